This design comes from an exercise in tuning for small area on the open sky130 flow, not from production work. Function was checked by simulation only, so behaviour that the tests miss may differ from the original. Runs are listed by start time; runs that overlapped did not see each other's results, and the first one shown may already differ from the original design. The series may have gaps, and a smaller design here may also do less where the tests do not look. Power and IR drop assume default switching activity.

--- flow/run.sh ---
#!/bin/bash
# synth_recipe.tcl (not shown) runs the flow's synth.tcl, then flattens the netlist and writes it again
# the make line also repeats each setting of config.mk as NAME=value (left out here)
make -C /OpenROAD-flow-scripts/flow DESIGN_CONFIG=/design/flow/config.mk WORK_HOME=/design/flow/orfs CLKGATE_MAP_FILE= SYNTH_SCRIPT=/design/flow/synth_recipe.tcl finish
--- flow/config.mk ---
export PLATFORM = sky130hd
export DESIGN_NAME = MIPS_top_module
export DESIGN_NICKNAME = MIPS_top_module
export VERILOG_FILES = /design/flow/design.v
export SDC_FILE = /design/flow/constraint.sdc
export NUM_CORES = 4
export LEC_CHECK = 0
export CAP_MARGIN = 20
export CORE_MARGIN = 2
export CORE_UTILIZATION = 40
export SLEW_MARGIN = 20
--- flow/constraint.sdc ---
create_clock -name core_clock -period 12.0 [get_ports {clk}]
set_input_delay 2.4000 -clock core_clock [delete_from_list [all_inputs] [get_ports {clk}]]
set_output_delay 2.4000 -clock core_clock [all_outputs]
set_load 0.01 [all_outputs]
--- flow/design.v ---
`timescale 1ns / 1ps
module MIPS_top_module(data_out,data_in, clk, interrupt, reset,
                       pm_addr, pm_data, dm_en, dm_we, dm_addr, dm_wdata, dm_rdata);
output [7:0] data_out;
wire [7:0] A, B, current_address, mux_ans_dm, ans_wb;
wire [19:0] ins;
input [7:0] data_in;
input clk, interrupt, reset;
output [7:0] pm_addr;
input [19:0] pm_data;
output dm_en, dm_we;
output [7:0] dm_addr, dm_wdata;
input [7:0] dm_rdata;
wire [3:0] flag_ex;
wire [7:0] ans_ex,B_Bypass,jmp_loc,Imm;
wire [4:0] RW_ex,op_dec,RW_dec,RW_dm;
wire mem_en_ex,mem_rw_ex,mem_mux_sel_ex,mem_en_dec,mem_rw_dec,mem_mux_sel_dec,pc_mux_sel,stall,stall_pm,imm_sel;
wire [1:0] mux_sel_A, mux_sel_B;
wire [19:0] ins_pm;
Execution_Block e(flag_ex,ans_ex,data_out,B_Bypass,mem_en_ex,mem_rw_ex,mem_mux_sel_ex,RW_ex,A,B,data_in,op_dec,clk,mem_en_dec,mem_rw_dec,mem_mux_sel_dec,RW_dec,reset); 
PC_IM pc(ins,ins_pm,current_address,jmp_loc,pc_mux_sel,stall,stall_pm,reset,clk,pm_addr,pm_data);
Reg_Bank r(A,B,ins,RW_dm,ans_ex,mux_ans_dm,ans_wb,Imm,mux_sel_A,mux_sel_B,imm_sel,clk,reset);
Data_Mem dm(mux_ans_dm,RW_dm,ans_ex,B_Bypass,RW_ex,mem_en_ex,mem_rw_ex,mem_mux_sel_ex,clk,reset,dm_en,dm_we,dm_addr,dm_wdata,dm_rdata);
Stall_Control_Block scb(stall, stall_pm, ins_pm, clk, reset);
Jump_Control_Block jcb(pc_mux_sel,jmp_loc,ins,clk,interrupt,current_address,flag_ex,reset);
Data_Dependency dd(mux_sel_A,mux_sel_B,imm_sel,Imm,mem_en_dec,mem_rw_dec,mem_mux_sel_dec,RW_dec,op_dec,ins,clk,reset);
Writeback_Block wb(ans_wb,mux_ans_dm,clk,reset);
endmodule
`timescale 1ns / 1ps
module PC_IM(ins,ins_pm,current_address,jmp_loc,pc_mux_sel,stall,stall_pm,reset,clk,pm_addr,pm_data);
	output [19:0] ins,ins_pm;
	output [7:0] current_address;
	input [7:0] jmp_loc;
	input pc_mux_sel,stall,stall_pm,reset,clk;
	output [7:0] pm_addr;
	input [19:0] pm_data;
	reg [7:0] address_hold,next_address;
	reg [19:0] ins_out;
	wire [7:0] current_address_temp,i_address,curr_addr, addr_temp, next_addr_temp;
	wire [19:0] ins_pm_temp,ins_temp;
    assign current_address_temp = (stall == 1'b1) ? address_hold : next_address;
    assign current_address = (pc_mux_sel == 1'b1) ? jmp_loc : current_address_temp;  
    assign curr_addr = (reset == 1'b0) ? 8'b0 : current_address;	 
	 assign ins_pm = (reset == 1'b0) ? 20'b0 : ins; 
	assign ins = (stall_pm == 1'b1) ? ins_out : ins_pm_temp;
	assign  ins_temp = (reset == 1'b0) ? 20'b0 : ins;
   assign i_address = current_address + 8'b00000001;    
	assign addr_temp = (reset == 1'b0) ? 8'b0 : current_address;
	assign next_addr_temp = (reset == 1'b0) ? 8'b0 : i_address;
   always@(posedge clk)
	  begin
	       address_hold <= addr_temp;
			 next_address <= next_addr_temp;
			 ins_out <= ins_temp;
	  end
assign pm_addr = curr_addr;
assign ins_pm_temp = pm_data;
endmodule
`timescale 1ns / 1ps
module Reg_Bank(A,B,ins,RW_dm,ans_ex,mux_ans_dm,ans_wb,imm,mux_sel_A,mux_sel_B,imm_sel,clk,reset);
output [7:0] A,B;
input [19:0] ins;
input [4:0] RW_dm;
input [7:0] ans_ex, mux_ans_dm, ans_wb, imm;
input [1:0] mux_sel_A, mux_sel_B;
input imm_sel, clk, reset;
wire [7:0] reg_A, reg_B;
wire [7:0] temp_B; 
reg  [7:0] temp_ra, temp_rb;
reg  [7:0] memory [31:0];
integer i;
assign reg_A = (reset==1'b0) ? 0 : temp_ra;
assign reg_B = (reset==1'b0) ? 0 : temp_rb;
always@(posedge clk)
begin 
	temp_ra <= memory[ins[9:5]];
	temp_rb <= memory[ins[4:0]];
	if (reset == 1'b0)
	begin
		for (i = 0; i < 32; i = i + 1)
			memory[i] <= (i == 5) ? 8'h00 : i;
	end
	else
		memory[RW_dm] <= mux_ans_dm;
end
assign A = 	(mux_sel_A == 2'b00) ? reg_A :
				(mux_sel_A == 2'b01) ? ans_ex :
				(mux_sel_A == 2'b10) ? mux_ans_dm :
				(mux_sel_A == 2'b11) ? ans_wb :
				8'bx;
assign temp_B = (mux_sel_B == 2'b00) ? reg_B :
					(mux_sel_B == 2'b01) ? ans_ex :
					(mux_sel_B == 2'b10) ? mux_ans_dm :
					(mux_sel_B == 2'b11) ? ans_wb :
					8'bx;
assign B = (imm_sel == 0) ? temp_B : imm;
endmodule
`timescale 1ns / 1ps
module Data_Mem(mux_ans_dm,RW_dm,ans_ex,B_Bypass,RW_ex,mem_en_ex,mem_rw_ex,mem_mux_sel_ex,clk,reset,dm_en,dm_we,dm_addr,dm_wdata,dm_rdata);
output [7:0] mux_ans_dm;
output reg [4:0] RW_dm;
input [7:0] ans_ex, B_Bypass;
input [4:0] RW_ex;
input mem_en_ex, mem_rw_ex, mem_mux_sel_ex, clk, reset;
output dm_en, dm_we;
output [7:0] dm_addr, dm_wdata;
input [7:0] dm_rdata;
wire [7:0] ans_dm, ans_ex_temp;
reg [7:0] ans_reg;
reg mem_mux_sel_dm;
wire [4:0] RW_ex_temp;
wire mem_mul_sel_ex_temp;
assign RW_ex_temp = (reset == 1'b1) ? RW_ex : 0;
assign mem_mul_sel_ex_temp = (reset == 1'b1) ? mem_mux_sel_ex : 0;
assign ans_ex_temp = (reset == 1'b1) ? ans_ex : 0;
always @(posedge clk)
begin
		RW_dm <= RW_ex_temp;
		mem_mux_sel_dm <= mem_mul_sel_ex_temp;
		ans_reg <= ans_ex_temp;
end
assign dm_en = mem_en_ex;
assign dm_we = mem_rw_ex;
assign dm_addr = ans_ex;
assign dm_wdata = B_Bypass;
assign ans_dm = dm_rdata;
assign mux_ans_dm = (mem_mux_sel_dm == 0) ? ans_reg : ans_dm;
endmodule
`timescale 1ns / 1ps
module Execution_Block(flag_ex,ans_ex,data_out,B_Bypass,mem_en_ex,mem_rw_ex,mem_mux_sel_ex,RW_ex,A,B,data_in,op_dec,clk,mem_en_dec,mem_rw_dec,mem_mux_sel_dec,RW_dec,reset); 
output [3:0] flag_ex;
output reg [7:0] ans_ex,data_out,B_Bypass;
output reg [4:0] RW_ex;
output reg mem_en_ex,mem_rw_ex,mem_mux_sel_ex;
input [7:0] A,B,data_in;
input [4:0] op_dec,RW_dec;
input clk,reset,mem_en_dec,mem_rw_dec,mem_mux_sel_dec;
wire [7:0] data_out_buff,ans_temp,t_add,t_sub,temp_rsa,comp_B,ans_ex_temp,data_out_temp,B_bypass_temp;
wire [3:0] flag_temp,flag;
reg [3:0] flag_ex_reg;
wire [6:0] ct,cs;
wire [4:0] RW_ex_temp;
wire a_carry,s_carry,overflow_a,overflow_s,zero,parity,mem_en_ex_temp,mem_rw_ex_temp,mem_mux_sel_ex_temp;
assign comp_B = (~B) + 8'b00000001;
assign {ct[0],t_add[0]} = A[0] + B[0];
assign {ct[1],t_add[1]} = A[1] + B[1] + ct[0];
assign {ct[2],t_add[2]} = A[2] + B[2] + ct[1];
assign {ct[3],t_add[3]} = A[3] + B[3] + ct[2];
assign {ct[4],t_add[4]} = A[4] + B[4] + ct[3];
assign {ct[5],t_add[5]} = A[5] + B[5] + ct[4];
assign {ct[6],t_add[6]} = A[6] + B[6] + ct[5];
assign {a_carry,t_add[7]} = A[7] + B[7] + ct[6];
assign overflow_a = a_carry ^ ct[6];
assign {cs[0],t_sub[0]} = A[0] + comp_B[0];
assign {cs[1],t_sub[1]} = A[1] + comp_B[1] + cs[0];
assign {cs[2],t_sub[2]} = A[2] + comp_B[2] + cs[1];
assign {cs[3],t_sub[3]} = A[3] + comp_B[3] + cs[2];
assign {cs[4],t_sub[4]} = A[4] + comp_B[4] + cs[3];
assign {cs[5],t_sub[5]} = A[5] + comp_B[5] + cs[4];
assign {cs[6],t_sub[6]} = A[6] + comp_B[6] + cs[5];
assign {s_carry,t_sub[7]} = A[7] + comp_B[7] + cs[6];
assign overflow_s = s_carry ^ cs[6];
assign temp_rsa = (B[2:0] == 3'b000) ? A :
                  (B[2:0] == 3'b001) ? {A[7],A[7:1]} :
						(B[2:0] == 3'b010) ? {A[7],A[7],A[7:2]} :
						(B[2:0] == 3'b011) ? {A[7],A[7],A[7],A[7:3]} :
						(B[2:0] == 3'b100) ? {A[7],A[7],A[7],A[7],A[7:4]} :
						(B[2:0] == 3'b101) ? {A[7],A[7],A[7],A[7],A[7],A[7:5]} :
               	(B[2:0] == 3'b110) ? {A[7],A[7],A[7],A[7],A[7],A[7],A[7:6]} :
                  {A[7],A[7],A[7],A[7],A[7],A[7],A[7],A[7]};
assign data_out_buff = (op_dec == 5'b10111) ? A : data_out;
assign ans_temp = (op_dec == 5'b00000) ? t_add :
                  (op_dec == 5'b00001) ? t_sub :
						(op_dec == 5'b00010) ? B :
						(op_dec == 5'b00100) ? A&B :
						(op_dec == 5'b00101) ? A|B :
						(op_dec == 5'b00110) ? A^B :
						(op_dec == 5'b00111) ? (~B) :
						(op_dec == 5'b01000) ? t_add :
						(op_dec == 5'b01001) ? t_sub :
						(op_dec == 5'b01010) ? B :
						(op_dec == 5'b01100) ? A&B :
						(op_dec == 5'b01101) ? A|B :
						(op_dec == 5'b01110) ? A^B :
						(op_dec == 5'b01111) ? (~B) :
						(op_dec == 5'b10000) ? ans_ex:
						(op_dec == 5'b10001) ? ans_ex:
						(op_dec == 5'b10100) ? A :
						(op_dec == 5'b10101) ? A :
						(op_dec == 5'b10110) ? data_in :
						(op_dec == 5'b10111) ? ans_ex :
						(op_dec == 5'b11000) ? ans_ex:
						(op_dec == 5'b11001) ? A<<B :
						(op_dec == 5'b11010) ? A>>B : 
						(op_dec == 5'b11011) ? temp_rsa :
						(op_dec == 5'b11100) ? ans_ex:
						(op_dec == 5'b11101) ? ans_ex :
						(op_dec == 5'b11110) ? ans_ex:
						(op_dec == 5'b11111) ? ans_ex: 8'b0;
assign zero = ~(ans_temp[0] | ans_temp[1] | ans_temp[2] | ans_temp[3] | ans_temp[4] | ans_temp[5] | ans_temp[6] | ans_temp[7]);
assign parity =  (ans_temp[0] ^ ans_temp[1] ^ ans_temp[2] ^ ans_temp[3] ^ans_temp[4] ^ans_temp[5] ^ ans_temp[6] ^ ans_temp[7]);
assign flag_temp =(op_dec == 5'b00000) ? {parity,overflow_a,zero,a_carry} :
                  (op_dec == 5'b00001) ? {parity,overflow_s,zero,s_carry} :
						(op_dec == 5'b00010) ? {parity,1'b0,zero,1'b0} :
						(op_dec == 5'b00100) ? {parity,1'b0,zero,1'b0} :
						(op_dec == 5'b00101) ? {parity,1'b0,zero,1'b0} :
						(op_dec == 5'b00110) ? {parity,1'b0,zero,1'b0} :
						(op_dec == 5'b00111) ? {parity,1'b0,zero,1'b0} :
						(op_dec == 5'b01000) ? {parity,overflow_a,zero,a_carry} :
						(op_dec == 5'b01001) ? {parity,overflow_s,zero,s_carry} :
						(op_dec == 5'b01010) ? {parity,1'b0,zero,1'b0} :
						(op_dec == 5'b01100) ? {parity,1'b0,zero,1'b0} :
						(op_dec == 5'b01101) ? {parity,1'b0,zero,1'b0} :
						(op_dec == 5'b01110) ? {parity,1'b0,zero,1'b0} :
						(op_dec == 5'b01111) ? {parity,1'b0,zero,1'b0} :
						(op_dec == 5'b10000) ? 4'b0000 :
						(op_dec == 5'b10001) ? 4'b0000 :
						(op_dec == 5'b10100) ? flag_ex_reg :
						(op_dec == 5'b10101) ? flag_ex_reg :
						(op_dec == 5'b10110) ? {parity,1'b0,zero,1'b0} :
						(op_dec == 5'b10111) ? flag_ex_reg :
						(op_dec == 5'b11000) ? flag_ex_reg :
						(op_dec == 5'b11001) ? {parity,1'b0,zero,1'b0} :
						(op_dec == 5'b11010) ? {parity,1'b0,zero,1'b0} :
						(op_dec == 5'b11011) ? {parity,1'b0,zero,1'b0} :
						(op_dec == 5'b11100) ? flag_ex_reg :
						(op_dec == 5'b11101) ? flag_ex_reg :
						(op_dec == 5'b11110) ? flag_ex_reg :
						(op_dec == 5'b11111) ? flag_ex_reg : 8'b0;
assign flag_ex  = flag_temp;
assign ans_ex_temp = (reset ==1'b0) ? 0 : ans_temp;
assign B_bypass_temp = (reset ==1'b0) ? 0 : B;
assign data_out_temp = (reset ==1'b0) ? 0 : data_out_buff;
assign RW_ex_temp = (reset ==1'b0) ? 0 : RW_dec;
assign mem_en_ex_temp = (reset ==1'b0) ? 0 : mem_en_dec;
assign mem_rw_ex_temp = (reset ==1'b0) ? 0 : mem_rw_dec;
assign mem_mux_sel_ex_temp = (reset ==1'b0) ? 0 : mem_mux_sel_dec;
assign flag = (reset == 1'b0) ? 0 : flag_ex;
always@(posedge clk)
begin
	 begin
	    ans_ex <= ans_ex_temp;
		 B_Bypass <= B_bypass_temp;
		 data_out <= data_out_temp;
       mem_en_ex <= mem_en_ex_temp;
		 mem_rw_ex <= mem_rw_ex_temp;
		 mem_mux_sel_ex <= mem_mux_sel_ex_temp;
		 RW_ex <= RW_ex_temp;
		 flag_ex_reg <= flag;
	 end
end
endmodule
`timescale 1ns / 1ps
module Data_Dependency(mux_sel_a,mux_sel_b,imm_sel,Imm,mem_en_dec,mem_rw_dec,mem_mux_sel_dec,RW_dec,op_dec,ins,clk,reset);
output  [7:0] Imm;
output reg [4:0] RW_dec, op_dec;
output [1:0] mux_sel_a, mux_sel_b;
output reg imm_sel, mem_en_dec, mem_rw_dec;
output mem_mux_sel_dec;
input [19:0] ins;
input clk, reset;
wire [4:0] op_dec_temp, t1_a, t1_b, t2, t3, t4, t;
wire  c_t2_t1_a, c_t3_t1_a, c_t4_t1_a, c_t2_t1_b, c_t3_t1_b, c_t4_t1_b, and2_a, and3_a, and2_b, and3_b;
wire c_and, unc_and, ld_and, imm_and, ld_st_and, a1,a2, ld_and_temp, a1_temp, a2_temp, imm_sel_temp, nor_temp;
wire [4:0] imm_temp;
wire [14:0] ext,ins_temp;
reg ld_and_r;
reg [4:0] t1_a_out, t1_b_out, t2_out, t3_out, t4_out,imm_reg;
assign op_dec_temp = (reset == 1'b0) ? 0 : ins[19:15];
assign imm_and = ((~ins[19]) & ins[18]);
assign ld_st_and = (ins[19] & (~ins[18]) & ins[17] & (~ins[16]));
assign a1_temp = (reset == 1'b0) ? 0 : a1;
assign a1 = (~mem_rw_dec) & ins[15];
assign a2_temp = (reset == 1'b0) ? 0 : a2;
assign a2 = (~mem_en_dec) & ld_st_and;
assign mem_mux_sel_dec = (~mem_rw_dec) & mem_en_dec;
assign imm_sel_temp = (reset == 1'b0) ? 0 : imm_and;
assign imm_temp = (reset == 1'b0) ? 0: ins[4:0];
assign c_and = (ins[19] & ins[18] & (~ins[17]) & (~ins[16]) & (~ins[15]));
assign unc_and = (ins[19] & ins[18] & ins[17]);
assign ld_and_temp = (reset == 1'b0) ? 0 : ld_and;
assign ld_and = (ins[19] & (~ins[18]) & ins[17] & (~ins[16]) & (~ins[15]) & (~ld_and_r));
assign nor_temp = ~(c_and | unc_and | ld_and_r);
assign ext = {15{nor_temp}};
assign ins_temp = ext & ins[14:0];
assign t1_a = (reset == 1'b0) ? 0 : ins_temp[9:5];
assign t1_b = (reset == 1'b0) ? 0 : ins_temp[4:0];
assign t = (reset == 1'b0) ? 0 : ins_temp[14:10];
assign t2 = (reset == 1'b0) ? 0 : RW_dec;
assign t3 = (reset == 1'b0) ? 0 : t2_out;
assign t4 = (reset == 1'b0) ? 0 : t3_out;
always @(posedge clk)
begin
	op_dec <= op_dec_temp;
	mem_rw_dec <= a1_temp;
	mem_en_dec <= a2_temp;
	imm_sel <= imm_sel_temp;
	imm_reg <= imm_temp;
	ld_and_r <= ld_and_temp;
	t1_a_out <= t1_a;
	t1_b_out <= t1_b;
	RW_dec <= t;
	t2_out <= t2;
	t3_out <= t3;
	t4_out <= t4;
end
assign Imm = {3'b000,imm_reg};
assign c_t2_t1_a = (t2_out == t1_a_out) ? 1 : 0;
assign c_t3_t1_a = (t3_out == t1_a_out) ? 1 : 0;
assign c_t4_t1_a = (t4_out == t1_a_out) ? 1 : 0;
assign c_t2_t1_b = (t2_out == t1_b_out) ? 1 : 0;
assign c_t3_t1_b = (t3_out == t1_b_out) ? 1 : 0;
assign c_t4_t1_b = (t4_out == t1_b_out) ? 1 : 0;
assign and2_a = (~c_t2_t1_a) & (c_t3_t1_a);
assign and3_a = (~c_t2_t1_a) & (~c_t3_t1_a) & c_t4_t1_a;
assign and2_b = (~c_t2_t1_b) & (c_t3_t1_b);
assign and3_b = (~c_t2_t1_b) & (~c_t3_t1_b) & c_t4_t1_b;
assign mux_sel_a[1] = and3_a | and2_a;
assign mux_sel_a[0] = and3_a | (c_t2_t1_a & (~and2_a));
assign mux_sel_b[1] = and3_b | and2_b;
assign mux_sel_b[0] = and3_b | (c_t2_t1_b & (~and2_b));
endmodule
`timescale 1ns / 1ps
module Stall_Control_Block(stall, stall_pm, ins_pm, clk, reset);
output stall;
output reg stall_pm;
input [19:0] ins_pm;
input clk, reset;
wire hlt_out, ld_out, jump_out;
wire temp_ld, temp_j1,temp_j2,temp;
reg t1,t2,t3;
assign hlt_out = (ins_pm[15] & (~ins_pm[16]) & (~ins_pm[17]) & (~ins_pm[18]) & ins_pm[19]);
assign ld_out = ((~ins_pm[15]) & (~ins_pm[16]) & ins_pm[17] & (~ins_pm[18]) & ins_pm[19] & (~t1));
assign jump_out = (ins_pm[17] & ins_pm[18] & ins_pm[19] & (~t3));
assign stall = ( hlt_out | ld_out | jump_out);
assign temp_ld = (reset == 1'b0) ? 1'b0 : ld_out;
assign temp_j1 = (reset == 1'b0) ? 1'b0 : jump_out;
assign temp_j2 = (reset == 1'b0) ? 1'b0 : t2;
assign temp = (reset == 1'b0) ? 1'b0 : stall;
always@(posedge clk)
begin
   t1 <= temp_ld;
	t2 <= temp_j1;
	t3 <= temp_j2;
	stall_pm <= temp;
end
endmodule
`timescale 1ns / 1ps
module Jump_Control_Block(pc_mux_sel,jmp_loc,ins,clk,interrupt,current_address,flag_ex,reset);
output  pc_mux_sel;
output  [7:0] jmp_loc;
input [19:0] ins;
input clk,interrupt,reset;
input [7:0] current_address;
input [3:0] flag_ex;
wire [7:0] t1,t2,t9;
wire t8;
reg [7:0] t3;
reg [3:0] t6;
reg r1;
wire [3:0] t4,t5,t7;
wire ret,jc,jnc,jz,jnz,jmp,m1,m2,m3,m4;
assign t1 = (interrupt == 1'b1) ? current_address : t3;
assign t2 = (reset == 1'b0) ? 0 : t1;
always@(posedge clk)
begin
   t3 <= t2;
end
assign t4 = (interrupt == 1'b1) ? flag_ex : t6;
assign t5 = (reset == 1'b0) ? 0 : t4;
always@(posedge clk)
begin
   t6 <= t5;
end
assign ret = (ins[19] & (~ins[18]) & (~ins[17]) & (~ins[16]) & (~ins[15]));
assign t7 = (ret == 1'b1) ? t6 : flag_ex;
assign t8 = (reset == 1'b0) ? 0 : interrupt;
always@(posedge clk)
begin
   r1 <= t8;
end
assign t9 = (r1 == 1'b1) ? 8'hf0 : ins[7:0];
assign jmp_loc = (ret == 1'b1) ? t3 : t9;
assign jc = (ins[19] & ins[18] & ins[17] & (~ins[16]) & (~ins[15]));
assign jnc = (ins[19] & ins[18] & ins[17] & (~ins[16]) & ins[15]);
assign jz = (ins[19] & ins[18] & ins[17] & ins[16] & (~ins[15]));
assign jnz = (ins[19] & ins[18] & ins[17] & ins[16] & ins[15]);
assign jmp = (ins[19] & ins[18] & (~ins[17]) & (~ins[16]) & (~ins[15]));
assign m1 = (jc & t7[0]);
assign m2 = ((~t7[0]) & jnc);
assign m3 = (jz & t7[1]);
assign m4 = ((~t7[1]) & jnz);
assign pc_mux_sel = (m1 | m2 | m3 | ret | m4 | jmp | r1 );
endmodule
`timescale 1ns / 1ps
module Writeback_Block(ans_wb,mux_ans_dm,clk,reset);
output reg [7:0] ans_wb;
input [7:0] mux_ans_dm;
input reset,clk;
wire [7:0] ans_wb_temp;
assign ans_wb_temp = (reset == 1'b0) ? 1'b0 : mux_ans_dm;
always@(posedge clk)
begin 
   ans_wb <= ans_wb_temp;
end
endmodule
==> results.yml, run 1 <==
routing:
  wl_um: 93800
  drtPass1Iterations: 5
  vias: 21394
  routed_via_density: 6.12
  drt_iter0_drc: 2088
  ant_nets: 0
  avgRoutedWirePerCell_um: 26.8
  drc_errors: 0
critical_path:
  max_stage_delay_ns: 0.42
  end_kind: "output port"
  worstPathMaxFanout: 4
  path_common_cell: "fa_1"
  slowest_stage: "fa_1"
  cp.arrival_ns: 9.28
  critPathRequiredTime_ns: 9.60
  startpoint_type: "input port"
  critical_path_class: "input port to output port"
synth:
  synth_cell_types: 93
  yosysMostFrequentCell: "nand2_1"
  seq_area_frac_synth_pct: 44.6
  syn-mean-instance-area_um2: 9.09
  synthArstFlopShare_pct: 0
  yosysTopAreaCellShare_pct: 32.0
  synthFlopType: "edfxtp_1"
  synth_area_leaders: "edfxtp_1, dfxtp_1, nand2_1, mux2i_1, nor2_1"
  postSynthCellCount: 2639
  yosys-top-cells-count: "nand2_1, nor2_1, edfxtp_1"
  synth-seq-cells: 406
  synth_area_um2: 24000
  yosysTopAreaCell: "edfxtp_1"
  yosys_warnings: 8
  synth-edff-count: 256
  synth_fp_nets: 2715
floorplan:
  start_util_pct: 40.6
  die_w_um: 249
  dieArea_um2: 62000
  num_rows: 89
  core-area_um2: 59100
  design.portCount: 73
  die_h_um: 249
placement:
  place_inst: 3397
  place_ws_ns: -0.497
  place_congestion: 0.986
  dp_hpwl_um: 67400
  place.port_buffers: 72
outcome:
  outcome: "timing/DRC/antenna clean"
sta:
  tightest_slew_ns: 1.12
  setup_viol: 0
  period_needed_ns: 11.68
  relSlewSlack_pct: 25.5
  fin_crit_sh_pct: 97.3
  setup_ws_ns: 0.320
  slew_viol_final: 0
  hold_viol_final: 0
  tns_ns: 0
  timing.hold.ws_ns: 0.414
  fmax_mhz: 85.6
  fin_worst_skew_ns: 0.0479
global_routing:
  grt_usage_pct: 29.6
  grt_pass1_vias: 20997
  grt_max_degree: 85
  gr-usage-met1_pct: 36.6
  grt_pass1_wl_um: 139000
  grt_busiest_layer: "met2"
  grt_antenna_before_repair: 1
  grt.met3_usage_pct: 3.65
  overflow: 0
  grtUsageMet2_pct: 49.5
power:
  power.total_w: 0.00463
  irDropWorstVdd_uv: 118
  p_leak_nw: 9.86
  power.density_nw_per_um2: 168
clock_network:
  cts_buffers: 48
  root_buffer: "clkbuf_16"
  cts_tree: "built"
  clock_path_buffers: 3
  cts_max_level: 2
  cts_hold_buf: 0
  cts.sinks: 406
  clkSlewWorstSetupHoldPaths_ns: 0.06
  clk_latency_ns: 0.63
layout:
  area_delta_synth_final_pct: 15.0
  largest_reg_flops: 256
  largest_register: "r.memory"
  fillCellCount: 5621
  reg_top3: "r.memory x256, pc.ins_out x20"
  fin_nets: 2757
  drive_gt1_share_pct: 11.5
  layout.cells.non_filler: 3494
hold_path:
  hp-class: "register to register"
run:
  max_cap_viol_count: 0
[metal layers]
layer  routed length, um  vias up
met1               37100    10452
met5                   0        -
li1                    -     9700
met3                5850      265
met2               44500      977
met4                6350        0
[layout make-up]
type                            count  area (um^2)  share of cell area (%)
Antenna cell                        2         5.00                  0.0181
Clock buffer                       59         1310                    4.76
Clock inverter                     29          269                   0.975
Inverter                           48          183                   0.662
Multi-Input combinational cell   1984        12600                    45.5
Sequential cell                   406        10700                    38.8
Tap cell                          773          967                    3.51
Timing Repair Buffer              193         1600                    5.79
[timing repair]
item	in CTS	in global routing
pin swaps	3	8
gates cloned	0	1
endpoints found under the hold margin	0	0
setup buffers	5	1
gates resized for setup	15	34
endpoints found under the setup margin	8	8
[kinds of logic (layout without fill, tap and decap cells)]
| kind of cell | after synthesis | count (layout) | synth area share [%] |
|---|---|---|---|
| AOI/OAI and AO/OA | 611 | 611 | 18.4 |
| xor gates and xnor gates | 37 | 37 | 1.35 |
| DFF | 406 | 406 | 44.6 |
| muxes | 159 | 159 | 7.54 |
| other | 0 | 2 | 0 |
| and+or+nand+nor | 1139 | 1140 | 21.6 |
| buffers and inverters | 250 | 329 | 4.23 |
| adders and majority gates | 37 | 37 | 2.37 |
[cells in the final DEF (no fill, tap or decap), types with 8 or more instances in the layout]
cell type	netlist	layout
o221ai_1	9	8
a22oi_1	9	9
nand4_1	13	13
inv_1	34	34
a32oi_1	10	10
a211oi_1	161	159
mux4_2	16	16
a21oi_1	98	98
buf_4	4	122
nor2b_1	17	16
or3_1	10	10
dfxtp_1	150	148
inv_2	12	13
o22ai_1	16	16
xnor2_1	31	31
a31oi_1	57	57
a221oi_1	21	21
mux2i_4	0	11
or2_2	9	9
nand2b_1	25	25
o211ai_1	10	10
mux2i_1	132	116
a21o_1	22	22
nand3_1	55	55
a311oi_1	49	49
edfxtp_1	256	256
nor3_1	34	33
fa_1	14	12
a2111oi_0	10	9
ha_1	23	22
o21ai_0	55	55
clkinv_2	0	11
and3_1	17	17
and2_1	154	152
nor2_1	329	328
clkdlybuf4s50_1	0	61
nor4_1	8	8
clkbuf_16	0	49
nand2_1	436	436
[where the power goes]
part / internal [W] / switching (W)
Combinational: 0.000547 / 0.000979
Clock: 0.000847 / 0.000630
Sequential: 0.00156 / 0.0000715
Total: 0.00296 / 0.00168
[final timing paths]
kind / cells after the start / to / slack (ns) / from
hold reg to reg: 1 / dd.mem_en_dec / 0.41 / dd.mem_en_dec
setup / recovery: 34 / pm_addr[6] / 0.32 / dm_rdata[0]
setup reg to reg: 37 / pc.next_address[4] / 3.30 / dm.RW_dm[0]
hold / removal: 1 / dd.mem_en_dec / 0.41 / dd.mem_en_dec
[per-stage QoR]
step	cell area (um^2)	utilization, %
floorplan	24000	-
global placement	25800	43.7
finish	27600	46.7
global route	27600	46.6
CTS	27500	46.5
detailed placement	25800	43.7
[worst max-delay path, delay by kind of cell]
| family | cells | cell delay, ns |
|---|---|---|
| adders and majority gates | 8 | 2.75 |
| AOI/OAI and AO/OA | 7 | 1.36 |
| and+or+nand+nor | 8 | 1.01 |
| buffers and inverters | 8 | 0.97 |
| muxes | 3 | 0.77 |
==> run 2: changes to the inputs <==
==> flow/design.v (replaced) <==
`timescale 1ns / 1ps
module MIPS_top_module(data_out, data_in, clk, interrupt, reset,
                       pm_addr, pm_data, dm_en, dm_we, dm_addr, dm_wdata, dm_rdata);
output [7:0] data_out;
input  [7:0] data_in;
input clk, interrupt, reset;
output [7:0] pm_addr;
input  [19:0] pm_data;
output dm_en, dm_we;
output [7:0] dm_addr, dm_wdata;
input  [7:0] dm_rdata;
reg  [7:0] addr_hold;      
reg        rst_d;          
reg  [3:0] io_op;          
reg  [7:0] io_tgt;         
reg        stall_pm;
wire [4:0] op   = stall_pm ? {1'b1, io_op} : pm_data[19:15];
wire [7:0] tgt  = stall_pm ? io_tgt : pm_data[7:0];
reg ld_r, j_t2, j_t3;
wire is_hlt = (op == 5'b10001);
wire is_ld  = (op == 5'b10100);
wire is_cj  = (op[4:2] == 3'b111);
wire is_jmp = (op == 5'b11000);
wire is_ret = (op == 5'b10000);
wire ld_out = is_ld & ~ld_r;
wire jump_out = is_cj & ~j_t3;
wire stall = is_hlt | ld_out | jump_out;
reg [4:0] op_dec, ra_dec, rb_dec, rw_dec;
reg mem_en_dec, mem_rw_dec, bub;
wire mask = is_jmp | is_cj | ld_r;
reg [7:0] ans_ex, b_byp, data_out_r, ans_reg, hold_a, ret_addr;
reg [4:0] rw_ex, rw_dm;
reg mem_en_ex, mem_rw_ex, msel_dm, z4, irq_r;
reg [1:0] flg;             
wire [7:0] mux_ans_dm = msel_dm ? dm_rdata : ans_reg;
wire [7:0] wd0 = reset ? mux_ans_dm : 8'h00;
wire [7:0] wd1 = reset ? mux_ans_dm : 8'hff;
reg  [7:0] rf [0:31];
wire [31:0] wsel;
wire [31:0] sela, selb;
genvar g;
generate for (g = 0; g < 32; g = g + 1) begin : rfg
  localparam [7:0] INIT = (g == 5) ? 8'h00 : g;
  assign wsel[g] = ~reset | (rw_dm == g);
  wire [7:0] wd = (wd1 & INIT) | (wd0 & ~INIT);
  wire [7:0] nxt = (rf[g] & {8{~wsel[g]}}) | (wd & {8{wsel[g]}});
  always @(posedge clk) rf[g] <= nxt;
  assign sela[g] = (ra_dec == g);
  assign selb[g] = (rb_dec == g);
end endgenerate
reg [7:0] rd_a, rd_b;
integer i;
always @(*) begin
  rd_a = 8'h00; rd_b = 8'h00;
  for (i = 0; i < 32; i = i + 1) begin
    rd_a = rd_a | (rf[i] & {8{sela[i]}});
    rd_b = rd_b | (rf[i] & {8{selb[i]}});
  end
end
wire c2a = (rw_ex == ra_dec), c3a = (rw_dm == ra_dec);
wire c2b = (rw_ex == rb_dec), c3b = (rw_dm == rb_dec);
wire [7:0] rfa = (bub & ~z4) ? hold_a : rd_a;
wire [7:0] A = c2a ? ans_ex : c3a ? mux_ans_dm : rfa;
wire imm_sel = ~op_dec[4] & op_dec[3];
wire [7:0] B = imm_sel ? {3'b000, rb_dec} : c2b ? ans_ex : c3b ? mux_ans_dm : rd_b;
wire sub = op_dec[0];
wire [8:0] sum = {1'b0, A} + {1'b0, B ^ {8{sub}}} + {8'b0, sub};
wire b_nz = |B;
wire cy = sub ? (sum[8] & b_nz) : sum[8];
wire sh_big = |B[7:3];
wire [7:0] shl = sh_big ? 8'h00 : (A << B[2:0]);
wire [7:0] shr = sh_big ? 8'h00 : (A >> B[2:0]);
wire [15:0] sra_x = {{8{A[7]}}, A} >> B[2:0];
wire [7:0] sra = sra_x[7:0];
reg [7:0] ans_t;
reg [1:0] kind;    
always @(*) begin
  ans_t = 8'h00; kind = 2'd0;
  casez (op_dec)
    5'b0?000, 5'b0?001: begin ans_t = sum[7:0]; kind = 2'd2; end
    5'b0?010: begin ans_t = B;      kind = 2'd1; end
    5'b0?011: begin ans_t = 8'h00;  kind = 2'd0; end
    5'b0?100: begin ans_t = A & B;  kind = 2'd1; end
    5'b0?101: begin ans_t = A | B;  kind = 2'd1; end
    5'b0?110: begin ans_t = A ^ B;  kind = 2'd1; end
    5'b0?111: begin ans_t = ~B;     kind = 2'd1; end
    5'b1000?: begin ans_t = ans_ex; kind = 2'd0; end
    5'b1001?: begin ans_t = 8'h00;  kind = 2'd0; end
    5'b1010?: begin ans_t = A;      kind = 2'd3; end
    5'b10110: begin ans_t = data_in; kind = 2'd1; end
    5'b10111: begin ans_t = ans_ex; kind = 2'd3; end
    5'b11000: begin ans_t = ans_ex; kind = 2'd3; end
    5'b11001: begin ans_t = shl;    kind = 2'd1; end
    5'b11010: begin ans_t = shr;    kind = 2'd1; end
    5'b11011: begin ans_t = sra;    kind = 2'd1; end
    default:  begin ans_t = ans_ex; kind = 2'd3; end    
  endcase
end
wire zf = ~|ans_t;
wire [1:0] flag = (kind == 2'd3) ? flg :
                  (kind == 2'd2) ? {zf, cy} :
                  (kind == 2'd1) ? {zf, 1'b0} : 2'b00;
wire cond = op[1] ? flag[1] : flag[0];
wire taken = (is_cj & (cond ^ op[0])) | is_ret | is_jmp | irq_r;
wire [7:0] jmp_loc = is_ret ? ret_addr : irq_r ? 8'hf0 : tgt;
wire [7:0] cur_addr = taken ? jmp_loc : addr_hold + {7'b0, ~stall & ~rst_d};
assign pm_addr = reset ? cur_addr : 8'h00;
always @(posedge clk) begin
  addr_hold <= reset ? cur_addr : 8'h00;
  rst_d     <= ~reset;
  io_op     <= op[3:0];
  io_tgt    <= tgt;
  stall_pm  <= reset & stall;
  ld_r      <= reset & ld_out;
  j_t2      <= reset & jump_out;
  j_t3      <= reset & j_t2;
  op_dec     <= reset ? op : 5'b0;
  mem_rw_dec <= reset & ~mem_rw_dec & op[0];
  mem_en_dec <= reset & ~mem_en_dec & (op[4:1] == 4'b1010);
  ra_dec     <= (reset & ~mask) ? pm_data[9:5] : 5'b0;
  rb_dec     <= (reset & ~mask) ? pm_data[4:0] : 5'b0;
  rw_dec     <= (reset & ~mask) ? pm_data[14:10] : 5'b0;
  bub        <= reset & ld_r;
  ans_ex     <= reset ? ans_t : 8'h00;
  b_byp      <= B;
  data_out_r <= reset ? ((op_dec == 5'b10111) ? A : data_out_r) : 8'h00;
  mem_en_ex  <= reset & mem_en_dec;
  mem_rw_ex  <= reset & mem_rw_dec;
  rw_ex      <= reset ? rw_dec : 5'b0;
  flg        <= reset ? flag : 2'b00;
  hold_a     <= rd_a;
  z4         <= (rw_dm == 5'd0);
  rw_dm      <= reset ? rw_ex : 5'b0;
  msel_dm    <= reset & mem_en_ex & ~mem_rw_ex;
  ans_reg    <= reset ? ans_ex : 8'h00;
  ret_addr   <= reset ? (interrupt ? cur_addr : ret_addr) : 8'h00;
  irq_r      <= reset & interrupt;
end
assign data_out = data_out_r;
assign dm_en    = mem_en_ex;
assign dm_we    = mem_rw_ex;
assign dm_addr  = ans_ex;
assign dm_wdata = b_byp;
endmodule
==> run 2 against run 1 <==
Largest cell class is now flip-flops and latches. Non-clock buffer count down 1. Wire length grew 12%. Largest power group unchanged. Clock skew is 0.023 ns lower. Critical path depth decreased by 7. Combinational power decreased by about 30%. Area after synthesis shrank 18%. Synthesized cell count decreased by 29%.
==> results.yml, run 2 <==
outcome:
  outcome: "timing/DRC/antenna clean"
critical_path:
  startpoint_type: "register"
  critical_path_class: "register to output port"
  critPathRequiredTime_ns: 9.60
  cp.arrival_ns: 9.04
  worstPathMaxFanout: 13
  end_kind: "output port"
clock_network:
  cts_setup_buffers: 0
  cts_max_level: 2
  cts_tree: "built"
  clock_path_buffers: 3
  post_cts_resized: 0
  clk_latency_ns: 0.60
  cts_buffers: 43
  cts.sinks: 369
  root_buffer: "clkbuf_16"
  cts_hold_buf: 0
  clkSlewWorstSetupHoldPaths_ns: 0.06
global_routing:
  grt_usage_pct: 40.3
  grt_max_degree: 72
  overflow: 0
  grt_pass1_vias: 17046
  grt_pass1_wl_um: 141000
  grt_antenna_before_repair: 8
layout:
  fin_nets: 2046
  final_cell_mix: "edfxtp_1, nand3_1, buf_4, nor2_1, nand2_1"
  area_delta_synth_final_pct: 16.7
  drive_gt1_share_pct: 15.3
  final_common_cell: "edfxtp_1"
  post-route-util_pct: 47.3
sta:
  period_needed_ns: 11.44
  slew_viol_final: 0
  tightest_slew_ns: 1.15
  relSlewSlack_pct: 23.1
  fmax_mhz: 87.4
  fin_crit_sh_pct: 95.3
  setup_viol: 0
  hold_viol_final: 0
  fin_worst_skew_ns: 0.0252
  rsz0062_at_grt: "false"
  tns_ns: 0
routing:
  wl_um: 105000
  drtPass1Iterations: 6
  routed_via_density: 6.97
  drt_iter0_drc: 3274
  avgRoutedWirePerCell_um: 39.2
  vias: 18652
  drc_errors: 0
  ant_nets: 0
power:
  power.total_w: 0.00410
  p_leak_nw: 8.37
  power.density_nw_per_um2: 177
  irDropWorstVdd_uv: 123
synth:
  synthFlopType: "edfxtp_1"
  seq_area_frac_synth_pct: 50.3
  synthMuxAreaShare_pct: 6.01
  synth_fp_nets: 1936
  yosys_warnings: 2
  synth_area_um2: 19800
  yosysTopAreaCellShare_pct: 38.9
  yosysTopAreaCell: "edfxtp_1"
  synthArstFlopShare_pct: 0
  synth_area_leaders: "edfxtp_1, dfxtp_1, mux2i_1, nand3_1, nor2_1"
  postSynthCellCount: 1870
  yosys-top-cells-count: "edfxtp_1, nand3_1, nor2_1"
  synth-simple-area-share_pct: 19.2
  synth-seq-cells: 369
  synth_cell_types: 105
  yosysMostFrequentCell: "edfxtp_1"
  synth_xor_area_share_pct: 1.42
  synth-edff-count: 256
  synth_top_family_by_area: "simple AND/OR/NAND/NOR gates"
  syn-mean-instance-area_um2: 10.6
  synth_compound_area_share_pct: 16.7
  synthAdderAreaFrac_pct: 1.75
run:
  max_cap_viol_count: 0
placement:
  place.port_buffers: 72
  dp_hpwl_um: 74800
  place_congestion: 1.06
floorplan:
  num_rows: 81
  design.portCount: 73
  dieArea_um2: 51300
  die_w_um: 226
  start_util_pct: 40.5
  die_h_um: 226
  core-area_um2: 48800
hold_path:
  hp-class: "register to register"
[run 2: cell count changes in the layout (fill, tap and decap cells not counted), moves of 26 or more]
cell,before,now
and3_1,17,43
dfxtp_1,148,103
nand2_1,436,106
a311oi_1,49,4
mux2i_1,116,78
a21oi_1,98,62
nor2_1,328,117
a211oi_1,159,7
nand3_1,55,122
and2_1,152,52
a32oi_1,10,40
[run 2: logic make-up after synthesis]
logic type / count (synthesis)
flip-flops: 369
XOR/XNOR: 32
adder cells (fa/ha/maj): 27
AND/OR/NAND/NOR: 694
buffers and inverters: 181
multiplexers: 112
AO/OA/AOI/OAI: 455
[run 2: stage by stage]
stage               setup WS (ns)  instances  instance area, um^2  hold slack (ns)
floorplan                    3.21       1870                19800            0.390
global placement             1.13       2599                21600            0.400
detailed placement           1.05       2599                21600            0.405
CTS                         0.907       2674                23100            0.413
global route                0.404       2674                23100            0.431
finish                      0.563       2675                23100            0.413
[run 2: worst paths after layout]
check,start,endpoint,slack (ns),cells after the start
worst max register to register,ra_dec[2],ret_addr[3],4.04,26
worst min register to register,mem_en_dec,mem_en_dec,0.41,1
worst max-delay path,ra_dec[2],pm_addr[3],0.56,27
worst min-delay path,mem_en_dec,mem_en_dec,0.41,1
[run 2: area by class of cell]
class	instances	area (um^2)
fillers	4633	25800
flip-flops and latches	369	9960
multi-input cells	1320	9020
repair buffers	192	1630
clock buffers	58	1250
well taps	664	831
clock inverters	17	206
inverters	54	203
diodes	1	2.50
[run 2: power by group]
part           total [W]  switching (W)  internal, W  leakage (nW)
Combinational    0.00107       0.000699     0.000369          4.11
Clock            0.00138       0.000578     0.000799         0.721
Sequential       0.00165       0.000138      0.00152          3.54
Total            0.00410        0.00141      0.00268          8.37
[run 2: critical path, cell delays in order, from the launching register on]
cell	delay, ns
dfxtp_2	0.75
buf_4	0.30
nand2b_1	0.54
nor3_2	0.25
buf_4	0.23
a221oi_1	0.35
nand3_1	0.14
nor4_1	0.53
buf_4	0.26
a22o_1	0.36
inv_1	0.18
ha_1	0.39
nor2b_1	0.15
o21ai_0	0.23
a21boi_0	0.16
o21ai_0	0.19
nand2b_1	0.12
xor2_1	0.15
a221oi_1	0.34
nand2_1	0.11
a221oi_1	0.24
and3_4	0.26
nand4b_4	0.13
or3_4	0.41
o211ai_2	0.56
nor2_1	0.17
a211oi_1	0.30
clkdlybuf4s50_1	0.59
[run 2: layer usage]
| metal | up-vias | routed length, um | track usage [%] |
|---|---|---|---|
| met1 | 9318 | 42700 | 56.6 |
| met4 | 4 | 5910 | 18.6 |
| met3 | 306 | 15400 | 15.9 |
| met2 | 1570 | 40800 | 53.6 |
| li1 | 7454 | - | - |
| met5 | - | 29 | 0 |
==> run 3: changes to the inputs <==
==> flow/flow/run.sh (new file) <==
#!/bin/bash
# Layout flow: the standard ORFS flow, except that the ABC step of the
# standard synthesis uses an area-oriented mapping script (flow/area.abc).
# Everything else (synthesis passes, register mapping, floorplan, placement,
# CTS, routing) is the standard flow unchanged.
set -euo pipefail
HERE=$(pwd)
export MY_ABC_SCRIPT=$HERE/flow/area.abc
sed "s#SYNTH_SCRIPT=[^ ]*#SYNTH_SCRIPT=$HERE/flow/my_synth.tcl#" standard.sh > my_standard.sh
grep -q "SYNTH_SCRIPT=$HERE/flow/my_synth.tcl" my_standard.sh
bash my_standard.sh synth > synth.log 2>&1
bash my_standard.sh > layout.log 2>&1
==> flow/flow/area.abc (new file) <==
strash
&get -n
&fraig -x
&put
scorr
dc2
dretime
strash
&get -n
&dch -f
&nf -R 1000
&put
==> flow/flow/my_synth.tcl (new file) <==
# The standard synthesis script (synth_recipe.tcl), with the ABC call
# pointed at an area-oriented script. The flip-flops are mapped before ABC
# runs, so the registers, their names and cell types are unchanged.
proc synth {args} { yosys synth -nofsm -noshare {*}$args }
proc abc {args} {
  set i [lsearch -exact $args -script]
  if { $i >= 0 } { lset args [expr {$i + 1}] $::env(MY_ABC_SCRIPT) }
  yosys abc {*}$args
}
source $::env(SCRIPTS_DIR)/synth.tcl
# left out here: clear keep_hierarchy, flatten, clean up, hide names made inside functions, write 1_2_yosys.v
==> flow/standard.sh (new file) <==
#!/bin/bash
# synth_recipe.tcl (not shown) runs the flow's synth.tcl, then flattens the netlist and writes it again
# the make line also repeats each setting of config.mk as NAME=value (left out here)
make -C /OpenROAD-flow-scripts/flow DESIGN_CONFIG=/design/flow/config.mk WORK_HOME=/design/flow/orfs CLKGATE_MAP_FILE= SYNTH_SCRIPT=/design/flow/synth_recipe.tcl "${@:-finish}"
removed: flow/run.sh
==> run 3 against run 2 <==
Still clean. Critical path depth is 7 higher. Sequential cell count stayed put. Utilization is 2.2 points higher. Highest routed layer is now met4. Largest power group unchanged. Critical endpoint is now pm_addr[5].
==> results.yml, run 3 <==
placement:
  place.port_buffers: 72
  dp_hpwl_um: 57600
  place_area_um2: 18600
  place_congestion: 1.06
synth:
  synth-edff-count: 256
  yosys_warnings: 2
  synth-seq-cells: 369
  syn-mean-instance-area_um2: 11.9
  synth_fp_nets: 1453
  yosysTopAreaCell: "edfxtp_1"
  synth_area_leaders: "edfxtp_1, dfxtp_1, a222oi_1, a22oi_1, o21ai_0"
  synth_cell_types: 57
  synthArstFlopShare_pct: 0
  yosysTopAreaCellShare_pct: 46.6
  synthFlopType: "edfxtp_1"
  postSynthCellCount: 1387
  seq_area_frac_synth_pct: 60.3
  synth_area_um2: 16500
  yosys-top-cells-count: "edfxtp_1, dfxtp_1, a222oi_1"
  yosysMostFrequentCell: "edfxtp_1"
floorplan:
  design.portCount: 73
  num_rows: 74
  die_w_um: 207
  core-area_um2: 40700
  start_util_pct: 40.5
  dieArea_um2: 42900
  die_h_um: 207
layout:
  multiInputGateArea_um2: 6560
  final_common_cell: "edfxtp_1"
  final_cell_mix: "edfxtp_1, dfxtp_1, a222oi_1, nand2_1, nor2_1"
  fillCellCount: 3696
  area.sequential_um2: 9950
  fin_nets: 1648
  area_delta_synth_final_pct: 22.2
  fin_area_um2: 20200
  drive_gt1_share_pct: 11.1
clock_network:
  cts_hold_buf: 0
  clock_path_buffers: 3
  clk_latency_ns: 0.60
  cts_buffers: 41
  cts_max_level: 2
  cts.sinks: 369
  post_cts_resized: 0
  cts_setup_buffers: 0
  root_buffer: "clkbuf_16"
  cts_tree: "built"
  clkSlewWorstSetupHoldPaths_ns: 0.06
sta:
  fin_worst_skew_ns: 0.0436
  fmax_mhz: 87.9
  tightest_slew_ns: 1.16
  period_needed_ns: 11.37
  slew_viol_final: 0
  fin_crit_sh_pct: 94.8
  hold_viol_final: 0
  setup_viol: 0
  rsz0062_at_grt: "false"
  tns_ns: 0
  relSlewSlack_pct: 22.7
global_routing:
  grt_usage_pct: 36.8
  grt_pass1_vias: 13932
  grt_max_degree: 48
  grt_pass1_wl_um: 111000
  overflow: 0
  grt_antenna_before_repair: 1
power:
  p_leak_nw: 7.29
  irDropWorstVdd_uv: 125
  power.density_nw_per_um2: 190
  power.total_w: 0.00382
routing:
  drtPass1Iterations: 13
  drt_iter0_drc: 3811
  ant_nets: 0
  drc_errors: 0
  vias: 14974
  wl_um: 80800
  avgRoutedWirePerCell_um: 37.6
  routed_via_density: 6.96
critical_path:
  end_kind: "output port"
  critPathRequiredTime_ns: 9.60
  cp.arrival_ns: 8.97
  max_stage_delay_ns: 0.83
  startpoint_type: "register"
  critical_path_class: "register to output port"
  worstPathMaxFanout: 22
  r2r_slack_ns: 4.09
  slowest_stage: "a211oi_1"
hold_path:
  hp-class: "register to register"
outcome:
  outcome: "timing/DRC/antenna clean"
run:
  max_cap_viol_count: 0
run 3: cell families (layout without fill, tap and decap cells):
logic type | Yosys count | count (layout) | share of synthesized area (%)
compound gates | 427 | 427 | 19.1
buf+inv | 37 | 265 | 0.842
simple gates | 470 | 470 | 14.3
fa+ha+maj | 27 | 27 | 2.09
other cells | 0 | 3 | 0
mux | 28 | 28 | 1.80
xor+xnor | 29 | 29 | 1.54
flops | 369 | 369 | 60.3
run 3: final timing paths:
check             startpoint      endpoint  depth (start not counted)
setup / recovery   rb_dec[1]    pm_addr[5]                         34
hold / removal    mem_rw_dec    mem_rw_dec                          1
setup reg to reg   rb_dec[1]  addr_hold[5]                         33
hold reg to reg   mem_rw_dec    mem_rw_dec                          1
run 3: power breakdown:
| part | internal, W | switching [W] | total [W] | leakage, nW |
|---|---|---|---|---|
| registers | 0.00152 | 0.000135 | 0.00166 | 3.54 |
| clock network | 0.000868 | 0.000555 | 0.00142 | 0.743 |
| logic | 0.000253 | 0.000487 | 0.000741 | 3.01 |
run 3: layout make-up:
cell class / count / share of cell area [%]
Clock inverter: 18 / 1.45
Sequential cell: 369 / 49.4
Clock buffer: 58 / 6.08
Antenna cell: 3 / 0.0372
Timing Repair Buffer: 152 / 6.57
Inverter: 37 / 0.689
Tap cell: 532 / 3.30
Multi-Input combinational cell: 981 / 32.5
run 3: critical path: cells and delay by family, from the launching register on:
family | cells | cell delay (ns)
compound gates | 12 | 2.99
simple gates | 14 | 2.50
buf+inv | 4 | 1.22
flops | 1 | 0.78
fa+ha+maj | 1 | 0.35
xor+xnor | 2 | 0.31
mux | 1 | 0.21
run 3: per-stage QoR:
stage | std cells | worst slack (ns) | utilization [%] | hold WS (ns)
floorplan | 1387 | 1.58 | - | 0.385
global placement | 2070 | 1.49 | 45.7 | 0.397
detailed placement | 2070 | 1.23 | 45.7 | 0.399
CTS | 2146 | 0.999 | 49.4 | 0.408
global route | 2147 | 0.292 | 49.5 | 0.427
finish | 2150 | 0.626 | 49.5 | 0.406
run 3: layer usage:
layer,vias to the layer above,GRT usage [%],wire [um],part of all wire [%]
met5,-,0.222,0,0
met4,0,14.4,3530,4.4
met3,229,15.8,12500,15
met2,1313,48.7,31400,39
met1,7346,52.5,33400,41
li1,6086,-,-,-
==> run 4: changes to the inputs <==
==> flow/design.v (replaced) <==
`timescale 1ns / 1ps
module MIPS_top_module(data_out, data_in, clk, interrupt, reset,
                       pm_addr, pm_data, dm_en, dm_we, dm_addr, dm_wdata, dm_rdata);
output [7:0] data_out;
input  [7:0] data_in;
input clk, interrupt, reset;
output [7:0] pm_addr;
input  [19:0] pm_data;
output dm_en, dm_we;
output [7:0] dm_addr, dm_wdata;
input  [7:0] dm_rdata;
reg  [7:0] addr_hold;      
reg        rst_d;          
reg [4:0] op_dec, ra_dec, rb_dec, rw_dec;
reg ld_r, j_t2, j_t3;
wire stall_pm = ld_r | j_t2 | (op_dec == 5'b10001);
wire [4:0] op   = stall_pm ? op_dec : pm_data[19:15];
wire [7:0] tgt  = stall_pm ? {ra_dec[2:0], rb_dec} : pm_data[7:0];
wire is_hlt = (op == 5'b10001);
wire is_ld  = (op == 5'b10100);
wire is_cj  = (op[4:2] == 3'b111);
wire is_jmp = (op == 5'b11000);
wire is_ret = (op == 5'b10000);
wire ld_out = is_ld & ~ld_r;
wire jump_out = is_cj & ~j_t3;
wire stall = is_hlt | ld_out | jump_out;
reg mem_en_dec, mem_rw_dec;
wire bub = (op_dec == 5'b10100) & ~ld_r;
wire ld_first = (op_dec == 5'b10100) & ld_r;
wire mask = is_jmp | is_cj | ld_r;    
reg [7:0] ans_ex, b_byp, data_out_r, ans_reg, ret_addr;
reg [4:0] rw_ex, rw_dm;
reg mem_en_ex, mem_rw_ex, msel_dm, z4, irq_r;
reg [1:0] flg;             
wire [7:0] mux_ans_dm = msel_dm ? dm_rdata : ans_reg;
wire [7:0] wd0 = reset ? mux_ans_dm : 8'h00;
wire [7:0] wd1 = reset ? mux_ans_dm : 8'hff;
wire [7:0] rf [0:31];
wire [31:0] wsel;
wire [31:0] sela, selb;
genvar g;
generate for (g = 0; g < 32; g = g + 1) begin : rfg
  localparam [7:0] INIT = (g == 5) ? 8'h00 : g;
  assign wsel[g] = ~reset | (rw_dm == g);
  wire [7:0] wd = (wd1 & INIT) | (wd0 & ~INIT);
  reg  [7:0] q;
  always @(posedge clk) if (wsel[g]) q <= wd;
  assign rf[g] = q;
  assign sela[g] = (ra_dec == g);
  assign selb[g] = (rb_dec == g);
end endgenerate
wire c2a = (rw_ex == ra_dec), c3a = (rw_dm == ra_dec);
wire c2b = (rw_ex == rb_dec), c3b = (rw_dm == rb_dec);
wire use_hold = bub & ~z4;
wire imm_sel = ~op_dec[4] & op_dec[3];
wire fbi = imm_sel;
wire fb2 = ~imm_sel & c2b;
wire fb3 = ~imm_sel & ~c2b & c3b;
wire fbr = ~imm_sel & ~c2b & ~c3b;
reg [7:0] rd_a, rd_b;
integer i;
always @(*) begin
  rd_a = 8'h00; rd_b = 8'h00;
  for (i = 0; i < 32; i = i + 1) begin
    rd_a = rd_a | (rf[i] & {8{sela[i]}});
    rd_b = rd_b | (rf[i] & {8{selb[i] & fbr}});
  end
end
wire [7:0] A = c2a ? ans_ex : c3a ? mux_ans_dm : use_hold ? b_byp : rd_a;
wire [7:0] B = rd_b | (ans_ex & {8{fb2}}) | (mux_ans_dm & {8{fb3}}) | ({3'b000, rb_dec} & {8{fbi}});
wire sub = op_dec[0];
wire [7:0] bx = B ^ {8{sub}};
wire [8:0] sum = {1'b0, A} + {1'b0, bx} + {8'b0, sub};
wire [7:0] zc = {A[6:0] | bx[6:0], sub};
wire z_sum = &(~(A ^ bx ^ zc));
wire b_nz = |B;
wire cy = sub ? (sum[8] & b_nz) : sum[8];
wire sh_left = ~op_dec[1];
wire sh_arith = op_dec[0] & op_dec[1];
wire [7:0] a_rev = {A[0], A[1], A[2], A[3], A[4], A[5], A[6], A[7]};
wire [7:0] sh_in = sh_left ? a_rev : A;
wire [15:0] sh_x = {{8{sh_arith & A[7]}}, sh_in} >> B[2:0];
wire [7:0] sh_r = (|B[7:3] & ~sh_arith) ? 8'h00 : sh_x[7:0];
wire [7:0] sh = sh_left ? {sh_r[0], sh_r[1], sh_r[2], sh_r[3], sh_r[4], sh_r[5], sh_r[6], sh_r[7]} : sh_r;
reg [7:0] ans_t;
reg [1:0] kind;    
always @(*) begin
  ans_t = 8'h00; kind = 2'd0;
  casez (op_dec)
    5'b0?000, 5'b0?001: begin ans_t = 8'h00;  kind = 2'd2; end
    5'b0?010: begin ans_t = B;      kind = 2'd1; end
    5'b0?011: begin ans_t = 8'h00;  kind = 2'd0; end
    5'b0?100: begin ans_t = A & B;  kind = 2'd1; end
    5'b0?101: begin ans_t = A | B;  kind = 2'd1; end
    5'b0?110: begin ans_t = A ^ B;  kind = 2'd1; end
    5'b0?111: begin ans_t = ~B;     kind = 2'd1; end
    5'b1000?: begin ans_t = ans_ex; kind = 2'd0; end
    5'b1001?: begin ans_t = 8'h00;  kind = 2'd0; end
    5'b1010?: begin ans_t = A;      kind = 2'd3; end
    5'b10110: begin ans_t = data_in; kind = 2'd1; end
    5'b10111: begin ans_t = ans_ex; kind = 2'd3; end
    5'b11000: begin ans_t = ans_ex; kind = 2'd3; end
    5'b11001, 5'b11010, 5'b11011: begin ans_t = sh; kind = 2'd1; end
    default:  begin ans_t = ans_ex; kind = 2'd3; end    
  endcase
end
wire zf = ~|ans_t;
wire [1:0] flag = (kind == 2'd3) ? flg :
                  (kind == 2'd2) ? {z_sum, cy} :
                  (kind == 2'd1) ? {zf, 1'b0} : 2'b00;
wire cond = op[1] ? flag[1] : flag[0];
wire taken = (is_cj & (cond ^ op[0])) | is_ret | is_jmp | irq_r;
wire [7:0] jmp_loc = is_ret ? ret_addr : irq_r ? 8'hf0 : tgt;
wire [7:0] cur_addr = taken ? jmp_loc : addr_hold + {7'b0, ~stall & ~rst_d};
assign pm_addr = reset ? cur_addr : 8'h00;
always @(posedge clk) begin
  addr_hold <= reset ? cur_addr : 8'h00;
  rst_d     <= ~reset;
  ld_r      <= reset & ld_out;
  j_t2      <= reset & jump_out;
  j_t3      <= j_t2;
  op_dec     <= reset ? op : 5'b0;
  mem_rw_dec <= reset & ~mem_rw_dec & op[0];
  mem_en_dec <= reset & ~mem_en_dec & (op[4:1] == 4'b1010);
  ra_dec     <= (reset & ~ld_r) ? {pm_data[9:8], tgt[7:5]} : 5'b0;
  rb_dec     <= reset ? tgt[4:0] : 5'b0;
  rw_dec     <= (reset & ~mask) ? pm_data[14:10] : 5'b0;
  ans_ex     <= reset ? ((kind == 2'd2) ? sum[7:0] : ans_t) : 8'h00;
  b_byp      <= ld_first ? rd_a : B;
  data_out_r <= reset ? ((op_dec == 5'b10111) ? A : data_out_r) : 8'h00;
  mem_en_ex  <= reset & mem_en_dec;
  mem_rw_ex  <= mem_rw_dec;
  rw_ex      <= reset ? rw_dec : 5'b0;
  flg        <= reset ? flag : 2'b00;
  z4         <= (rw_dm == 5'd0);
  rw_dm      <= rw_ex;
  msel_dm    <= mem_en_ex & ~mem_rw_ex;
  ans_reg    <= ans_ex;
  ret_addr   <= reset ? (interrupt ? cur_addr : ret_addr) : 8'h00;
  irq_r      <= reset & interrupt;
end
assign data_out = data_out_r;
assign dm_en    = mem_en_ex;
assign dm_we    = mem_rw_ex;
assign dm_addr  = ans_ex;
assign dm_wdata = b_byp;
endmodule
==> flow/flow/run.sh (replaced) <==
#!/bin/bash
set -euo pipefail
HERE=$(pwd)
export MY_ABC_SCRIPT=$HERE/flow/area.abc
sed "s#SYNTH_SCRIPT=[^ ]*#SYNTH_SCRIPT=$HERE/flow/my_synth.tcl#" standard.sh > my_standard.sh
grep -q "SYNTH_SCRIPT=$HERE/flow/my_synth.tcl" my_standard.sh
EXTRA=("BUFFER_PORTS_ARGS=-buffer_cell sky130_fd_sc_hd__buf_1"
       "CTS_ARGS=-sink_clustering_enable -repair_clock_nets -dont_use_dummy_load -sink_clustering_size 8 -sink_clustering_max_diameter 40 -buf_list sky130_fd_sc_hd__clkbuf_4")
bash my_standard.sh "${EXTRA[@]}" ADDER_MAP_FILE= synth > synth.log 2>&1
bash my_standard.sh "${EXTRA[@]}" floorplan > floorplan.log 2>&1
bash my_standard.sh "${EXTRA[@]}" place > place.log 2>&1
bash my_standard.sh "${EXTRA[@]}" cts > cts.log 2>&1
bash my_standard.sh "${EXTRA[@]}" route > route.log 2>&1
bash my_standard.sh "${EXTRA[@]}" finish > finish.log 2>&1
test -s out/final.def
==> flow/flow/area.abc (replaced) <==
strash
&get -n
&fraig -x
&put
scorr
dc2
dretime
strash
&get -n
&deepsyn -T 30
&dch -f
&nf -R 1000
&put
--- a/flow/config.mk
+++ b/flow/config.mk
@@ -5,7 +5,9 @@
 export SDC_FILE = /design/flow/constraint.sdc
 export NUM_CORES = 4
 export LEC_CHECK = 0
-export CAP_MARGIN = 20
+export CAP_MARGIN = 10
+export CELL_PAD_IN_SITES_DETAIL_PLACEMENT = 1
 export CORE_MARGIN = 2
-export CORE_UTILIZATION = 40
-export SLEW_MARGIN = 20
+export CORE_UTILIZATION = 50
+export GPL_TIMING_DRIVEN = 0
+export SLEW_MARGIN = 10
==> run 4 against run 3 <==
Worst hold slack worse by 0.049 ns. Combinational power increased by 5.1%. Critical endpoint is now pm_addr[4]. Final area is 12% lower. Highest routed layer is now met5. Cell count decreased by 12%. Sequential share of layout area up 4.0 points. Worst setup slack worse by 0.34 ns. Sequential cell count decreased by 22. Non-clock buffer count down 18. Utilization rose by 8.8 points. The layout now fails its checks (max-capacitance violations, max-slew violations).
==> results.yml, run 4 <==
floorplan:
  die_h_um: 180
  dieArea_um2: 32500
  start_util_pct: 50.8
  die_w_um: 180
  design.portCount: 73
  core-area_um2: 30600
  num_rows: 64
synth:
  synth_cell_types: 51
  synth-edff-count: 256
  syn-mean-instance-area_um2: 12.0
  synthArstFlopShare_pct: 0
  postSynthCellCount: 1296
  synth_area_um2: 15500
  synthFlopType: "edfxtp_1"
  yosysMostFrequentCell: "edfxtp_1"
  seq_area_frac_synth_pct: 61.2
  synth_area_leaders: "edfxtp_1, dfxtp_1, a222oi_1, a22oi_1, nor2_1"
  yosys-top-cells-count: "edfxtp_1, nor2_1, nand2_1"
  yosysTopAreaCell: "edfxtp_1"
  synth-seq-cells: 347
  yosysTopAreaCellShare_pct: 49.5
  yosys_warnings: 1
  synth_fp_nets: 1335
sta:
  period_needed_ns: 11.71
  fin_crit_sh_pct: 97.6
  setup_viol: 0
  timing.hold.ws_ns: 0.357
  fin_worst_skew_ns: 0.145
  relSlewSlack_pct: -6.92
  tightest_slew_ns: 1.60
  rsz0062_at_grt: "false"
  hold_viol_final: 0
  fmax_mhz: 85.4
  slew_viol_final: 18
  setup_ws_ns: 0.287
power:
  irDropWorstVdd_uv: 90.8
  p_leak_nw: 6.18
  power.density_nw_per_um2: 175
clock_network:
  cts_tree: "built"
  clkSlewWorstSetupHoldPaths_ns: 0.10
  clock_path_buffers: 3
  cts.sinks: 347
  cts_max_level: 2
  clk_latency_ns: 0.93
  cts_buffers: 57
  root_buffer: "clkbuf_4"
layout:
  largest_reg_flops: 256
  largest_register: "rfg.q"
  final_common_cell: "edfxtp_1"
  fillCellCount: 3227
  multiInputGateArea_um2: 6210
  area_delta_synth_final_pct: 14.8
  area.sequential_um2: 9520
  final_cell_mix: "edfxtp_1, nand2_1, a222oi_1, nor2_1, dfxtp_1"
  fin_nets: 1528
  drive_gt1_share_pct: 14.1
global_routing:
  overflow: 0
  grt_max_degree: 35
  grt_usage_pct: 46.7
  grt_pass1_wl_um: 106000
  grt_pass1_vias: 14403
  grt_antenna_before_repair: 5
placement:
  place_ws_ns: 0.0577
  dp_hpwl_um: 52800
  place.port_buffers: 72
  place_congestion: 1.02
critical_path:
  critPathTopFamily: "simple AND/OR/NAND/NOR gates"
  critPathRequiredTime_ns: 9.60
  cp.arrival_ns: 9.31
  worstPathMaxFanout: 16
  end_kind: "output port"
  path_common_cell: "nor2_1"
  max_stage_delay_ns: 1.14
  cp_num_buf_inv: 5
  slowest_stage: "nor2_1"
  startpoint_type: "register"
  critical_path_class: "register to output port"
routing:
  wl_um: 77200
  drc_errors: 0
  avgRoutedWirePerCell_um: 41.0
  vias: 14889
  routed_via_density: 7.90
  drtPass1Iterations: 13
  drt_iter0_drc: 3463
  ant_nets: 0
outcome:
  outcome: "finished with violations"
  so.violations: "max-capacitance violations, max-slew violations"
hold_path:
  hp-class: "register to register"
run:
  max_cap_viol_count: 3
run 4: final timing paths:
check / startpoint / end / slack [ns] / depth (start not counted)
max reg2reg: rb_dec[3] / ret_addr[4] / 3.51 / 35
min: mem_rw_dec / mem_rw_ex / 0.36 / 0
max: rb_dec[3] / pm_addr[4] / 0.29 / 36
min reg2reg: mem_rw_dec / mem_rw_ex / 0.36 / 0
run 4: kinds of logic (layout without fill, tap and decap cells):
kind of cell,Yosys count,in the layout,synth area share (%)
other,0,2,0
multiplexers,40,40,2.68
AND/OR/NAND/NOR,438,438,13.4
XOR/XNOR,35,35,1.97
AO/OA/AOI/OAI,403,403,19.9
buffers and inverters,31,222,0.749
adder cells (fa/ha/maj),2,2,0.129
flip-flops,347,347,61.2
run 4: power breakdown:
| part | internal [W] | total (W) | switching, W |
|---|---|---|---|
| clock network | 0.000215 | 0.000633 | 0.000418 |
| logic | 0.000242 | 0.000779 | 0.000536 |
| registers | 0.00153 | 0.00170 | 0.000166 |
run 4: layout make-up:
| class | count | area share (%) |
|---|---|---|
| Sequential cell | 347 | 53.4 |
| Inverter | 31 | 0.660 |
| Timing Repair Buffer | 134 | 5.88 |
| Clock buffer | 57 | 2.40 |
| Multi-Input combinational cell | 918 | 34.9 |
| Antenna cell | 2 | 0.0281 |
| Tap cell | 396 | 2.78 |
run 4: worst reg2reg max path: cells and delay by family, from the launching register on:
kind / cells / cell delay [ns]
buffers and inverters: 4 / 0.63
AO/OA/AOI/OAI: 14 / 2.79
XOR/XNOR: 2 / 0.36
adder cells (fa/ha/maj): 2 / 0.85
multiplexers: 1 / 0.17
AND/OR/NAND/NOR: 12 / 2.72
flip-flops: 1 / 0.85
run 4: metal layers:
layer	up-vias	routed length (um)	share of wire, %	global-route usage [%]
li1	5722	-	-	-
met1	7214	25800	33	55.2
met2	1488	32100	42	67.0
met3	455	13000	17	24.7
met4	10	6130	7.9	28.4
met5	-	156	0.20	0.593
run 4: repair_timing:
action                                  4_1_cts  5_1_grt
endpoints found under the setup margin        8        8
pin swaps                                     1        0
buffers inserted                              4        0
hold buffers                                  0        0
gates resized for setup                       0       12
run 4: per-stage QoR:
stage	instances	TNS, ns	utilization (%)	area (um^2)	power [W]
2_1_floorplan	1296	0	-	15500	0.00207
3_3_place_gp	1764	-5.98	53.3	16300	0.00238
3_5_place_dp	1818	0	56.4	17200	0.00243
4_1_cts	1879	0	57.9	17700	0.00305
5_1_grt	1885	0	58.3	17800	0.00320
6_report	1885	0	58.3	17800	0.00311
==> run 5: changes to the inputs <==
--- a/flow/config.mk
+++ b/flow/config.mk
@@ -5,9 +5,9 @@
 export SDC_FILE = /design/flow/constraint.sdc
 export NUM_CORES = 4
 export LEC_CHECK = 0
-export CAP_MARGIN = 10
+export CAP_MARGIN = 20
 export CELL_PAD_IN_SITES_DETAIL_PLACEMENT = 1
 export CORE_MARGIN = 2
-export CORE_UTILIZATION = 50
+export CORE_UTILIZATION = 45
 export GPL_TIMING_DRIVEN = 0
-export SLEW_MARGIN = 10
+export SLEW_MARGIN = 20
==> run 5 against run 4 <==
Now clean on timing, DRC and antenna. Final area decreased by 0.15%. Clock skew increased by 0.020 ns. Non-clock buffer count decreased by 4. Power decreased by 0.95%. Utilization decreased by 6.4 points. Sequential cell count unchanged. Cell count increased by 2.9%. Worst hold slack improved by 0.0035 ns. Highest routed layer unchanged.
==> results.yml, run 5 <==
synth:
  synth_cell_types: 51
  yosys-top-cells-count: "edfxtp_1, nor2_1, nand2_1"
  synth_area_leaders: "edfxtp_1, dfxtp_1, a222oi_1, a22oi_1, nor2_1"
  syn-mean-instance-area_um2: 12.0
  synthArstFlopShare_pct: 0
  synth-seq-cells: 347
  synthFlopType: "edfxtp_1"
  yosysTopAreaCell: "edfxtp_1"
  yosysTopAreaCellShare_pct: 49.5
  yosysMostFrequentCell: "edfxtp_1"
  yosys_warnings: 1
  seq_area_frac_synth_pct: 61.2
  synth_fp_nets: 1335
  synth-edff-count: 256
  postSynthCellCount: 1296
  synth_area_um2: 15500
global_routing:
  grt_usage_pct: 41.3
  grt_antenna_before_repair: 3
  grt_pass1_wl_um: 103000
  grt_pass1_vias: 14051
  grt_max_degree: 33
  overflow: 0
clock_network:
  cts.sinks: 347
  root_buffer: "clkbuf_4"
  cts_tree: "built"
  cts_hold_buf: 0
  clkSlewWorstSetupHoldPaths_ns: 0.09
  cts_buffers: 56
  cts_max_level: 2
  clk_latency_ns: 0.89
  clock_path_buffers: 3
sta:
  tightest_slew_ns: 1.32
  relSlewSlack_pct: 11.7
  fin_crit_sh_pct: 95.1
  setup_ws_ns: 0.583
  rsz0062_at_grt: "false"
  fmax_mhz: 87.6
  slew_viol_final: 0
  hold_viol_final: 0
  fin_worst_skew_ns: 0.166
  period_needed_ns: 11.42
  setup_viol: 0
  tns_ns: 0
hold_path:
  holdCritStartpoint: "mem_rw_dec"
  hp-class: "register to register"
  whs_endpoint: "mem_rw_ex"
  holdPathStages: 0
routing:
  routed_via_density: 7.49
  avgRoutedWirePerCell_um: 38.3
  drc_errors: 0
  wl_um: 74300
  drt_iter0_drc: 2750
  drtPass1Iterations: 11
  vias: 14523
  ant_nets: 0
power:
  power.density_nw_per_um2: 173
  clockPowerShare_pct: 20.0
  p_leak_nw: 6.12
  p_sw_w: 0.00110
  power.total_w: 0.00308
  seq_power_share_pct: 55.2
  irDropWorstVdd_uv: 81.5
  swShare_pct: 35.7
  intPower_w: 0.00198
  p_comb_share_pct: 24.8
floorplan:
  dieArea_um2: 36000
  design.portCount: 73
  die_h_um: 190
  num_rows: 68
  core-area_um2: 34300
  die_w_um: 190
  start_util_pct: 45.3
layout:
  drive_gt1_share_pct: 14.3
  fin_nets: 1523
  layout.cells.non_filler: 1940
  largest_register: "rfg.q"
  area_delta_synth_final_pct: 14.6
  fin_area_um2: 17800
  largest_reg_flops: 256
  final_cell_mix: "edfxtp_1, nand2_1, a222oi_1, dfxtp_1, nor2_1"
  final_common_cell: "edfxtp_1"
critical_path:
  startpoint_type: "register"
  critPathRequiredTime_ns: 9.60
  rr_worst_depth: 31
  r2r_slack_ns: 3.70
  slowest_stage: "nor2_1"
  path_common_cell: "nor2_1"
  critical_path_class: "register to output port"
  cp.arrival_ns: 9.02
  end_kind: "output port"
  max_stage_delay_ns: 1.01
  regToRegEndpoint: "ret_addr[4]"
  r2r_start: "ra_dec[0]"
  worstPathMaxFanout: 13
run:
  max_cap_viol_count: 0
placement:
  dp_hpwl_um: 52500
  place_area_um2: 17300
  place.port_buffers: 72
  place_inst: 1877
  place_ws_ns: -0.0442
  place_congestion: 1.05
outcome:
  outcome: "timing/DRC/antenna clean"
-- run 5: cell types whose count changed in the layout (fill, tap and decap cells not counted), moves of 2 or more --
| cell | previous run | this run |
|---|---|---|
| buf_8 | 26 | 6 |
| buf_6 | 19 | 39 |
| dfxtp_4 | 2 | 0 |
| nor3_2 | 19 | 17 |
| buf_4 | 14 | 11 |
| nor2_1 | 93 | 84 |
| nor2_2 | 31 | 40 |
-- run 5: critical path, delay by kind of cell (launching register included) --
kind,cells,cell delay [ns]
and+or+nand+nor,14,3.51
muxes,1,0.16
adders and majority gates,2,0.87
buffers and inverters,2,0.36
AOI/OAI and AO/OA,11,2.21
xor gates and xnor gates,2,0.36
DFF,1,0.75
-- run 5: per-layer routing --
metal | global-route usage (%) | wire (um) | vias to the layer above
met3 | 15.6 | 10800 | 417
met4 | 30.1 | 6830 | 4
met1 | 49.0 | 25200 | 6980
li1 | - | - | 5710
met2 | 61.3 | 31400 | 1412
met5 | 1.10 | 104 | -
-- run 5: cell families (layout without fill, tap and decap cells) --
group	count (synthesis)	count (layout)	synth area share, %
flops	347	347	61.2
fa+ha+maj	2	2	0.129
mux	40	40	2.68
compound gates	403	403	19.9
buf+inv	31	217	0.749
xor+xnor	35	35	1.97
other cells	0	3	0
simple gates	438	438	13.4
-- run 5: repair_timing --
item | CTS | global route
pin swaps | 1 | 0
resized for setup | 0 | 7
endpoints found under the setup margin | 8 | 8
setup buffers | 3 | 0
-- run 5: per-stage QoR --
step | utilization, % | hold WS [ns]
global placement | 47.7 | 0.340
global route | 51.9 | 0.387
floorplan | - | 0.332
CTS | 51.8 | 0.369
detailed placement | 50.5 | 0.341
finish | 51.9 | 0.360
-- run 5: power groups by stage --
| stage | clock network (W) | logic, W | registers [W] |
|---|---|---|---|
| 2_1_floorplan | 0 | 0.000424 | 0.00165 |
| 3_3_place_gp | 0 | 0.000671 | 0.00171 |
| 3_5_place_dp | 0 | 0.000722 | 0.00171 |
| 4_1_cts | 0.000622 | 0.000732 | 0.00169 |
| 5_1_grt | 0.000659 | 0.000805 | 0.00171 |
| 6_report | 0.000616 | 0.000765 | 0.00170 |
-- run 5: cell type report --
type                            instances  area (um^2)
Sequential cell                       347         9510
Antenna cell                            3         7.51
Timing Repair Buffer                  130          931
Tap cell                              455          569
Inverter                               31          118
Fill cell                            3601        16500
Clock buffer                           56          420
Multi-Input combinational cell        918         6240
-- run 5: how the worst max path moves through the flow --
stage,from,end,slack (ns),depth (start not counted)
after floorplan,dm_rdata[1],pm_addr[2],1.81,25
after global placement,rb_dec[1],pm_addr[2],-0.71,35
after global routing,rb_dec[2],pm_addr[4],0.05,40
after CTS,rb_dec[1],pm_addr[4],0.16,40
after detailed placement,dm_rdata[0],pm_addr[4],-0.04,31
final,ra_dec[0],pm_addr[4],0.58,32
==> run 6: changes to the inputs <==
--- a/flow/config.mk
+++ b/flow/config.mk
@@ -8,6 +8,6 @@
 export CAP_MARGIN = 20
 export CELL_PAD_IN_SITES_DETAIL_PLACEMENT = 1
 export CORE_MARGIN = 2
-export CORE_UTILIZATION = 45
+export CORE_UTILIZATION = 50
 export GPL_TIMING_DRIVEN = 0
 export SLEW_MARGIN = 20
==> run 6 against run 5 <==
Utilization increased by 6.1 points. Non-clock buffer count down 7. Sequential cell count unchanged. Count of clock-buffer cells in the layout grew 1. Still clean.
==> results.yml, run 6 <==
routing:
  drc_errors: 0
  topRoutingLayerUsed: "met5"
  wl_met1_um: 25200
  routed_via_density: 7.96
  avgRoutedWirePerCell_um: 40.4
  wl_met2_um: 30200
  ant_nets: 0
  drt_iter0_drc: 3541
  vias: 14822
  wl_um: 75200
  drtPass1Iterations: 13
  routed-wl-met3_um: 12800
sta:
  period_needed_ns: 11.65
  timing.hold.ws_ns: 0.361
  fmax_mhz: 85.8
  tightest_slew_ns: 1.24
  tns_ns: 0
  fin_crit_sh_pct: 97.1
  setup_viol: 0
  relSlewSlack_pct: 17.4
  hold_viol_final: 0
  slew_viol_final: 0
  fin_worst_skew_ns: 0.113
hold_path:
  whs_endpoint: "mem_rw_ex"
  holdPathStages: 0
  holdCritStartpoint: "mem_rw_dec"
  hp-class: "register to register"
synth:
  synthMuxAreaShare_pct: 2.64
  yosysTopAreaCell: "edfxtp_1"
  yosys_warnings: 1
  synth_area_um2: 15500
  synth_compound_area_share_pct: 19.2
  synthArstFlopShare_pct: 0
  synth_cell_types: 48
  synth-simple-area-share_pct: 14.1
  yosysMostFrequentCell: "edfxtp_1"
  synthAdderAreaFrac_pct: 0.0647
  synth-edff-count: 256
  synth_area_leaders: "edfxtp_1, dfxtp_1, a222oi_1, nor2_1, a22oi_1"
  seq_area_frac_synth_pct: 61.5
  postSynthCellCount: 1283
  synth_fp_nets: 1322
  synthFlopType: "edfxtp_1"
  synth-seq-cells: 347
  synth_top_family_by_area: "compound AO/OA/AOI/OAI gates"
  yosysTopAreaCellShare_pct: 49.7
  synth_xor_area_share_pct: 1.87
  yosys-top-cells-count: "edfxtp_1, nor2_1, a222oi_1"
  syn-mean-instance-area_um2: 12.1
critical_path:
  end_kind: "output port"
  cp_num_buf_inv: 3
  r2r_start: "rb_dec[3]"
  critPathTopFamily: "compound AO/OA/AOI/OAI gates"
  slowest_stage: "nor2_2"
  r2r_slack_ns: 3.54
  critical_path_class: "register to output port"
  worstPathMaxFanout: 14
  cp.arrival_ns: 9.25
  critPathRequiredTime_ns: 9.60
  rr_worst_depth: 30
  regToRegEndpoint: "ret_addr[7]"
  startpoint_type: "register"
  max_stage_delay_ns: 0.85
  path_common_cell: "a21oi_1"
layout:
  fin_area_um2: 17700
  post-route-util_pct: 58.0
  largest_reg_flops: 256
  drive_gt1_share_pct: 14.7
  area_delta_synth_final_pct: 14.3
  final_cell_mix: "edfxtp_1, a222oi_1, nor2_1, nand2_1, dfxtp_1"
  layout.cells.non_filler: 1861
  fin_nets: 1504
  fillCellCount: 3170
  area.sequential_um2: 9510
  multiInputGateArea_um2: 6230
  largest_register: "rfg.q"
  final_common_cell: "edfxtp_1"
clock_network:
  cts_buffers: 57
  clkSlewWorstSetupHoldPaths_ns: 0.08
  cts_tree: "built"
  cts_hold_buf: 0
  root_buffer: "clkbuf_4"
  clock_path_buffers: 3
  clk_latency_ns: 0.80
  cts_max_level: 2
  cts_setup_buffers: 0
  post_cts_resized: 0
  cts.sinks: 347
global_routing:
  grt_pass1_vias: 14303
  grt_usage_pct: 45.5
  grt_antenna_before_repair: 3
  grt_max_degree: 33
  overflow: 0
  grt_pass1_wl_um: 104000
placement:
  dp_hpwl_um: 51800
  place.port_buffers: 72
  place_congestion: 1.02
  place_area_um2: 17200
  place_inst: 1800
power:
  power.density_nw_per_um2: 172
  p_leak_nw: 6.06
  irDropWorstVdd_uv: 95.7
floorplan:
  design.portCount: 73
  dieArea_um2: 32400
  start_util_pct: 50.7
  num_rows: 64
  die_w_um: 180
  core-area_um2: 30500
  die_h_um: 180
outcome:
  outcome: "timing/DRC/antenna clean"
run:
  max_cap_viol_count: 0
==> run 6: cell families (layout without fill, tap and decap cells) <==
family / count (synthesis) / after routing
fa+ha+maj: 1 / 1
buf+inv: 25 / 205
flops: 347 / 347
xor+xnor: 33 / 33
other cells: 0 / 2
compound gates: 385 / 385
mux: 39 / 39
simple gates: 453 / 453
==> run 6: worst max-delay path by stage <==
| stage | start | to | cells after the start |
|---|---|---|---|
| 2_1_floorplan | dm_rdata[0] | pm_addr[0] | 25 |
| 3_3_place_gp | rb_dec[0] | pm_addr[2] | 27 |
| 3_5_place_dp | dm_rdata[0] | pm_addr[4] | 26 |
| 4_1_cts | ra_dec[1] | pm_addr[4] | 30 |
| 5_1_grt | rb_dec[2] | pm_addr[3] | 31 |
| 6_report | rb_dec[3] | pm_addr[4] | 31 |
==> run 6: per-stage QoR <==
stage	power (W)	setup slack [ns]
CTS	0.00298	0.306
detailed placement	0.00239	1.00
finish	0.00303	0.348
global route	0.00312	-0.0160
floorplan	0.00203	1.72
global placement	0.00233	-0.527
==> run 6: power breakdown <==
| part | total (W) | internal, W | leakage (nW) | switching [W] |
|---|---|---|---|---|
| combinational | 0.000741 | 0.000227 | 2.45 | 0.000514 |
| clock | 0.000613 | 0.000215 | 0.262 | 0.000397 |
| sequential | 0.00168 | 0.00152 | 3.34 | 0.000157 |
| total | 0.00303 | 0.00197 | 6.06 | 0.00107 |
==> run 6: layout make-up <==
class / count / share of cell area (%)
multi-input combinational: 911 / 35.3
sequential: 347 / 53.8
inverter: 25 / 0.531
antenna: 2 / 0.0283
clock buffer: 57 / 2.42
timing repair buffer: 123 / 5.19
tap: 396 / 2.80
==> run 6: layer usage <==
layer	vias up	GRT usage (%)
met5	-	1.78
met4	2	31.4
met3	505	22.4
met2	1549	63.7
met1	7116	54.8
li1	5650	-
==> run 7: changes to the inputs <==
--- a/flow/flow/run.sh
+++ b/flow/flow/run.sh
@@ -1,4 +1,12 @@
 #!/bin/bash
+# Layout flow: the standard ORFS flow (standard.sh) with these changes:
+#  - the standard synthesis leaves adders to ABC (no full/half-adder cells),
+#    and its ABC step uses an area-oriented script (flow/area.abc); the
+#    flip-flops are mapped before ABC runs, so the registers, their names and
+#    their cell types are those of the standard synthesis;
+#  - every input and output port still gets a buffer, but a buf_1;
+#  - CTS uses clkbuf_4 buffers, clusters of at most 8 sinks within 40 um,
+#    and adds no dummy loads;
 set -euo pipefail
 HERE=$(pwd)
 export MY_ABC_SCRIPT=$HERE/flow/area.abc
--- a/flow/config.mk
+++ b/flow/config.mk
@@ -10,4 +10,5 @@
 export CORE_MARGIN = 2
 export CORE_UTILIZATION = 50
 export GPL_TIMING_DRIVEN = 0
+export SETUP_SLACK_MARGIN = 0.2
 export SLEW_MARGIN = 20
==> run 7 against run 6 <==
Register-to-register slack better by 0.11 ns. Still clean on timing, DRC and antenna. Critical path depth stayed put. Wire length is 0.22% higher. Critical path type unchanged. Area after synthesis stayed put. Clock power hardly changed. Highest routed layer unchanged. Final area is 0.33% higher.
==> results.yml, run 7 <==
critical_path:
  critPathTopFamily: "compound AO/OA/AOI/OAI gates"
  cp_num_buf_inv: 4
  critPathRequiredTime_ns: 9.60
  end_kind: "output port"
  path_common_cell: "a21oi_1"
  r2r_start: "rb_dec[3]"
  worstPathMaxFanout: 15
  max_stage_delay_ns: 0.94
  startpoint_type: "register"
  cp.arrival_ns: 9.14
  cp-startpoint: "rb_dec[3]"
  critical_path_class: "register to output port"
  slowest_stage: "nor3_2"
synth:
  yosysTopAreaCell: "edfxtp_1"
  postSynthCellCount: 1283
  synth_fp_nets: 1322
  synthArstFlopShare_pct: 0
  synthFlopType: "edfxtp_1"
  yosysMostFrequentCell: "edfxtp_1"
  yosys_warnings: 1
  synth-seq-cells: 347
  yosysTopAreaCellShare_pct: 49.7
  syn-mean-instance-area_um2: 12.1
  synth_area_um2: 15500
  synth_area_leaders: "edfxtp_1, dfxtp_1, a222oi_1, nor2_1, a22oi_1"
  seq_area_frac_synth_pct: 61.5
  yosys-top-cells-count: "edfxtp_1, nor2_1, a222oi_1"
  synth-edff-count: 256
  synth_cell_types: 48
clock_network:
  cts.sinks: 347
  clk_latency_ns: 0.81
  clkSlewWorstSetupHoldPaths_ns: 0.08
  clock_path_buffers: 3
  root_buffer: "clkbuf_4"
  cts_buffers: 57
  cts_hold_buf: 0
  cts_max_level: 2
  cts_tree: "built"
floorplan:
  start_util_pct: 50.7
  die_w_um: 180
  num_rows: 64
  die_h_um: 180
  core-area_um2: 30500
  design.portCount: 73
  dieArea_um2: 32400
layout:
  final_common_cell: "edfxtp_1"
  fin_nets: 1505
  drive_gt1_share_pct: 14.9
  area_delta_synth_final_pct: 14.7
  layout.cells.non_filler: 1863
  post-route-util_pct: 58.2
  fillCellCount: 3170
  largest_reg_flops: 256
  final_cell_mix: "edfxtp_1, a222oi_1, nor2_1, nand2_1, dfxtp_1"
  largest_register: "rfg.q"
sta:
  tns_ns: 0
  timing.hold.ws_ns: 0.361
  relSlewSlack_pct: 19.2
  fmax_mhz: 86.6
  hold_viol_final: 0
  setup_viol: 0
  fin_crit_sh_pct: 96.2
  tightest_slew_ns: 1.21
  fin_worst_skew_ns: 0.125
  slew_viol_final: 0
  period_needed_ns: 11.54
  rsz0062_at_grt: "false"
hold_path:
  holdCritStartpoint: "mem_rw_dec"
  hp-class: "register to register"
global_routing:
  overflow: 0
  grt_max_degree: 33
  grt_pass1_wl_um: 104000
  grt_pass1_vias: 14303
  grt_usage_pct: 45.5
  grt_antenna_before_repair: 3
routing:
  drtPass1Iterations: 14
  vias: 14763
  routed_via_density: 7.92
  ant_nets: 0
  drc_errors: 0
  drt_iter0_drc: 3433
  wl_um: 75400
  avgRoutedWirePerCell_um: 40.5
placement:
  place.port_buffers: 72
  place_inst: 1800
  place_congestion: 1.02
  dp_hpwl_um: 51800
power:
  power.density_nw_per_um2: 171
  irDropWorstVdd_uv: 96.2
  p_leak_nw: 6.07
run:
  max_cap_viol_count: 0
outcome:
  outcome: "timing/DRC/antenna clean"
run 7: cell count changes in the layout (fill, tap and decap cells not counted), sizes merged:
cell   previous run  this run
buf             122       123
diode             2         3
run 7: what timing repair did:
action	4_1_cts	5_1_grt
gates resized for setup	0	21
setup endpoints to repair	0	8
buffers inserted	0	1
run 7: cell type report:
type                            count  area [um^2]  share of cell area, %
Inverter                           25         93.8                  0.529
Multi-Input combinational cell    911         6280                   35.4
Sequential cell                   347         9510                   53.6
Clock buffer                       57          428                   2.41
Timing Repair Buffer              124          925                   5.21
Tap cell                          396          495                   2.79
Antenna cell                        3         7.51                 0.0423
run 7: kinds of logic after synthesis:
logic type | share of synthesized area [%]
flip-flops | 61.5
AO/OA/AOI/OAI | 19.2
AND/OR/NAND/NOR | 14.1
XOR/XNOR | 1.87
buffers and inverters | 0.607
multiplexers | 2.64
adder cells (fa/ha/maj) | 0.0647
run 7: worst paths after layout:
path,to,slack [ns],cells past startpoint
hold reg to reg,mem_rw_ex,0.36,0
setup / recovery,pm_addr[4],0.46,31
setup reg to reg,ret_addr[7],3.65,30
hold / removal,mem_rw_ex,0.36,0
run 7: per-stage QoR:
step | total power (W) | cell area (um^2) | worst slack (ns)
6_report | 0.00304 | 17700 | 0.456
5_1_grt | 0.00312 | 17700 | 0.170
4_1_cts | 0.00298 | 17600 | 0.306
3_5_place_dp | 0.00239 | 17200 | 1.00
3_3_place_gp | 0.00233 | 16200 | -0.527
2_1_floorplan | 0.00203 | 15500 | 1.72
run 7: power breakdown:
part	internal (W)	switching, W
clock	0.000215	0.000398
sequential	0.00152	0.000158
combinational	0.000229	0.000517
total	0.00197	0.00107
run 7: routing by layer:
| layer | up-vias | GRT usage (%) | routed length [um] | share of wire [%] |
|---|---|---|---|---|
| li1 | 5656 | - | - | - |
| met1 | 7087 | 54.8 | 25200 | 33 |
| met2 | 1529 | 63.7 | 30300 | 40 |
| met3 | 483 | 22.4 | 12900 | 17 |
| met4 | 8 | 31.4 | 6960 | 9.2 |
| met5 | - | 1.78 | 123 | 0.16 |
run 7: worst register-to-register path: cells and delay by family (launching register included):
family	cells	cell delay, ns
adder cells (fa/ha/maj)	1	0.23
AND/OR/NAND/NOR	10	2.62
XOR/XNOR	1	0.35
buffers and inverters	3	0.77
AO/OA/AOI/OAI	15	3.47
flip-flops	1	0.77

-- re-timing with driven ports --
No port has a modelled driver above. Below, the same layouts with a new extraction and two added sets of constraints. Step 1: set_driving_cell puts a clkbuf_16 on clk and a buf_2 on each other input, an assumption about the parent block. Step 2 times the ports against the registers' clock, not the clock port: input delays grow and output delays shrink by t, the midpoint of the rising clock arrivals with the driver on. Three values: ideal, step 1, step 2; two values: the first two.
| run | shift t [ns] | slack for setup (ns) | hold WS [ns] | worst register clock-pin slew, ns | worst data-port slew with drivers (ns) |
|---|---|---|---|---|---|
| run 1 | 0.665 | 0.320 / 0.292 / 0.292 | 0.414 / 0.414 / 0.414 | 0.06 / 0.06 | 0.13 |
| run 2 | 0.649 | 0.563 / 0.501 / 0.925 | 0.413 / 0.413 / 0.413 | 0.07 / 0.07 | 0.07 |
| run 3 | 0.629 | 0.626 / 0.573 / 1.063 | 0.406 / 0.406 / 0.406 | 0.07 / 0.07 | 0.06 |
| run 4 | 0.903 | 0.287 / 0.236 / 0.701 | 0.357 / 0.357 / 0.357 | 0.10 / 0.10 | 0.04 |
| run 5 | 0.859 | 0.583 / 0.535 / 0.932 | 0.360 / 0.360 / 0.360 | 0.10 / 0.10 | 0.04 |
| run 6 | 0.795 | 0.348 / 0.296 / 0.901 | 0.361 / 0.361 / 0.361 | 0.10 / 0.10 | 0.04 |
| run 7 | 0.803 | 0.456 / 0.404 / 0.904 | 0.361 / 0.361 / 0.361 | 0.11 / 0.11 | 0.04 |
For run 1, which loses most, drivers alone change the setup slack by -0.028 ns; drivers and shift together by -0.028 ns.
